Source: an optimization exercise on an open RTL-to-GDS flow (aim: small area). Production flows keep margins and buffers that such runs may drop.
Where RTL was checked, it was by simulation tests only, not by an equivalence proof against the original.
Runs are listed by start time; runs that overlapped did not see each other's results, and the first one shown may already differ from the original design.
Some runs may be left out. An edit can pass the tests and still lose a function that they never use.
Function not checked in run 1: the RTL went through the layout flow alone.
No activity file was given, so power comes from the tool's default toggle rates.

**flow/run.sh**
```bash
#!/bin/bash
# synth_recipe.tcl (not shown) runs the flow's synth.tcl, then flattens the netlist and writes it again
# the make line also repeats each setting of config.mk as NAME=value (left out here)
make -C /OpenROAD-flow-scripts/flow DESIGN_CONFIG=/design/flow/config.mk WORK_HOME=/design/flow/orfs CLKGATE_MAP_FILE= SYNTH_SCRIPT=/design/flow/synth_recipe.tcl finish
```
**flow/config.mk**
```make
export PLATFORM = sky130hd
export DESIGN_NAME = mem_controller
export DESIGN_NICKNAME = mem_controller
export VERILOG_FILES = /design/flow/design.v
export SDC_FILE = /design/flow/constraint.sdc
export NUM_CORES = 4
export LEC_CHECK = 0
export CAP_MARGIN = 20
export CORE_MARGIN = 2
export CORE_UTILIZATION = 45
export PLACE_DENSITY = 0.6
export SLEW_MARGIN = 20
```
**flow/design.v**
```verilog
module ram  
#(
  parameter DATA_WIDTH    = 10,
  parameter  ADDR_WIDTH    = 12,
  parameter         RAM_TYPE      = "block",
  parameter IF_WIDTH  =   34
)
(
  input  wire                         clk,
  input  wire                         reset,
  input  wire                         s_read_req,
  input  wire [ ADDR_WIDTH  -1 : 0 ]  s_read_addr,
  output reg  [ DATA_WIDTH  -1 : 0 ]  s_read_data,
  input  wire                         s_write_req,
  input  wire [ ADDR_WIDTH  -1 : 0 ]  s_write_addr,
  input  wire [ DATA_WIDTH  -1 : 0 ]  s_write_data
);
  (* RAM_STYLE = RAM_TYPE *)
  reg  [ DATA_WIDTH -1 : 0 ] mem [ 0 : (1<<ADDR_WIDTH) - 1 ];
  reg[ADDR_WIDTH-1:0] rd_addr;
  reg[ADDR_WIDTH-1:0] wr_addr;
  reg[DATA_WIDTH-1:0] wr_data;
  reg[ DATA_WIDTH  -1 : 0 ]  read_data_reg;
  reg rd_addr_v;
  reg wr_addr_v;
  reg [4:0]i;
  always @(posedge clk)
  begin: RAM_WRITE
    if (s_write_req)
      mem[s_write_addr] <= s_write_data;
  end
  always @(posedge clk)
  begin: RAM_READ
    if (reset)
      s_read_data <= 0;
    else if (s_read_req)
      s_read_data <= mem[s_read_addr];
    else 
      s_read_data <= s_read_data;
  end
endmodule
module ram_flag  
#(
  parameter DATA_WIDTH    = 1,
  parameter ADDR_WIDTH    = 4,
  parameter RAM_TYPE      = "block",
  parameter READ_FLAG_LENGTH   = 6
)
(
  input  wire                         clk,
  input                               reset,
  input                               ram_mode,
  input                               s_write_req,
  input  wire [ ADDR_WIDTH  -1 : 0 ]  s_write_addr,
  input  wire [ DATA_WIDTH  -1 : 0 ]  s_write_data,
  input  wire                         s_read_req,
  input  wire [ ADDR_WIDTH  -1 : 0 ]  s_read_addr,
  output reg                          s_read_data_p,
  output reg[READ_FLAG_LENGTH -1 : 0] s_read_data_s
);
  (* RAM_STYLE = RAM_TYPE *)
  reg  [ DATA_WIDTH -1 : 0 ] mem [ 0 : (1<<ADDR_WIDTH) - 1 ];
  wire [ ADDR_WIDTH -1 : 0 ] rd_addr_1 = s_read_addr + 1;
  wire [ ADDR_WIDTH -1 : 0 ] rd_addr_2 = s_read_addr + 2;
  wire [ ADDR_WIDTH -1 : 0 ] rd_addr_3 = s_read_addr + 3;
  wire [ ADDR_WIDTH -1 : 0 ] rd_addr_4 = s_read_addr + 4;
  wire [ ADDR_WIDTH -1 : 0 ] rd_addr_5 = s_read_addr + 5;
  always @(posedge clk)
  begin: RAM_WRITE
    if (s_write_req)
      mem[s_write_addr] <= s_write_data;
  end
  always @(posedge clk) begin: RAM_READ
    if (reset) begin
      s_read_data_s <= 0;
      s_read_data_p <= 0;
    end else if (ram_mode == 1 ) begin
        if ( s_read_req)
          s_read_data_p <= mem[s_read_addr];
        else
          s_read_data_p <= 0;
    end else if (ram_mode == 0) begin
      if ( s_read_req ) begin
        s_read_data_s[0] <= mem[s_read_addr    ];
        s_read_data_s[1] <= mem[rd_addr_1];
        s_read_data_s[2] <= mem[rd_addr_2];
        s_read_data_s[3] <= mem[rd_addr_3];
        s_read_data_s[4] <= mem[rd_addr_4];
        s_read_data_s[5] <= mem[rd_addr_5];
      end else begin
        s_read_data_s[0] <= 0;
        s_read_data_s[1] <= 0;
        s_read_data_s[2] <= 0;
        s_read_data_s[3] <= 0;
        s_read_data_s[4] <= 0;
        s_read_data_s[5] <= 0;
      end
    end       
  end
endmodule
module column_parallel #(	parameter DATA_WIDTH	=	8,
				parameter ADDR_WIDTH  =	6
)(
	input  clk,     
	input  reset,   
  input  mode,
  input  wr_req_p,
  input  [ DATA_WIDTH  - 1 : 0 ] wr_data_p,
  input  rd_en,
	input  rd_req_p,	   
  output	[ DATA_WIDTH	- 1 : 0 ]	rd_data_p
);
  reg   [ ADDR_WIDTH	- 1 : 0 ]	rd_addr;
  reg   [ ADDR_WIDTH  - 1 : 0 ] wr_addr_p;
  wire 	[ DATA_WIDTH	- 1 : 0	]	rd_data;
  reg   [ ADDR_WIDTH  - 1 : 0 ] wr_addr;
  reg								flag_d;
  always @(posedge clk) begin : proc_flag_delay  
  	if(reset) begin
  		flag_d <= 0;
  	end else begin
      flag_d <= rd_req_p; 
  	end
  end
  assign rd_data_p = ( mode == 0 || flag_d ) ? rd_data : 0;  
  always @(posedge clk ) begin : proc_rd_addr
  	if(reset) begin
  		rd_addr <= 0;
  	end 
    else begin
      if(rd_req_p && rd_en )
  			rd_addr <= rd_addr + 1; 
      else
        rd_addr <= rd_addr;
  	end
  end
  always @(posedge clk ) begin : proc_wr_addr_p
    if(reset) begin
      wr_addr_p <= 0;
    end else if(wr_req_p) begin
      wr_addr_p <= wr_addr_p + 1;
    end
  end
  ram #(
    .DATA_WIDTH               ( DATA_WIDTH      ),
    .ADDR_WIDTH               ( ADDR_WIDTH      )
  ) ram_bank (
    .clk                      ( clk             ),   
    .reset                    ( reset           ),   
    .s_write_req              ( wr_req_p       ),   
    .s_write_data             ( wr_data_p      ),   
    .s_write_addr             ( wr_addr_p      ),   
    .s_read_req               ( rd_req_p       	  ),   
    .s_read_data              ( rd_data         ),   
    .s_read_addr              ( rd_addr         )    
  );
endmodule
module mem_controller #(
  parameter DATA_WIDTH  =  8,
  parameter READ_FLAG_LENGTH   = 6,
  parameter READ_REQ_ACT_FLAG = 9'b000_000_111,
  parameter READ_REQ_ACT = 9'b000_000_001,
  parameter ADDR_WIDTH = 4,
  parameter PARALLEL_WIDTH = DATA_WIDTH * 9 , 
  parameter SHIFT_WIDTH = DATA_WIDTH*3,
  parameter NUM_BLOCK = ( 16 / 3 + 1 ) * ( 16 / 3 + 1 ), 
  parameter BLOCK_ADDR_WIDTH = (
(NUM_BLOCK) <= (1<<0) ? 0 : (NUM_BLOCK) <= (1<<1) ? 1 :
(NUM_BLOCK) <= (1<<2) ? 2 : (NUM_BLOCK) <= (1<<3) ? 3 :
(NUM_BLOCK) <= (1<<4) ? 4 : (NUM_BLOCK) <= (1<<5) ? 5 :
(NUM_BLOCK) <= (1<<6) ? 6 : (NUM_BLOCK) <= (1<<7) ? 7 :
(NUM_BLOCK) <= (1<<8) ? 8 : (NUM_BLOCK) <= (1<<9) ? 9 :
(NUM_BLOCK) <= (1<<10) ? 10 : (NUM_BLOCK) <= (1<<11) ? 11 :
(NUM_BLOCK) <= (1<<12) ? 12 : (NUM_BLOCK) <= (1<<13) ? 13 :
(NUM_BLOCK) <= (1<<14) ? 14 : (NUM_BLOCK) <= (1<<15) ? 15 :
(NUM_BLOCK) <= (1<<16) ? 16 : (NUM_BLOCK) <= (1<<17) ? 17 :
(NUM_BLOCK) <= (1<<18) ? 18 : (NUM_BLOCK) <= (1<<19) ? 19 :
(NUM_BLOCK) <= (1<<20) ? 20 : (NUM_BLOCK) <= (1<<21) ? 21 :
(NUM_BLOCK) <= (1<<22) ? 22 : (NUM_BLOCK) <= (1<<23) ? 23 :
(NUM_BLOCK) <= (1<<24) ? 24 : (NUM_BLOCK) <= (1<<25) ? 25 :
(NUM_BLOCK) <= (1<<26) ? 26 : (NUM_BLOCK) <= (1<<27) ? 27 :
(NUM_BLOCK) <= (1<<28) ? 28 : (NUM_BLOCK) <= (1<<29) ? 29 :
(NUM_BLOCK) <= (1<<30) ? 30 : (NUM_BLOCK) <= (1<<31) ? 31 : 32) 
)(
	input	wire	                        clk,     
	input	wire	                        reset,   
  input                               wr_req_pflag,   
  input                               wr_data_pflag0,        
  input                               wr_data_pflag1,
  input                               wr_data_pflag2,
  input                               wr_data_pflag3,
  input                               wr_data_pflag4,
  input                               wr_data_pflag5,
  input                               wr_data_pflag6,
  input                               wr_data_pflag7,
  input                               wr_data_pflag8,
  input                               wr_req_p,
  input [ DATA_WIDTH       - 1 : 0 ]  wr_data_p0,        
  input [ DATA_WIDTH       - 1 : 0 ]  wr_data_p1,
  input [ DATA_WIDTH       - 1 : 0 ]  wr_data_p2,
  input [ DATA_WIDTH       - 1 : 0 ]  wr_data_p3,
  input [ DATA_WIDTH       - 1 : 0 ]  wr_data_p4,
  input [ DATA_WIDTH       - 1 : 0 ]  wr_data_p5,
  input [ DATA_WIDTH       - 1 : 0 ]  wr_data_p6,
  input [ DATA_WIDTH       - 1 : 0 ]  wr_data_p7,
  input [ DATA_WIDTH       - 1 : 0 ]  wr_data_p8,
  input                               wr_req_sflag,
  input [ 16        - 1 : 0 ]  wr_data_sflag,
  input                               wr_req_s,
  input [ DATA_WIDTH       - 1 : 0 ]  wr_data_s,
  input                               mode,   
  input                               start,
  output reg                          en,
  output [ PARALLEL_WIDTH   - 1 : 0 ] parallel_out,
  output [ DATA_WIDTH       - 1 : 0 ] serial_out,
  output [ 4 - 1 : 0 ] act_index,
  output [ 2 - 1 : 0 ] wei_index,  
  output [ 4     : 0 ] row_index,
  output [ 4 - 1 : 0 ] row_val_num,  
  output                              zero_flag,   
  input  [ 4 - 1 : 0 ] cnt,
  input                               row_finish_done_0,  
  input                               row_finish_done_1,   
  input                               row_cal_done
);
  reg [ 1 : 0] state;
  reg  signed [ 4   : 0 ] row_index_signed;
  assign  row_index = row_index_signed[3:0];
  reg                           start_on;
  reg                           start_d;
  reg                           start_dd;
  reg                           start_ddd;
  wire[9      - 1 : 0 ] wr_data_pflag;
  wire[ PARALLEL_WIDTH   - 1 : 0 ] parallel_out_wire;
  wire index_finish;
  assign wr_data_pflag = {wr_data_pflag8 ,   
  wr_data_pflag7,
  wr_data_pflag6,
  wr_data_pflag5,
  wr_data_pflag4,
  wr_data_pflag3,
  wr_data_pflag2,
  wr_data_pflag1,
  wr_data_pflag0} ;
  wire [ DATA_WIDTH       - 1 : 0 ] wr_data_p [ 0 : 9     - 1 ];
  assign wr_data_p[0] = wr_data_p0;
  assign wr_data_p[1] = wr_data_p1;
  assign wr_data_p[2] = wr_data_p2;
  assign wr_data_p[3] = wr_data_p3;
  assign wr_data_p[4] = wr_data_p4;
  assign wr_data_p[5] = wr_data_p5;
  assign wr_data_p[6] = wr_data_p6;
  assign wr_data_p[7] = wr_data_p7;
  assign wr_data_p[8] = wr_data_p8;
  parameter PREP = 2'b00;
  parameter COMP = 2'b01;
  parameter WAIT = 2'b11;
  always @(posedge clk) begin : proc_state
    if(reset) begin
      state <= PREP;
    end else begin
      case (state)
        PREP: if ( en )
                state <= WAIT;
        COMP: if (row_cal_done)
                state <= WAIT;
        WAIT: state <= COMP;
        default: state <= PREP;
      endcase
    end
  end
  parameter PARALLEL_READ = 2'b01;
  parameter PARALLEL_WAIT = 2'b11;
  wire read_wei_finish;
  reg  read_wei_finish_d;
  reg  read_wei_finish_dd;
  reg [1 : 0 ] state_parallel;
  wire parallel_row_read_finish;
  reg parallel_row_read_finish_d;
  always @(posedge clk ) begin : proc_parallel_row_read_finish_d
    if(reset) begin
      parallel_row_read_finish_d <= 0;
    end else begin
      parallel_row_read_finish_d <= parallel_row_read_finish;
    end
  end
  wire row_index_count_3;
  always @(posedge clk ) begin
    if (reset) begin
      state_parallel <= PARALLEL_WAIT;
    end
    else  begin
      case ( state_parallel )
      PARALLEL_WAIT: if( mode == 1 ) begin
                        if( start || en || row_index_count_3 )  
                          state_parallel <= PARALLEL_READ;
                      end else if( read_wei_finish ) 
                          state_parallel <= PARALLEL_READ;
      PARALLEL_READ: if ( parallel_row_read_finish )
                        state_parallel <= PARALLEL_WAIT;
      default: state_parallel <= PARALLEL_WAIT;
      endcase     
    end
  end
  reg flag_state_parallel;
  reg flag_state_parallel_d;
  always @(posedge clk ) begin
    if (reset) begin
      flag_state_parallel <= 0;
      flag_state_parallel_d <= 0;
    end
    else begin
      flag_state_parallel <= state_parallel == PARALLEL_READ;
      flag_state_parallel_d <= flag_state_parallel;      
    end
  end
  parameter SERIAL_READ = 2'b01;
  parameter SERIAL_WAIT = 2'b11;
  reg [1 : 0 ] state_serial;
  reg flag_wei_read;
  always @(posedge clk ) begin
    if (reset) begin
      state_serial <= SERIAL_WAIT;
      flag_wei_read <= 0;
    end
    else  begin
      case ( state_serial )
      SERIAL_WAIT: if( mode == 1 ) begin
                        if( parallel_row_read_finish && !flag_wei_read) begin  
                          state_serial <= SERIAL_READ;
                          flag_wei_read <= 1;
                        end
                    end else if( start )  
                          state_serial <= SERIAL_READ;
      SERIAL_READ: if ( mode == 1 ) 
                        state_serial <= SERIAL_WAIT;
                   else if ( read_wei_finish_d ) 
                        state_serial <= SERIAL_WAIT;
      default: state_serial <= SERIAL_WAIT;
      endcase     
    end
  end
  wire [ 4 - 1 : 0 ] position_1_act;
  wire [ 4 - 1 : 0 ] valid_act_index;
  reg [ 4 - 1 : 0 ] valid_act_index_d;
  reg [ 4 - 1 : 0 ] valid_act_index_dd;
    reg                           s_read_req;
  reg row_cal_done_d;
  wire [ 5 : 0] valid_num_0;
  reg  [ 5 : 0] valid_num_0_d;
  reg  [ 5 : 0] valid_num_0_dd;
  always @(posedge clk ) begin : proc_start_on
       if(reset) begin
         start_on <= 0;
         start_d  <= 0;
         start_dd <= 0;
         start_ddd <= 0;
         read_wei_finish_d <= 0;
         read_wei_finish_dd <= 0;
         valid_act_index_d <= 0;
         valid_act_index_dd <= 0;
         valid_num_0_d <= 0;
         valid_num_0_dd <= 0;
         row_cal_done_d <= 0;
       end else begin
         if(start) begin
           start_on <= 1;
         end
       start_d <= start;  
       start_dd   <= start_d;
       start_ddd <= start_dd;
       read_wei_finish_d <= read_wei_finish;
       read_wei_finish_dd <= read_wei_finish_d;
       valid_act_index_d <= valid_act_index;
       valid_act_index_dd <= valid_act_index_d;
       valid_num_0_d <= valid_num_0;
       valid_num_0_dd <= valid_num_0_d;
       row_cal_done_d <= row_cal_done;
     end
  end
wire [ 16    - 1 : 0 ] flag_serial;
reg signed  [ 16           : 0 ] flag_serial_reg;
  reg   [ ADDR_WIDTH  - 1 : 0 ] rd_addr_s;
wire [ 4 - 1 : 0]rd_addr_serial;
reg  [ 2 * 9    - 1 : 0 ] wei_index_array_full;
reg flag_en;
reg  [ 3:0] m;
  always @(posedge clk ) begin : proc_en
    if(reset) begin
      en <= 0;
      flag_en <= 0;
    end else if ( !flag_en && ( ( (mode == 1 ) && (flag_serial_reg == 0 ) && ( wei_index_array_full != 0) ) || ( mode == 0 && m == 6 ) )  )begin  
      en <= 1;
      flag_en <= 1;
    end else 
      en <= 0;
  end
  reg [ 2       - 1 : 0 ]     wei_index_d;
  wire [ 4  - 1 : 0 ] act_index_0;
  always @(posedge clk ) begin : proc_delay
    if(reset) begin
      wei_index_d <= 0;
    end else begin
      wei_index_d <= wei_index;
    end
  end
  reg [ 4 - 1 : 0 ]   act_index_base;
  assign act_index = ( mode == 1) ? act_index_base + wei_index_d : valid_act_index_d; 
  assign zero_flag = row_val_num == 15;   
  reg [ 2    - 1 : 0 ] row_index_count;
  wire row_index_count_1;
  wire row_index_count_2;
 always @ (posedge clk ) begin
  if(reset) begin
    row_index_count <= 0;  
  end 
  else if ( row_cal_done ) begin
    if(row_index_count < 3)
      row_index_count <= row_index_count + 1;
    else 
      row_index_count <= 1;
  end
 end
  assign row_index_count_1 = state == 3 && row_index_count == 1;
  assign row_index_count_2 = state == 3 && row_index_count == 2;
  assign row_index_count_3 = state == 3 && row_index_count == 3;  
  always @(posedge clk ) begin
  if(reset) begin
    if (mode == 1)
       row_index_signed <= 2;
    else 
      row_index_signed <= -1;
  end else if( ( mode == 1) && row_index_count_3) begin
    row_index_signed <= row_index_signed + 3;
  end else if( (mode == 0) && ( en || row_cal_done == 1 )) 
    row_index_signed <= row_index_signed + 1;
 end
 reg flag_stream_act_1;
always @(posedge clk ) begin
  if (reset) begin
    flag_stream_act_1 <= 0;
  end else if ( mode == 1)  begin
     if ( start || row_index_count_2 ) begin 
        flag_stream_act_1 <= 1;    
     end else if ( row_index_count_2 )
        flag_stream_act_1 <= 0;
  end
end
  reg    [ BLOCK_ADDR_WIDTH  - 1 : 0 ]  wr_addr_pflag;
  wire                                  read_req_pflag;
  wire   [ 9     - 1 : 0 ]   rd_act_flag_p ;
  wire   [ 9     - 1 : 0 ]  rd_req_act_flag;
  wire   [ READ_FLAG_LENGTH  - 1 : 0 ]  rd_act_flag_s   [ 0 : 9     - 1 ];
  reg    [ BLOCK_ADDR_WIDTH  - 1 : 0 ]  rd_addr_pflag;
  reg                                   flag_reused;
  always @(posedge clk) begin
    if (reset) begin
      flag_reused <= 0;
    end else if ( row_cal_done ) begin
      flag_reused <= 1;     
    end else if (row_index_count_3 )
      flag_reused <= 0;  
  end
  always @(posedge clk ) begin : proc_rd_addr_pflag
    if(reset) begin
      rd_addr_pflag <= 0;
    end else if(state_parallel == PARALLEL_READ) begin
      if( mode == 1 ) 
        rd_addr_pflag <= rd_addr_pflag + 1;
      else if( row_index_count_2 ) 
        rd_addr_pflag <= rd_addr_pflag + 6;
    end
  end
  assign parallel_row_read_finish = (mode==1)? ( rd_addr_pflag + 1 ) % 6 == 0 : state_parallel == PARALLEL_READ; 
  always @(posedge clk ) begin : proc_wr_addr_pflag
    if(reset) begin
      wr_addr_pflag <= 0;
    end else if(wr_req_pflag) begin
      wr_addr_pflag <= wr_addr_pflag + 1;
    end
  end
  wire [ 1: 0]block_index;  
  assign block_index = row_index_signed % 3;
  reg  [ 1 : 0 ] shift_pflag;
  always @(posedge clk ) begin : proc_shift_pflag
    if(reset) begin
      shift_pflag <= 0;
    end else if( en || row_cal_done ) begin  
      shift_pflag <= ( row_index_signed + 2 ) % 3;  
    end
  end
  assign rd_req_act_flag = ( mode == 1 ) ? ( state_parallel == PARALLEL_READ ? 9'b111111111 : 9'd0 ) : READ_REQ_ACT_FLAG <<< 3*shift_pflag;
  genvar gv_j;
  generate
    for (gv_j = 0; gv_j < 9; gv_j = gv_j + 1)
    begin : parallel_flag   
      ram_flag #(
        .DATA_WIDTH               ( 1                  ),
        .ADDR_WIDTH               ( BLOCK_ADDR_WIDTH   )
      )
      ram_flag (
        .clk                      ( clk                     ),   
        .reset                    ( reset                   ),   
        .ram_mode                 ( mode                    ),
        .s_write_req              ( wr_req_pflag            ),   
        .s_write_data             ( wr_data_pflag[gv_j]     ),   
        .s_write_addr             ( wr_addr_pflag           ),   
        .s_read_req               ( rd_req_act_flag[gv_j]   ), 
        .s_read_data_p            ( rd_act_flag_p[gv_j]     ),   
        .s_read_data_s            ( rd_act_flag_s[gv_j]     ),
        .s_read_addr              ( rd_addr_pflag           )    
      );
    end
  endgenerate
  wire [ READ_FLAG_LENGTH  - 1 : 0 ] rd_act_flag_s0;
  wire [ READ_FLAG_LENGTH  - 1 : 0 ] rd_act_flag_s1;
  wire [ READ_FLAG_LENGTH  - 1 : 0 ] rd_act_flag_s2;
  wire [ READ_FLAG_LENGTH * 3 - 1 : 0 ] row_act_flag;
  reg  [ READ_FLAG_LENGTH * 3 - 1 : 0 ] row_act_flag_reg;
  reg  [ 1 : 0 ] shift_pflag_d;
  always @(posedge clk ) begin : proc_shift_pflag_d
    if(reset) begin
      shift_pflag_d <= 0;
    end else begin
      shift_pflag_d <= shift_pflag;
    end
  end
  assign rd_act_flag_s0 = ( shift_pflag_d == 3 ) ? 0 : rd_act_flag_s [ 3*shift_pflag_d ];
  assign rd_act_flag_s1 = ( shift_pflag_d == 3 ) ? 0 : rd_act_flag_s [ 3*shift_pflag_d + 1 ];
  assign rd_act_flag_s2 = ( shift_pflag_d == 3 ) ? 0 : rd_act_flag_s [ 3*shift_pflag_d + 2 ];
  assign row_act_flag = { rd_act_flag_s2[5], rd_act_flag_s1[5], rd_act_flag_s0[5],
                          rd_act_flag_s2[4], rd_act_flag_s1[4], rd_act_flag_s0[4],
                          rd_act_flag_s2[3], rd_act_flag_s1[3], rd_act_flag_s0[3],
                          rd_act_flag_s2[2], rd_act_flag_s1[2], rd_act_flag_s0[2],
                          rd_act_flag_s2[1], rd_act_flag_s1[1], rd_act_flag_s0[1],
                          rd_act_flag_s2[0], rd_act_flag_s1[0], rd_act_flag_s0[0]};
  assign valid_num_0 =  rd_act_flag_s0[0]+ rd_act_flag_s1[0]+ rd_act_flag_s2[0]+
                        rd_act_flag_s0[1]+ rd_act_flag_s1[1]+ rd_act_flag_s2[1]+
                        rd_act_flag_s0[2]+ rd_act_flag_s1[2]+ rd_act_flag_s2[2]+
                        rd_act_flag_s0[3]+ rd_act_flag_s1[3]+ rd_act_flag_s2[3]+
                        rd_act_flag_s0[4]+ rd_act_flag_s1[4]+ rd_act_flag_s2[4]+
                        rd_act_flag_s0[5]+ rd_act_flag_s1[5]+ rd_act_flag_s2[5];
  assign position_1_act = (
((~row_act_flag_reg + 1 ) & row_act_flag_reg) <= (1<<0) ? 0 : ((~row_act_flag_reg + 1 ) & row_act_flag_reg) <= (1<<1) ? 1 :
((~row_act_flag_reg + 1 ) & row_act_flag_reg) <= (1<<2) ? 2 : ((~row_act_flag_reg + 1 ) & row_act_flag_reg) <= (1<<3) ? 3 :
((~row_act_flag_reg + 1 ) & row_act_flag_reg) <= (1<<4) ? 4 : ((~row_act_flag_reg + 1 ) & row_act_flag_reg) <= (1<<5) ? 5 :
((~row_act_flag_reg + 1 ) & row_act_flag_reg) <= (1<<6) ? 6 : ((~row_act_flag_reg + 1 ) & row_act_flag_reg) <= (1<<7) ? 7 :
((~row_act_flag_reg + 1 ) & row_act_flag_reg) <= (1<<8) ? 8 : ((~row_act_flag_reg + 1 ) & row_act_flag_reg) <= (1<<9) ? 9 :
((~row_act_flag_reg + 1 ) & row_act_flag_reg) <= (1<<10) ? 10 : ((~row_act_flag_reg + 1 ) & row_act_flag_reg) <= (1<<11) ? 11 :
((~row_act_flag_reg + 1 ) & row_act_flag_reg) <= (1<<12) ? 12 : ((~row_act_flag_reg + 1 ) & row_act_flag_reg) <= (1<<13) ? 13 :
((~row_act_flag_reg + 1 ) & row_act_flag_reg) <= (1<<14) ? 14 : ((~row_act_flag_reg + 1 ) & row_act_flag_reg) <= (1<<15) ? 15 :
((~row_act_flag_reg + 1 ) & row_act_flag_reg) <= (1<<16) ? 16 : ((~row_act_flag_reg + 1 ) & row_act_flag_reg) <= (1<<17) ? 17 :
((~row_act_flag_reg + 1 ) & row_act_flag_reg) <= (1<<18) ? 18 : ((~row_act_flag_reg + 1 ) & row_act_flag_reg) <= (1<<19) ? 19 :
((~row_act_flag_reg + 1 ) & row_act_flag_reg) <= (1<<20) ? 20 : ((~row_act_flag_reg + 1 ) & row_act_flag_reg) <= (1<<21) ? 21 :
((~row_act_flag_reg + 1 ) & row_act_flag_reg) <= (1<<22) ? 22 : ((~row_act_flag_reg + 1 ) & row_act_flag_reg) <= (1<<23) ? 23 :
((~row_act_flag_reg + 1 ) & row_act_flag_reg) <= (1<<24) ? 24 : ((~row_act_flag_reg + 1 ) & row_act_flag_reg) <= (1<<25) ? 25 :
((~row_act_flag_reg + 1 ) & row_act_flag_reg) <= (1<<26) ? 26 : ((~row_act_flag_reg + 1 ) & row_act_flag_reg) <= (1<<27) ? 27 :
((~row_act_flag_reg + 1 ) & row_act_flag_reg) <= (1<<28) ? 28 : ((~row_act_flag_reg + 1 ) & row_act_flag_reg) <= (1<<29) ? 29 :
((~row_act_flag_reg + 1 ) & row_act_flag_reg) <= (1<<30) ? 30 : ((~row_act_flag_reg + 1 ) & row_act_flag_reg) <= (1<<31) ? 31 : 32); 
  reg [ 4  - 1 : 0 ] valid_act_index_reg;
  always @(posedge clk) begin : proc_valid_act_index_reg
    if(reset) begin
      valid_act_index_reg <= 0;
    end else if( row_act_flag_reg != 0 ) begin
      valid_act_index_reg <= valid_act_index + 1;
    end
  end
  assign valid_act_index = position_1_act + valid_act_index_reg;
  always @(posedge clk ) begin : proc_row_act_flag_reg
    if(reset) begin
      row_act_flag_reg <= 0;
    end else if ( en || row_cal_done )  begin  
      row_act_flag_reg <= row_act_flag;
    end else
      row_act_flag_reg <= row_act_flag_reg >> ( position_1_act + 1);
  end
  wire  [ DATA_WIDTH  - 1 : 0 ] rd_data_p [ 0 : 9 -1 ];
  wire [ 9     - 1 : 0 ] rd_req_act;
  assign rd_req_act = ( mode == 1 )? rd_act_flag_p : READ_REQ_ACT <<< ( 3*block_index + valid_act_index % 3 ); 
  genvar gv_i;
  generate
  	for (gv_i = 0; gv_i < 9 ; gv_i  = gv_i + 1)
  	begin : parallel_data
	  column_parallel #(
	  )
	  column_parallel (
      .clk          ( clk                   ), 
      .reset	      ( reset                 ), 
      .mode         ( mode                  ),
      .wr_req_p     ( wr_req_p              ),   
      .wr_data_p    ( wr_data_p[gv_i]       ), 
      .rd_en        ( (mode == 1 || row_act_flag_reg != 0) ),
      .rd_req_p     ( rd_req_act[gv_i]      ), 
      .rd_data_p    ( rd_data_p[gv_i]       )
	  );
	end
  endgenerate
  wire [ DATA_WIDTH -1 : 0 ] serial_in;
  reg   [ 4  - 1 : 0 ] column_parallel_index;
  always @(posedge clk) begin : proc_column_parallel_index
    if(reset) begin
      column_parallel_index <= 0;
    end else begin
      column_parallel_index <= 3*block_index + valid_act_index % 3;
    end
  end
  assign serial_in = ( mode == 1 || column_parallel_index > 8 ) ? 8'b0 : rd_data_p [ column_parallel_index ];
  reg  [ DATA_WIDTH * 3        - 1 : 0 ]     serial_array;
  reg  [ DATA_WIDTH * 9 - 1 : 0 ] serial_array_full;
  wire [ PARALLEL_WIDTH   - 1 : 0 ] parallel_in;
  assign parallel_in = (mode == 1) ? {  rd_data_p [ 2 ], rd_data_p [ 5 ], rd_data_p [ 8 ],
                                        rd_data_p [ 1 ], rd_data_p [ 4 ], rd_data_p [ 7 ],
                                        rd_data_p [ 0 ], rd_data_p [ 3 ], rd_data_p [ 6 ] } : serial_array_full;   
  reg [ PARALLEL_WIDTH * 6  - 1 : 0 ] parallel_array;
  reg [ PARALLEL_WIDTH * 6  - 1 : 0 ] parallel_array_reg;
  always @(posedge clk ) begin
    if(reset) begin
      parallel_array_reg <= 0;
    end else if( ( mode == 1 ) && (flag_state_parallel_d == 1 ) ) begin  
      parallel_array_reg <= {parallel_in, parallel_array_reg [ PARALLEL_WIDTH * 6 - 1 : PARALLEL_WIDTH ]}; 
    end
  end
 always @(posedge clk) begin : proc_act_index_reg 
   if(reset) begin
    act_index_base  <= 0;
   end else if ( mode  == 1 )begin
      if( row_cal_done )
        act_index_base <= 0;
      else if( row_finish_done_0 ) 
          if ( act_index_base >= 12 ) 
            act_index_base <= 0;
          else
            act_index_base <= act_index_base + 3;
   end else begin
        act_index_base <= 0000000000000;
   end
 end
 always @(posedge clk ) begin : proc_parallel_array
   if(reset) begin
     parallel_array <= 0;
   end else if ( (mode == 1 ) && ( en || row_index_count_3) ) begin  
     parallel_array <= parallel_array_reg;  
   end else if ( ( mode == 0 ) && start_dd )
     parallel_array <= parallel_array_reg;  
 end
  assign parallel_out_wire = parallel_array[ ( act_index_base + wei_index_d )*SHIFT_WIDTH+: 3*SHIFT_WIDTH ];
  assign parallel_out = (mode == 1)? { parallel_out_wire [23:16], parallel_out_wire [47:40], parallel_out_wire [71:64],
                                       parallel_out_wire [15:8 ], parallel_out_wire [39:32], parallel_out_wire [63:56],
                                       parallel_out_wire [7 :0 ], parallel_out_wire [31:24], parallel_out_wire [55:48] } 
                                    : serial_array_full;
wire [ 2 * 3    - 1 : 0 ] valid_row;
  reg [ 4       - 1 : 0 ] rd_addr_sflag;
  reg [4 -1 : 0 ]rd_addr_d;
  reg [4 -1 : 0 ]wr_addr;
  wire [16 - 1 : 0 ]flag_array;
  reg                        start_on_d;  
  wire [ 2 - 1 : 0 ] valid_row0;
  wire [ 2 - 1 : 0 ] valid_row1;
  wire [ 2 - 1 : 0 ] valid_row2;
  reg rd_req_wei;
  always @(posedge clk ) begin : proc_rd_req_wei
    if(reset) begin
      rd_req_wei <= 0;
    end else if ( mode == 1 ) begin
      rd_req_wei <= parallel_row_read_finish && !flag_wei_read;  
    end else if ( mode == 0 ) begin
      rd_req_wei <= start;
    end
  end
  always @(posedge clk) begin : proc_rd_addr
     if(reset) begin
       rd_addr_sflag <= 0;
    end else if( rd_req_wei && mode == 1 ) begin 
      rd_addr_sflag <= rd_addr_sflag + 1; 
    end else if( mode == 0 && state_serial == SERIAL_READ )
      rd_addr_sflag <= rd_addr_sflag + 1; 
  end
  assign read_wei_finish = rd_addr_sflag == 9 || row_cal_done;  
  wire [ 4     - 1 : 0 ] valid_index; 
  reg  [ 4     - 1 : 0 ] valid_wei_index_d;
  assign valid_index = (
(( ~flag_serial_reg + 1 ) & flag_serial_reg) <= (1<<0) ? 0 : (( ~flag_serial_reg + 1 ) & flag_serial_reg) <= (1<<1) ? 1 :
(( ~flag_serial_reg + 1 ) & flag_serial_reg) <= (1<<2) ? 2 : (( ~flag_serial_reg + 1 ) & flag_serial_reg) <= (1<<3) ? 3 :
(( ~flag_serial_reg + 1 ) & flag_serial_reg) <= (1<<4) ? 4 : (( ~flag_serial_reg + 1 ) & flag_serial_reg) <= (1<<5) ? 5 :
(( ~flag_serial_reg + 1 ) & flag_serial_reg) <= (1<<6) ? 6 : (( ~flag_serial_reg + 1 ) & flag_serial_reg) <= (1<<7) ? 7 :
(( ~flag_serial_reg + 1 ) & flag_serial_reg) <= (1<<8) ? 8 : (( ~flag_serial_reg + 1 ) & flag_serial_reg) <= (1<<9) ? 9 :
(( ~flag_serial_reg + 1 ) & flag_serial_reg) <= (1<<10) ? 10 : (( ~flag_serial_reg + 1 ) & flag_serial_reg) <= (1<<11) ? 11 :
(( ~flag_serial_reg + 1 ) & flag_serial_reg) <= (1<<12) ? 12 : (( ~flag_serial_reg + 1 ) & flag_serial_reg) <= (1<<13) ? 13 :
(( ~flag_serial_reg + 1 ) & flag_serial_reg) <= (1<<14) ? 14 : (( ~flag_serial_reg + 1 ) & flag_serial_reg) <= (1<<15) ? 15 :
(( ~flag_serial_reg + 1 ) & flag_serial_reg) <= (1<<16) ? 16 : (( ~flag_serial_reg + 1 ) & flag_serial_reg) <= (1<<17) ? 17 :
(( ~flag_serial_reg + 1 ) & flag_serial_reg) <= (1<<18) ? 18 : (( ~flag_serial_reg + 1 ) & flag_serial_reg) <= (1<<19) ? 19 :
(( ~flag_serial_reg + 1 ) & flag_serial_reg) <= (1<<20) ? 20 : (( ~flag_serial_reg + 1 ) & flag_serial_reg) <= (1<<21) ? 21 :
(( ~flag_serial_reg + 1 ) & flag_serial_reg) <= (1<<22) ? 22 : (( ~flag_serial_reg + 1 ) & flag_serial_reg) <= (1<<23) ? 23 :
(( ~flag_serial_reg + 1 ) & flag_serial_reg) <= (1<<24) ? 24 : (( ~flag_serial_reg + 1 ) & flag_serial_reg) <= (1<<25) ? 25 :
(( ~flag_serial_reg + 1 ) & flag_serial_reg) <= (1<<26) ? 26 : (( ~flag_serial_reg + 1 ) & flag_serial_reg) <= (1<<27) ? 27 :
(( ~flag_serial_reg + 1 ) & flag_serial_reg) <= (1<<28) ? 28 : (( ~flag_serial_reg + 1 ) & flag_serial_reg) <= (1<<29) ? 29 :
(( ~flag_serial_reg + 1 ) & flag_serial_reg) <= (1<<30) ? 30 : (( ~flag_serial_reg + 1 ) & flag_serial_reg) <= (1<<31) ? 31 : 32); 
  wire [ 2   - 1 : 0 ] valid_wei_index;
   wire [ 2   - 1 : 0 ] valid_wei_index_back;
  always @(posedge clk ) begin : proc_valid_index_reg_d
    if(reset) begin
      valid_wei_index_d <= 0;
    end else if ( flag_serial_reg != 0) begin
      valid_wei_index_d <= valid_wei_index + 1;
    end
  end
  assign valid_wei_index = ( valid_index + valid_wei_index_d ) % 3; 
  assign valid_wei_index_back = 2 - valid_wei_index;
  reg flag_refresh_flag_serial;
  always @(posedge clk ) begin : proc_flag_refresh_flag_serial
    if(reset) begin
      flag_refresh_flag_serial <= 0;
    end else begin
      flag_refresh_flag_serial <= state_serial == SERIAL_READ;
    end
  end
  reg  [ 3:0] n;
  always @(posedge clk ) begin : proc_flag_serial_reg
    if(reset) begin
      flag_serial_reg <= 0;
    end else if ( flag_refresh_flag_serial )begin  
      flag_serial_reg <= flag_serial; 
    end else 
      flag_serial_reg <= flag_serial_reg >> ( valid_index + 1 ) ; 
  end
  assign index_finish = flag_serial_reg == 0;  
  always @(posedge clk ) begin : proc_wei_index_array_full
    if(reset) begin
      wei_index_array_full <= 0;
      n <= 0;
    end else if( mode == 1 && flag_serial_reg != 0 ) begin  
       wei_index_array_full <= {wei_index_array_full[ 2 * ( 9 - 1)  - 1 : 0 ], valid_wei_index_back }; 
         n <= n + 1;
    end
  end
  assign flag_array = flag_serial;
  assign valid_row0 = ( flag_array[8] + flag_array[7] + flag_array[6] );
  assign valid_row1 = ( flag_array[5] + flag_array[4] + flag_array[3] );
  assign valid_row2 = ( flag_array[2] + flag_array[1] + flag_array[0] );
  assign valid_row  = (mode == 1) ? {valid_row2, valid_row1, valid_row0} : valid_num_0; 
  always @(posedge clk ) begin
    if(reset) begin
      wr_addr <= 0;
    end else if(wr_req_sflag) begin
      wr_addr <= wr_addr + 1;
    end
  end
ram #(
    .DATA_WIDTH               ( 16              ),
    .ADDR_WIDTH               ( 4                    )
  ) ram_sflag (
    .clk                      ( clk                     ),   
    .reset                    ( reset                   ),   
    .s_write_req              ( wr_req_sflag                  ),   
    .s_write_data             ( wr_data_sflag                 ),   
    .s_write_addr             ( wr_addr                 ),   
    .s_read_req               ( rd_req_wei                  ),   
    .s_read_data              ( flag_serial             ),   
    .s_read_addr              ( rd_addr_sflag                 )    
  );
  wire [ DATA_WIDTH - 1 : 0 ] rd_data_wei;
  wire [ DATA_WIDTH - 1 : 0 ] s_read_data;
  wire rd_req_s;
  assign rd_req_s = flag_serial_reg != 0;
  reg   [ ADDR_WIDTH  - 1 : 0 ] wr_addr_s;
  reg  [ ADDR_WIDTH   - 1 : 0 ] k;
  reg                           s_read_req_d;
  reg                           flag_stream_wei;
  reg                           flag_stream_wei_d;
  always @(posedge clk ) begin : proc_s_read_req
    if(reset) begin
      s_read_req <= 0;
      s_read_req_d <= 0;
    end else if(mode == 1 && flag_serial_reg != 0) begin
        s_read_req <= 1;
    end else if( mode == 0 && flag_serial[k] == 1 ) begin
        s_read_req <= 1;
    end else begin
        s_read_req <= 0;
    end
    s_read_req_d <= s_read_req;
  end
  always @(posedge clk) begin : proc_rd_addr_s
    if(reset) begin
      rd_addr_s <= 0;
    end else if( s_read_req ) begin
      rd_addr_s <= rd_addr_s + 1;
    end
  end
  always @(posedge clk ) begin : proc_k
    if(reset) begin
      k <= 0;
    end else if ( mode == 0 && flag_serial != 0 ) begin
      if( k < 9 - 1 )
        k <= k + 1;
    end
  end
  always @(posedge clk ) begin : proc_flag_stream_wei
    if(reset) begin
      flag_stream_wei <= 0;
      flag_stream_wei_d <= 0;
    end else if ( mode == 0 && flag_serial != 0 )begin
      flag_stream_wei <= 1;
    end
    flag_stream_wei_d <= flag_stream_wei;
  end
  always @(posedge clk ) begin : proc_wr_addr_p
    if(reset) begin
      wr_addr_s <= 0;
    end else if(wr_req_s) begin
      wr_addr_s <= wr_addr_s + 1;
    end
  end
  ram #(
    .DATA_WIDTH               ( DATA_WIDTH      ),
    .ADDR_WIDTH               ( ADDR_WIDTH      )
  ) ram_bank (
    .clk                      ( clk             ),   
    .reset                    ( reset           ),   
    .s_write_req              ( wr_req_s       ),   
    .s_write_data             ( wr_data_s      ),   
    .s_write_addr             ( wr_addr_s      ),   
    .s_read_req               ( s_read_req    ),   
    .s_read_data              ( s_read_data    ),   
    .s_read_addr              ( rd_addr_s      )    
  );
   assign rd_data_wei = (mode ==1 )? s_read_data : s_read_req_d ? s_read_data : 0; 
   reg  [ 5       - 1 : 0 ]     row_val_num_a;
   integer     j;
   reg  [ 4       - 1 : 0 ]     count_array;
   reg  [ 4 * 16    - 1 : 0 ]     wei_index_array;
   reg                                        flag_serial_d;
   reg finish_wei_d, finish_wei_dd;
   reg [ DATA_WIDTH            - 1 : 0 ] column_out_serial_d;
   integer i;
  wire [ 35 : 0 ] wei_index_array_full_pad = { 18'b0, wei_index_array_full };
  wire [ 143 : 0 ] serial_array_full_pad = { 72'b0, serial_array_full };
  wire finish_wei;
  always @(posedge clk ) begin : proc_serial_array
    if(reset) begin
      serial_array_full <= 0;
      m <= 0;
    end else if(mode == 1) begin 
        if(s_read_req_d) begin
            if ( m < 9 )
              serial_array_full [ DATA_WIDTH*m +: DATA_WIDTH ] <= rd_data_wei;
            m <= m + 1;
      end       
    end else if ( mode == 0) begin
      if ( flag_stream_wei_d && ( m < 9 ) )  begin
            serial_array_full [ DATA_WIDTH*m +: DATA_WIDTH ] <= rd_data_wei;
            m <= m + 1;
      end
    end
    flag_serial_d <= flag_serial;
    finish_wei_d <= finish_wei;
    finish_wei_dd <= finish_wei_d;
  end
  reg [ DATA_WIDTH - 1: 0 ] serial_out_reg;
  assign serial_out = ( mode == 1)? serial_out_reg : serial_in;
  always @(posedge clk) begin : proc_serial_out
    if(reset) begin
      serial_out_reg   <= 0;
    end else if(mode ==1 ) begin
        begin
          serial_out_reg <= ( i < 3 ) ? serial_array[ DATA_WIDTH* i +:DATA_WIDTH ] : 0;  
        end
    end else if ( mode == 0 ) begin
    end
  end
  always @(posedge clk) begin : proc_wei_index_array  
    if(reset) begin
      j <= 0;
      row_val_num_a<= 0;
      wei_index_array<= 0;
      serial_array <= 0;
    end else if ( mode == 1 && (en || row_cal_done)  ) begin 
      row_val_num_a <= ( j <= 4 ) ? valid_row[ j  +: 2 ] : 2'b00;  
      wei_index_array <= wei_index_array_full_pad[ 2 *count_array +: 2 * 3 ];  
      serial_array <= serial_array_full_pad[ DATA_WIDTH * count_array +: DATA_WIDTH * 3 ]; 
      if( en || (j < 2*row_val_num_a) )
        j <= j + 2;
      else
        j <= 0;
    end else if ( mode == 0 && state == WAIT) begin  
      row_val_num_a <= valid_row;
      wei_index_array <= wei_index_array_full;
    end
  end
  always @(posedge clk ) begin : proc_count_array   
    if(reset) begin
      count_array <= 0;
    end else if( mode ==1 && ( state == WAIT)) begin
        count_array <= ( count_array + row_val_num_a <= ( valid_row[1:0] + valid_row[3:2] )) ? ( count_array + row_val_num_a ) : 0;
    end
  end
  integer base_index;
  always @(posedge clk ) begin : proc_i  
      if(en || reset) begin
        i <= 0;
        base_index <= 0;
      end else if (row_cal_done) begin 
        i <= 0 ;
      end else if( i < row_val_num  ) begin
        i <= i + 1;
      end else
        i <= 0;
    end
  assign row_val_num = row_val_num_a - 1;
  reg [ 4     - 1 : 0 ] valid_index_d;
  reg [ 4     - 1 : 0 ] valid_index_dd;  
  always @(posedge clk ) begin : proc_valid_index_d
    if(reset) begin
      valid_index_d <= 0;
    end else begin
      valid_index_d <= valid_index;
      valid_index_dd <= valid_index_d;  
    end
  end
  assign wei_index = (mode == 1)? wei_index_array[2*i +: 2] : valid_index_dd;  
endmodule
```
**flow/constraint.sdc**
```tcl
create_clock -name core_clock -period 10.0 [get_ports {clk}]
set_input_delay 2.0000 -clock core_clock [delete_from_list [all_inputs] [get_ports {clk}]]
set_output_delay 2.0000 -clock core_clock [all_outputs]
set_load 0.01 [all_outputs]
```
==> impl_metrics.tcl, run 1 <==
set metrics [dict create \
    clock-sinks 7051 \
    numPortBuffers 210 \
    ys_types 90 \
    finalSetupViolations 0 \
    postCtsSetupBuffers 0 \
    grt_max_degree 202 \
    clk_pin_slew_ps 60 \
    yosysMostFrequentCell "edfxtp_1" \
    syn-cell-area_um2 311000 \
    wl_per_cell_um 28.7 \
    clk_latency_ps 1160 \
    die_w_um 835 \
    die_y_um 835 \
    fillCellCount 57200 \
    drt_first_pass_iters 10 \
    fin_total_pwr_uw 73300 \
    tightestPinTransition_ps 1280 \
    fin_skew_ps 81.5 \
    num_vias 180000 \
    leakage_uw 0.105 \
    numCtsBuffers 721 \
    power_density_nw_per_um2 212 \
    drv_cap 0 \
    cts-root-buf "clkbuf_16" \
    crit_buf_inv 3 \
    worstPathMaxFanout 13 \
    core.rowCount 305 \
    synth_area_leader_cell "edfxtp_1" \
    wl_mm 846 \
    fin_nets 19900 \
    core_um2 689000 \
    synthTopCellsByArea "edfxtp_1 54%, mux4_2 20%, dfxtp_1 9.5%, nand2_1 3.1%, mux2i_1 2.1%" \
    run_status "complete, no violations" \
    cts_resized 0 \
    worst_path_most_repeated_cell "buf_4" \
    ir_worst_vdd_mv 1.38 \
    synth_area_per_cell_um2 15.7 \
    ys_warn_count 6 \
    crit_type "reg -> out" \
    synth_ff_type "edfxtp_1" \
    maxSlewHeadroom_pct 13.8 \
    netlist.area_leader.share_pct 53.8 \
    startpoint_type "flop" \
    async_reset_ff_share_pct 0 \
    finalCriticalPeriod_ps 9750 \
    hold-worst-slack_ps 362 \
    clk_path_buf_depth 4 \
    ctsHoldBuffers 0 \
    largest_reg_flops 4608 \
    path_delay_family "compound AO/OA/AOI/OAI gates" \
    fin_crit_sh_pct 97.5 \
    area_growth_syn_to_layout_pct 11.3 \
    hold_violations 0 \
    dieArea_um2 698000 \
    cts_tree "built" \
    max_stage_delay_ps 880 \
    synth_edf_count 5575 \
    crit_chain "ha_4, fa_1, xor2_1, ha_1, a21o_1, a21oi_1, xor2_4, nor4_2, nand2_1, buf_4, nor2_1, buf_4, a221oi_1, o22ai_1, clkdlybuf4s50_1" \
    syn_inst 19800 \
    ctsHtreeMaxLevel 6 \
    slew_violations 0 \
    first_iter_violations 20800 \
    rsz0062_at_grt "no" \
    antenna_found_initial 71 \
    hpwl_mm 541 \
    cp_slowest_cell "nor2_1" \
    grt.total_usage_pct 23.6 \
    crit_required_ps 8000 \
    drc 0 \
    cp_data_arrival_time_ps 7750 \
    gp_congestion 0.894 \
    worstHoldPathType "reg -> reg" \
    vias_per_cell 6.10 \
    max_freq_mhz 103 \
    setup_tns_ps 0 \
    drive_above_1_share_pct 22.6 \
    initial_core_util_pct 45.1 \
    end_kind "primary output" \
    ys_seq_elements 7051 \
    boundaryPins 217 \
    grt_pass1_vias 173000 \
    ys_top_cells_by_count "5575 x edfxtp_1, 2726 x mux4_2, 2531 x nand2_1, 1476 x dfxtp_1, 1402 x nor2_1" \
    fin_util_pct 50.2 \
    ant_nets 0 \
    overflow 0 \
    grt_pass1_wl_mm 1230 \
    seq_area_frac_synth_pct 63.3 \
]
## cell usage in the layout, fill, tap and decap left out, types with 115 or more instances in the layout
| cell | netlist | layout |
|---|---|---|
| clkinv_2 | 0 | 132 |
| mux4_2 | 2726 | 2726 |
| mux2i_1 | 648 | 648 |
| edfxtp_1 | 5575 | 5575 |
| nand2_1 | 2531 | 2530 |
| clkbuf_16 | 0 | 729 |
| clkbuf_1 | 1139 | 153 |
| nor2_1 | 1402 | 1353 |
| ha_1 | 120 | 115 |
| clkinv_1 | 2 | 116 |
| nor2b_1 | 154 | 152 |
| mux2_2 | 148 | 148 |
| nand3_1 | 224 | 224 |
| buf_4 | 5 | 317 |
| inv_1 | 183 | 182 |
| dfxtp_1 | 1476 | 1435 |
| clkdlybuf4s50_1 | 0 | 126 |
| a21oi_1 | 1288 | 1285 |
| a211oi_1 | 146 | 145 |
| o21ai_0 | 321 | 320 |
## stage by stage
stage               cells  setup slack, ps  cell area, um2
finish              29500              249          346000
global route        29400             7.82          346000
CTS                 29400              286          346000
detailed placement  28100              582          322000
global placement    28100              740          322000
floorplan           19800             1530          311000
## worst reg2reg max path: cells and delay by family (launching register included)
kind / cells / cell delay (ps)
AOI/OAI and AO/OA: 10 / 2730
xor gates and xnor gates: 2 / 650
adders and majority gates: 7 / 2230
buffers and inverters: 4 / 360
DFF: 1 / 340
muxes: 2 / 640
and+or+nand+nor: 9 / 2390
## power breakdown
| group | internal, uW | switching [uW] |
|---|---|---|
| clock | 15300 | 11600 |
| combinational | 4880 | 8880 |
| sequential | 32000 | 586 |
| total | 52200 | 21100 |
## worst paths after layout
kind	startpoint	endpoint	slack, ps	cells after the start
worst max-delay path	act_index_base[0]$_SDFFE_PP0P_	parallel_out[57]	250	15
worst min-delay path	flag_stream_wei$_SDFFE_PP0P_	flag_stream_wei_d$_DFF_P_	360	0
worst max register to register	row_act_flag_reg[7]$_SDFF_PP0_	parallel_data[5].column_parallel.rd_addr[5]$_SDFFE_PP0P_	600	34
worst min register to register	flag_stream_wei$_SDFFE_PP0P_	flag_stream_wei_d$_DFF_P_	360	0
## layout make-up
cell class	count	area [um2]	share of cell area, %
antenna	46	115	0.0333
clock inverter	399	4150	1.20
multi-input combinational	11100	108000	31.3
sequential	7051	197000	56.9
clock buffer	933	19500	5.63
timing repair buffer	533	4640	1.34
inverter	187	714	0.206
tap	9210	11500	3.33
## logic make-up after synthesis
family	count (synthesis)	share of synthesized area, %
flops	7051	63.3
simple gates	4810	6.46
mux	3523	22.4
compound gates	2432	4.71
buf+inv	1679	2.04
xor+xnor	158	0.455
fa+ha+maj	144	0.637
other cells	1	0.00121
## metal layers
layer | up-vias | share of wire, % | track usage, %
li1 | 77400 | - | -
met1 | 93300 | 42 | 33.9
met2 | 7399 | 46 | 36.5
met3 | 1583 | 7.6 | 3.93
met4 | 32 | 4.4 | 8.79
met5 | - | 0.023 | 0
==> run 2, diff against run 1 <==
--- a/flow/design.v
+++ b/flow/design.v
@@ -490,28 +490,78 @@
     end
   end
   assign rd_req_act_flag = ( mode == 1 ) ? ( state_parallel == PARALLEL_READ ? 9'b111111111 : 9'd0 ) : READ_REQ_ACT_FLAG <<< 3*shift_pflag;
-  genvar gv_j;
+  reg  [ 575 : 0 ] pfmem;
+  integer pfw_e;
+  always @(posedge clk) begin : proc_pfmem
+    for (pfw_e = 0; pfw_e < 64; pfw_e = pfw_e + 1)
+      if (wr_req_pflag && wr_addr_pflag == pfw_e)
+        pfmem[ 9*pfw_e +: 9 ] <= wr_data_pflag;
+  end
+  wire [ 2 : 0 ] pf_h1 = rd_addr_pflag[5:3] + 3'd1;
+  wire [ 7 : 0 ] pf_s0 = 8'd1 << rd_addr_pflag[5:3];
+  wire [ 7 : 0 ] pf_s1 = 8'd1 << pf_h1;
+  wire [ 71 : 0 ] pf_r0, pf_r1;
+  genvar gv_pb, gv_pe;
   generate
-    for (gv_j = 0; gv_j < 9; gv_j = gv_j + 1)
-    begin : parallel_flag   
-      ram_flag #(
-        .DATA_WIDTH               ( 1                  ),
-        .ADDR_WIDTH               ( BLOCK_ADDR_WIDTH   )
-      )
-      ram_flag (
-        .clk                      ( clk                     ),   
-        .reset                    ( reset                   ),   
-        .ram_mode                 ( mode                    ),
-        .s_write_req              ( wr_req_pflag            ),   
-        .s_write_data             ( wr_data_pflag[gv_j]     ),   
-        .s_write_addr             ( wr_addr_pflag           ),   
-        .s_read_req               ( rd_req_act_flag[gv_j]   ), 
-        .s_read_data_p            ( rd_act_flag_p[gv_j]     ),   
-        .s_read_data_s            ( rd_act_flag_s[gv_j]     ),
-        .s_read_addr              ( rd_addr_pflag           )    
-      );
+    for (gv_pb = 0; gv_pb < 72; gv_pb = gv_pb + 1) begin : pf_blk
+      wire [ 7 : 0 ] d;
+      for (gv_pe = 0; gv_pe < 8; gv_pe = gv_pe + 1) begin : pf_d
+        assign d[gv_pe] = pfmem[ 72*gv_pe + gv_pb ];
+      end
+      sel_or #( .N(8) ) u0 ( .d(d), .s(pf_s0), .y(pf_r0[gv_pb]) );
+      sel_or #( .N(8) ) u1 ( .d(d), .s(pf_s1), .y(pf_r1[gv_pb]) );
+    end
+  endgenerate
+  wire [ 7 : 0 ] pf_sl = 8'd1 << rd_addr_pflag[2:0];
+  wire [ 8 : 0 ] pf_entry;
+  genvar gv_pc;
+  generate
+    for (gv_pc = 0; gv_pc < 9; gv_pc = gv_pc + 1) begin : pf_ent
+      wire [ 7 : 0 ] d;
+      for (gv_pe = 0; gv_pe < 8; gv_pe = gv_pe + 1) begin : pf_d
+        assign d[gv_pe] = pf_r0[ 9*gv_pe + gv_pc ];
+      end
+      sel_or #( .N(8) ) u ( .d(d), .s(pf_sl), .y(pf_entry[gv_pc]) );
+    end
+  endgenerate
+  reg  [ 8 : 0 ] rd_act_flag_p_r;
+  always @(posedge clk) begin : proc_rd_act_flag_p
+    if (reset)
+      rd_act_flag_p_r <= 0;
+    else if (mode == 1 && state_parallel == PARALLEL_READ)
+      rd_act_flag_p_r <= pf_entry;
+    else
+      rd_act_flag_p_r <= 0;
+  end
+  assign rd_act_flag_p = rd_act_flag_p_r;
+  wire [ 2 : 0 ] pf_gs = { shift_pflag == 2, shift_pflag == 1, shift_pflag == 0 };
+  wire [ 47 : 0 ] pf_gn;  
+  genvar gv_pk;
+  generate
+    for (gv_pk = 0; gv_pk < 3; gv_pk = gv_pk + 1) begin : pf_grp
+      for (gv_pe = 0; gv_pe < 8; gv_pe = gv_pe + 1) begin : pf_e
+        sel_aoi3 u0 ( .d({ pf_r0[9*gv_pe + 6 + gv_pk], pf_r0[9*gv_pe + 3 + gv_pk], pf_r0[9*gv_pe + gv_pk] }), .s(pf_gs), .y(pf_gn[16*gv_pk + gv_pe]) );
+        sel_aoi3 u1 ( .d({ pf_r1[9*gv_pe + 6 + gv_pk], pf_r1[9*gv_pe + 3 + gv_pk], pf_r1[9*gv_pe + gv_pk] }), .s(pf_gs), .y(pf_gn[16*gv_pk + 8 + gv_pe]) );
+      end
     end
   endgenerate
+  wire [ 3 : 0 ] pf_ws = 4'd1 << rd_addr_pflag[2:1];
+  wire [ 17 : 0 ] pf_wn;  
+  genvar gv_pi;
+  generate
+    for (gv_pk = 0; gv_pk < 3; gv_pk = gv_pk + 1) begin : pf_wk
+      for (gv_pi = 0; gv_pi < 6; gv_pi = gv_pi + 1) begin : pf_wi
+        sel_or #( .N(4) ) u ( .d({ pf_gn[16*gv_pk + gv_pi + 6], pf_gn[16*gv_pk + gv_pi + 4], pf_gn[16*gv_pk + gv_pi + 2], pf_gn[16*gv_pk + gv_pi] }), .s(pf_ws), .y(pf_wn[6*gv_pk + gv_pi]) );
+      end
+    end
+  endgenerate
+  reg  [ 17 : 0 ] pf_win;
+  always @(posedge clk) begin : proc_pf_win
+    if (reset || mode == 1 || shift_pflag == 3)
+      pf_win <= 0;
+    else
+      pf_win <= ~pf_wn;
+  end
   wire [ READ_FLAG_LENGTH  - 1 : 0 ] rd_act_flag_s0;
   wire [ READ_FLAG_LENGTH  - 1 : 0 ] rd_act_flag_s1;
   wire [ READ_FLAG_LENGTH  - 1 : 0 ] rd_act_flag_s2;
@@ -525,9 +575,9 @@
       shift_pflag_d <= shift_pflag;
     end
   end
-  assign rd_act_flag_s0 = ( shift_pflag_d == 3 ) ? 0 : rd_act_flag_s [ 3*shift_pflag_d ];
-  assign rd_act_flag_s1 = ( shift_pflag_d == 3 ) ? 0 : rd_act_flag_s [ 3*shift_pflag_d + 1 ];
-  assign rd_act_flag_s2 = ( shift_pflag_d == 3 ) ? 0 : rd_act_flag_s [ 3*shift_pflag_d + 2 ];
+  assign rd_act_flag_s0 = pf_win[5:0];
+  assign rd_act_flag_s1 = pf_win[11:6];
+  assign rd_act_flag_s2 = pf_win[17:12];
   assign row_act_flag = { rd_act_flag_s2[5], rd_act_flag_s1[5], rd_act_flag_s0[5],
                           rd_act_flag_s2[4], rd_act_flag_s1[4], rd_act_flag_s0[4],
                           rd_act_flag_s2[3], rd_act_flag_s1[3], rd_act_flag_s0[3],
@@ -577,23 +627,55 @@
   wire  [ DATA_WIDTH  - 1 : 0 ] rd_data_p [ 0 : 9 -1 ];
   wire [ 9     - 1 : 0 ] rd_req_act;
   assign rd_req_act = ( mode == 1 )? rd_act_flag_p : READ_REQ_ACT <<< ( 3*block_index + valid_act_index % 3 ); 
-  genvar gv_i;
+  reg  [ 5 : 0 ] wr_addr_p;
+  always @(posedge clk) begin : proc_wr_addr_p_col
+    if (reset)
+      wr_addr_p <= 0;
+    else if (wr_req_p)
+      wr_addr_p <= wr_addr_p + 1;
+  end
+  wire [ 63 : 0 ] col_wsel = {64{wr_req_p}} & ( 64'd1 << wr_addr_p );
+  wire col_rd_en = ( mode == 1 || row_act_flag_reg != 0 );
+  genvar gv_i, gv_e, gv_b;
   generate
-  	for (gv_i = 0; gv_i < 9 ; gv_i  = gv_i + 1)
-  	begin : parallel_data
-	  column_parallel #(
-	  )
-	  column_parallel (
-      .clk          ( clk                   ), 
-      .reset	      ( reset                 ), 
-      .mode         ( mode                  ),
-      .wr_req_p     ( wr_req_p              ),   
-      .wr_data_p    ( wr_data_p[gv_i]       ), 
-      .rd_en        ( (mode == 1 || row_act_flag_reg != 0) ),
-      .rd_req_p     ( rd_req_act[gv_i]      ), 
-      .rd_data_p    ( rd_data_p[gv_i]       )
-	  );
-	end
+    for (gv_i = 0; gv_i < 9 ; gv_i = gv_i + 1)
+    begin : parallel_data
+      reg  [ 511 : 0 ] m;
+      reg  [ 5 : 0 ] ra;
+      reg  [ 7 : 0 ] q;
+      integer we;
+      always @(posedge clk) begin : proc_m
+        for (we = 0; we < 64; we = we + 1)
+          if (col_wsel[we])
+            m[ 8*we +: 8 ] <= wr_data_p[gv_i];
+      end
+      wire rq = rd_req_act[gv_i];
+      wire [ 7 : 0 ] hi = {8{rq}} & ( 8'd1 << ra[5:3] );
+      wire [ 7 : 0 ] lo = 8'd1 << ra[2:0];
+      wire [ 63 : 0 ] sel;
+      for (gv_e = 0; gv_e < 64; gv_e = gv_e + 1) begin : g_sel
+        assign sel[gv_e] = hi[gv_e/8] & lo[gv_e%8];
+      end
+      wire [ 7 : 0 ] r;
+      for (gv_b = 0; gv_b < 8; gv_b = gv_b + 1) begin : g_bit
+        wire [ 63 : 0 ] d;
+        for (gv_e = 0; gv_e < 64; gv_e = gv_e + 1) begin : g_d
+          assign d[gv_e] = m[ 8*gv_e + gv_b ];
+        end
+        sel_or #( .N(64) ) u ( .d(d), .s(sel), .y(r[gv_b]) );
+      end
+      always @(posedge clk) begin : proc_rd
+        if (reset)
+          ra <= 0;
+        else if (rq && col_rd_en)
+          ra <= ra + 1;
+        if (reset)
+          q <= 0;
+        else if (rq || mode == 1)
+          q <= r;
+      end
+      assign rd_data_p[gv_i] = q;
+    end
   endgenerate
   wire [ DATA_WIDTH -1 : 0 ] serial_in;
   reg   [ 4  - 1 : 0 ] column_parallel_index;
@@ -611,14 +693,10 @@
   assign parallel_in = (mode == 1) ? {  rd_data_p [ 2 ], rd_data_p [ 5 ], rd_data_p [ 8 ],
                                         rd_data_p [ 1 ], rd_data_p [ 4 ], rd_data_p [ 7 ],
                                         rd_data_p [ 0 ], rd_data_p [ 3 ], rd_data_p [ 6 ] } : serial_array_full;   
-  reg [ PARALLEL_WIDTH * 6  - 1 : 0 ] parallel_array;
   reg [ PARALLEL_WIDTH * 6  - 1 : 0 ] parallel_array_reg;
   always @(posedge clk ) begin
-    if(reset) begin
-      parallel_array_reg <= 0;
-    end else if( ( mode == 1 ) && (flag_state_parallel_d == 1 ) ) begin  
-      parallel_array_reg <= {parallel_in, parallel_array_reg [ PARALLEL_WIDTH * 6 - 1 : PARALLEL_WIDTH ]}; 
-    end
+    if( ( mode == 1 ) && (flag_state_parallel_d == 1 ) )
+      parallel_array_reg <= {parallel_in, parallel_array_reg [ PARALLEL_WIDTH * 6 - 1 : PARALLEL_WIDTH ]};
   end
  always @(posedge clk) begin : proc_act_index_reg 
    if(reset) begin
@@ -635,15 +713,30 @@
         act_index_base <= 0000000000000;
    end
  end
+ reg [ 407 : 0 ] parallel_array;
+ reg             parallel_loaded;
  always @(posedge clk ) begin : proc_parallel_array
-   if(reset) begin
-     parallel_array <= 0;
-   end else if ( (mode == 1 ) && ( en || row_index_count_3) ) begin  
-     parallel_array <= parallel_array_reg;  
-   end else if ( ( mode == 0 ) && start_dd )
-     parallel_array <= parallel_array_reg;  
+   if ( (mode == 1 ) && ( en || row_index_count_3) )
+     parallel_array <= parallel_array_reg[ 407 : 0 ];
  end
-  assign parallel_out_wire = parallel_array[ ( act_index_base + wei_index_d )*SHIFT_WIDTH+: 3*SHIFT_WIDTH ];
+ always @(posedge clk ) begin : proc_parallel_loaded
+   if(reset)
+     parallel_loaded <= 0;
+   else if ( (mode == 1 ) && ( en || row_index_count_3) )
+     parallel_loaded <= 1;
+ end
+  wire [ 4 : 0 ] par_off = act_index_base + wei_index_d;
+  wire [ 14 : 0 ] par_sel = {15{parallel_loaded}} & ( 15'd1 << par_off );
+  genvar gv_w, gv_x;
+  generate
+    for (gv_w = 0; gv_w < 72; gv_w = gv_w + 1) begin : par_w
+      wire [ 14 : 0 ] d;
+      for (gv_x = 0; gv_x < 15; gv_x = gv_x + 1) begin : par_d
+        assign d[gv_x] = parallel_array[ 24*gv_x + gv_w ];
+      end
+      sel_or #( .N(15) ) u ( .d(d), .s(par_sel), .y(parallel_out_wire[gv_w]) );
+    end
+  endgenerate
   assign parallel_out = (mode == 1)? { parallel_out_wire [23:16], parallel_out_wire [47:40], parallel_out_wire [71:64],
                                        parallel_out_wire [15:8 ], parallel_out_wire [39:32], parallel_out_wire [63:56],
                                        parallel_out_wire [7 :0 ], parallel_out_wire [31:24], parallel_out_wire [55:48] } 
@@ -745,19 +838,33 @@
       wr_addr <= wr_addr + 1;
     end
   end
-ram #(
-    .DATA_WIDTH               ( 16              ),
-    .ADDR_WIDTH               ( 4                    )
-  ) ram_sflag (
-    .clk                      ( clk                     ),   
-    .reset                    ( reset                   ),   
-    .s_write_req              ( wr_req_sflag                  ),   
-    .s_write_data             ( wr_data_sflag                 ),   
-    .s_write_addr             ( wr_addr                 ),   
-    .s_read_req               ( rd_req_wei                  ),   
-    .s_read_data              ( flag_serial             ),   
-    .s_read_addr              ( rd_addr_sflag                 )    
-  );
+  reg  [ 255 : 0 ] sfmem;
+  reg  [ 15 : 0 ] flag_serial_r;
+  integer sfw_e;
+  always @(posedge clk) begin : proc_sfmem
+    for (sfw_e = 0; sfw_e < 16; sfw_e = sfw_e + 1)
+      if (wr_req_sflag && wr_addr == sfw_e)
+        sfmem[ 16*sfw_e +: 16 ] <= wr_data_sflag;
+  end
+  wire [ 15 : 0 ] sf_sel = 16'd1 << rd_addr_sflag;
+  wire [ 15 : 0 ] sf_rd;
+  genvar gv_sb, gv_se;
+  generate
+    for (gv_sb = 0; gv_sb < 16; gv_sb = gv_sb + 1) begin : sf_b
+      wire [ 15 : 0 ] d;
+      for (gv_se = 0; gv_se < 16; gv_se = gv_se + 1) begin : sf_d
+        assign d[gv_se] = sfmem[ 16*gv_se + gv_sb ];
+      end
+      sel_or #( .N(16) ) u ( .d(d), .s(sf_sel), .y(sf_rd[gv_sb]) );
+    end
+  endgenerate
+  always @(posedge clk) begin : proc_flag_serial
+    if (reset)
+      flag_serial_r <= 0;
+    else if (rd_req_wei)
+      flag_serial_r <= sf_rd;
+  end
+  assign flag_serial = flag_serial_r;
   wire [ DATA_WIDTH - 1 : 0 ] rd_data_wei;
   wire [ DATA_WIDTH - 1 : 0 ] s_read_data;
   wire rd_req_s;
@@ -811,28 +918,42 @@
       wr_addr_s <= wr_addr_s + 1;
     end
   end
-  ram #(
-    .DATA_WIDTH               ( DATA_WIDTH      ),
-    .ADDR_WIDTH               ( ADDR_WIDTH      )
-  ) ram_bank (
-    .clk                      ( clk             ),   
-    .reset                    ( reset           ),   
-    .s_write_req              ( wr_req_s       ),   
-    .s_write_data             ( wr_data_s      ),   
-    .s_write_addr             ( wr_addr_s      ),   
-    .s_read_req               ( s_read_req    ),   
-    .s_read_data              ( s_read_data    ),   
-    .s_read_addr              ( rd_addr_s      )    
-  );
+  reg  [ 127 : 0 ] wmem;
+  reg  [ 7 : 0 ] s_read_data_r;
+  integer ww_e;
+  always @(posedge clk) begin : proc_wmem
+    for (ww_e = 0; ww_e < 16; ww_e = ww_e + 1)
+      if (wr_req_s && wr_addr_s == ww_e)
+        wmem[ 8*ww_e +: 8 ] <= wr_data_s;
+  end
+  wire [ 15 : 0 ] w_sel = 16'd1 << rd_addr_s;
+  wire [ 7 : 0 ] w_rd;
+  genvar gv_wb, gv_we;
+  generate
+    for (gv_wb = 0; gv_wb < 8; gv_wb = gv_wb + 1) begin : w_b
+      wire [ 15 : 0 ] d;
+      for (gv_we = 0; gv_we < 16; gv_we = gv_we + 1) begin : w_d
+        assign d[gv_we] = wmem[ 8*gv_we + gv_wb ];
+      end
+      sel_or #( .N(16) ) u ( .d(d), .s(w_sel), .y(w_rd[gv_wb]) );
+    end
+  endgenerate
+  always @(posedge clk) begin : proc_s_read_data
+    if (reset)
+      s_read_data_r <= 0;
+    else if (s_read_req)
+      s_read_data_r <= w_rd;
+  end
+  assign s_read_data = s_read_data_r;
    assign rd_data_wei = (mode ==1 )? s_read_data : s_read_req_d ? s_read_data : 0; 
    reg  [ 5       - 1 : 0 ]     row_val_num_a;
-   integer     j;
+   reg  [ 3 : 0 ] j;  
    reg  [ 4       - 1 : 0 ]     count_array;
-   reg  [ 4 * 16    - 1 : 0 ]     wei_index_array;
+   reg  [ 5 : 0 ]     wei_index_array;  
    reg                                        flag_serial_d;
    reg finish_wei_d, finish_wei_dd;
    reg [ DATA_WIDTH            - 1 : 0 ] column_out_serial_d;
-   integer i;
+   reg  [ 3 : 0 ] i;  
   wire [ 35 : 0 ] wei_index_array_full_pad = { 18'b0, wei_index_array_full };
   wire [ 143 : 0 ] serial_array_full_pad = { 72'b0, serial_array_full };
   wire finish_wei;
@@ -878,13 +999,12 @@
       row_val_num_a <= ( j <= 4 ) ? valid_row[ j  +: 2 ] : 2'b00;  
       wei_index_array <= wei_index_array_full_pad[ 2 *count_array +: 2 * 3 ];  
       serial_array <= serial_array_full_pad[ DATA_WIDTH * count_array +: DATA_WIDTH * 3 ]; 
-      if( en || (j < 2*row_val_num_a) )
+      if( en || ( {2'b00, j} < {row_val_num_a, 1'b0} ) )
         j <= j + 2;
       else
         j <= 0;
     end else if ( mode == 0 && state == WAIT) begin  
       row_val_num_a <= valid_row;
-      wei_index_array <= wei_index_array_full;
     end
   end
   always @(posedge clk ) begin : proc_count_array   
@@ -894,11 +1014,9 @@
         count_array <= ( count_array + row_val_num_a <= ( valid_row[1:0] + valid_row[3:2] )) ? ( count_array + row_val_num_a ) : 0;
     end
   end
-  integer base_index;
   always @(posedge clk ) begin : proc_i  
       if(en || reset) begin
         i <= 0;
-        base_index <= 0;
       end else if (row_cal_done) begin 
         i <= 0 ;
       end else if( i < row_val_num  ) begin
@@ -917,5 +1035,30 @@
       valid_index_dd <= valid_index_d;  
     end
   end
-  assign wei_index = (mode == 1)? wei_index_array[2*i +: 2] : valid_index_dd;  
+  assign wei_index = (mode == 1)? ( i < 3 ? wei_index_array[2*i +: 2] : 2'b00 ) : valid_index_dd;  
+endmodule
+module sel_aoi3 ( input [ 2 : 0 ] d, input [ 2 : 0 ] s, output y );
+  assign y = ~|( d & s );
+endmodule
+module sel_aoi2 ( input [ 1 : 0 ] d, input [ 1 : 0 ] s, output y );
+  assign y = ~|( d & s );
+endmodule
+module sel_or #( parameter N = 3 ) ( input [ N - 1 : 0 ] d, input [ N - 1 : 0 ] s, output y );
+  localparam N3 = ( N % 3 == 1 && N > 1 ) ? ( N - 4 ) / 3 : N / 3;
+  localparam N2 = ( N - 3*N3 == 4 ) ? 2 : ( N - 3*N3 == 2 ) ? 1 : 0;
+  localparam N1 = N - 3*N3 - 2*N2;
+  wire [ N3 + N2 + N1 - 1 : 0 ] t;
+  genvar g;
+  generate
+    for (g = 0; g < N3; g = g + 1) begin : g3
+      sel_aoi3 u ( .d(d[3*g +: 3]), .s(s[3*g +: 3]), .y(t[g]) );
+    end
+    for (g = 0; g < N2; g = g + 1) begin : g2
+      sel_aoi2 u ( .d(d[3*N3 + 2*g +: 2]), .s(s[3*N3 + 2*g +: 2]), .y(t[N3 + g]) );
+    end
+    if (N1 == 1) begin : g1
+      assign t[N3 + N2] = ~( d[N-1] & s[N-1] );
+    end
+  endgenerate
+  assign y = ~&t;
 endmodule
--- a/flow/config.mk
+++ b/flow/config.mk
@@ -7,6 +7,10 @@
 export LEC_CHECK = 0
 export CAP_MARGIN = 20
 export CORE_MARGIN = 2
-export CORE_UTILIZATION = 45
-export PLACE_DENSITY = 0.6
+export CORE_UTILIZATION = 65
+export CTS_BUF_LIST = sky130_fd_sc_hd__clkbuf_16
+export CTS_CLUSTER_DIAMETER = 60
+export CTS_CLUSTER_SIZE = 24
+export PLACE_DENSITY = 0.75
 export SLEW_MARGIN = 20
+export SYNTH_HIERARCHICAL = 1
==> impl_metrics.tcl, run 2 <==
set metrics [dict create \
    overflow 0 \
    num_vias 156000 \
    slew_violations 0 \
    syn-cell-area_um2 256000 \
    ir_worst_vdd_mv 0.730 \
    ys_types 100 \
    die_w_um 631 \
    met3_length_mm 94.6 \
    maxSlewHeadroom_pct 18.5 \
    sequentialPowerShare_pct 50.1 \
    switching_power_uw 19300 \
    wl_met2_mm 330 \
    fin_skew_ps 53.1 \
    synth_edf_count 6415 \
    r2r_slack_ps 300 \
    cp_slowest_cell "or4_1" \
    vias_per_cell 7.53 \
    power_density_nw_per_um2 227 \
    largest_reg_flops 4608 \
    first_iter_violations 35500 \
    worstPathMaxFanout 8 \
    hpwl_mm 450 \
    numCtsBuffers 432 \
    run_status "complete, no violations" \
    setup_tns_ps 0 \
    cp_data_arrival_time_ps 10590 \
    rr_worst_depth 38 \
    synth_area_leader_cell "edfxtp_1" \
    finalCriticalPeriod_ps 9700 \
    ys_warn_count 7 \
    gp_congestion 0.956 \
    hold_violations 0 \
    end_kind "flop" \
    ys_seq_elements 6857 \
    worstHoldPathType "reg -> reg" \
    netlist.area_leader.share_pct 75.4 \
    grt.total_usage_pct 34.6 \
    numPortBuffers 210 \
    core.rowCount 230 \
    cts_tree "built" \
    syn_inst 14100 \
    fin_nets 15400 \
    crit_type "reg -> reg" \
    boundaryPins 217 \
    grt_max_degree 167 \
    clock-sinks 6857 \
    yosysMostFrequentCell "edfxtp_1" \
    startpoint_type "flop" \
    tightestPinTransition_ps 1220 \
    min_to "flag_stream_wei_d$_DFF_P_" \
    finalSetupViolations 0 \
    hold-worst-slack_ps 361 \
    drive_above_1_share_pct 13.1 \
    drv_cap 0 \
    ys_top_cells_by_count "6415 x edfxtp_1, 2176 x a222oi_1, 1103 x nor2_1, 719 x nand2_1, 442 x dfxtp_1" \
    grt_pass1_wl_mm 1010 \
    synthTopCellsByArea "edfxtp_1 75%, a222oi_1 8.5%, dfxtp_1 3.5%, a22oi_2 1.7%, nor2_1 1.6%" \
    r2r-end "parallel_data[6].q[5]$_SDFFE_PP0P_" \
    worstReg2RegStart "row_act_flag_reg[14]$_SDFF_PP0_" \
    power_frac_comb_pct 19.6 \
    drc 0 \
    clk_path_buf_depth 4 \
    crit_required_ps 10890 \
    max_stage_delay_ps 570 \
    hold_path_depth 0 \
    ctsHtreeMaxLevel 5 \
    clk_latency_ps 1030 \
    wl_mm 706 \
    seq_area_frac_synth_pct 78.8 \
    drt-met1-wl_mm 242 \
    clk_pin_slew_ps 90 \
    final_common_cell "edfxtp_1" \
    initial_core_util_pct 65.2 \
    dieArea_um2 398000 \
    area_growth_syn_to_layout_pct 11.0 \
    antenna_found_initial 37 \
    swShare_pct 29.9 \
    fin_util_pct 72.4 \
    layout_common_cells "6415 x edfxtp_1, 2176 x a222oi_1, 1005 x nor2_1" \
    synth_ff_type "edfxtp_1" \
    wl_per_cell_um 34.1 \
    grt_pass1_vias 149000 \
    min-delay-start "flag_stream_wei$_SDFFE_PP0P_" \
    async_reset_ff_share_pct 0 \
    fin_crit_sh_pct 97.0 \
    cts-root-buf "clkbuf_16" \
    internal_power_uw 45300 \
    leakage_uw 0.0890 \
    drt_first_pass_iters 17 \
    die_y_um 631 \
    core_um2 392000 \
    pre_cts_ws_ps -300 \
    final_cell_count_no_fill 20700 \
    layout_setup_ws_ps 298 \
    dp_cells 19900 \
    ant_nets 0 \
    top_layer_used "met5" \
    clockPowerShare_pct 30.2 \
    max_freq_mhz 103 \
    synth_area_per_cell_um2 18.1 \
]
==> run 2: changes by cell type in the layout (fill, tap and decap cells not counted), moves of 285 or more <==
cell	before	now
nand2_1	2530	713
mux2i_1	648	326
edfxtp_1	5575	6415
a21oi_1	1285	130
nor2_1	1353	1005
a222oi_1	28	2176
nand4_1	58	377
a22oi_2	0	345
clkbuf_16	729	438
buf_4	317	602
dfxtp_1	1435	439
mux4_2	2726	34
==> run 2: power groups by stage <==
| stage | clock [uW] | sequential, uW | combinational, uW |
|---|---|---|---|
| after floorplan | 0 | 32600 | 7040 |
| final | 19500 | 32300 | 12700 |
| after global routing | 20600 | 32400 | 13300 |
| after CTS | 19600 | 32300 | 12000 |
| after detailed placement | 0 | 33000 | 11900 |
| after global placement | 0 | 32900 | 11600 |
==> run 2: worst max path at each step <==
stage,startpoint,endpoint,slack [ps],depth (start not counted)
5_1_grt,row_act_flag_reg[14]$_SDFF_PP0_,parallel_data[2].q[4]$_SDFFE_PP0P_,-80,37
3_3_place_gp,row_act_flag_reg[14]$_SDFF_PP0_,parallel_data[1].q[0]$_SDFFE_PP0P_,-360,37
4_1_cts,row_act_flag_reg[14]$_SDFF_PP0_,parallel_data[2].q[4]$_SDFFE_PP0P_,-2,37
3_5_place_dp,row_act_flag_reg[14]$_SDFF_PP0_,parallel_data[1].q[0]$_SDFFE_PP0P_,-300,38
2_1_floorplan,mode,parallel_array_reg[0]$_DFFE_PP_,910,5
6_report,row_act_flag_reg[14]$_SDFF_PP0_,parallel_data[6].q[5]$_SDFFE_PP0P_,300,38
==> run 2: per-stage QoR <==
stage          total power (uW)  area [um2]
2_1_floorplan             39600      256000
3_3_place_gp              44600      268000
3_5_place_dp              44900      268000
4_1_cts                   64000      283000
5_1_grt                   66300      284000
6_report                  64500      284000
==> run 2: critical path: cells and delay by family, from the launching register on <==
family	cells	cell delay (ps)
adders and majority gates	6	1850
and+or+nand+nor	16	4010
AOI/OAI and AO/OA	7	1770
muxes	2	240
buffers and inverters	5	650
xor gates and xnor gates	2	680
DFF	1	360
==> run 2: metal layers <==
metal / track usage, % / vias up
met3: 7.74 / 1713
met2: 54.6 / 12600
met4: 17.0 / 2
li1: - / 63800
met1: 46.2 / 77800
met5: 0 / -
==> run 2: cells by family (layout without fill, tap and decap cells) <==
logic type               after synthesis  count (layout)  share of synthesized area (%)
other                                  1              34                        0.00147
XOR/XNOR                              85              85                          0.302
buffers and inverters                386            1687                          0.595
AND/OR/NAND/NOR                     3228            3228                           6.08
flip-flops                          6857            6857                           78.8
multiplexers                         384             384                           1.69
AO/OA/AOI/OAI                       3017            3017                           11.5
adder cells (fa/ha/maj)              187             187                          0.982
==> run 2: repair_timing <==
item,4_1_cts,5_1_grt
gates cloned,0,0
endpoints found under the setup margin,7,72
pin swaps,0,14
hold buffers,0,0
setup buffers,0,7
gates resized for setup,9,50
==> run 2: area by class of cell <==
cell class | instances | area (um2)
Tap cell | 5220 | 6530
Sequential cell | 6857 | 201000
Clock buffer | 438 | 11000
Antenna cell | 33 | 82.6
Inverter | 135 | 509
Clock inverter | 356 | 4250
Multi-Input combinational cell | 6902 | 53700
Timing Repair Buffer | 758 | 6200
Fill cell | 23100 | 108000
==> run 2: modules after synthesis (local to each module, per instance), a selection <==
module	cells	cell area, um2	flops+latches	times used
sel_aoi2	1	12.5	0	345
mem_controller	10800	224000	6857	1
sel_aoi3	1	10.0	0	2166
==> run 3, diff against run 2 <==
--- a/flow/config.mk
+++ b/flow/config.mk
@@ -8,9 +8,9 @@
 export CAP_MARGIN = 20
 export CORE_MARGIN = 2
 export CORE_UTILIZATION = 65
-export CTS_BUF_LIST = sky130_fd_sc_hd__clkbuf_16
-export CTS_CLUSTER_DIAMETER = 60
-export CTS_CLUSTER_SIZE = 24
+export CTS_BUF_LIST = sky130_fd_sc_hd__clkbuf_8
+export CTS_CLUSTER_DIAMETER = 40
+export CTS_CLUSTER_SIZE = 18
 export PLACE_DENSITY = 0.75
 export SLEW_MARGIN = 20
 export SYNTH_HIERARCHICAL = 1
==> impl_metrics.tcl, run 3 <==
set metrics [dict create \
    run_status "complete, no violations" \
    num_vias 157000 \
    rsz0062_at_grt "yes" \
    synth_area_per_cell_um2 18.1 \
    finalCriticalPeriod_ps 9630 \
    cts_tree "built" \
    leakage_uw 0.0891 \
    die_w_um 631 \
    synthTopCellsByArea "edfxtp_1 75%, a222oi_1 8.5%, dfxtp_1 3.5%, a22oi_2 1.7%, nor2_1 1.6%" \
    wl_per_cell_um 33.4 \
    area_growth_syn_to_layout_pct 10.9 \
    ys_types 100 \
    fin_area_um2 283000 \
    ys_top_cells_by_count "6415 x edfxtp_1, 2176 x a222oi_1, 1103 x nor2_1, 719 x nand2_1, 442 x dfxtp_1" \
    syn-cell-area_um2 256000 \
    grt_pass1_wl_mm 1010 \
    fin_crit_sh_pct 96.3 \
    fin_total_pwr_uw 63600 \
    gp_congestion 0.956 \
    startpoint_type "flop" \
    worstPathMaxFanout 8 \
    vias_per_cell 7.42 \
    synthSimpleGateAreaFrac_pct 6.08 \
    max_stage_delay_ps 570 \
    end_kind "flop" \
    worstReg2RegStart "row_act_flag_reg[14]$_SDFF_PP0_" \
    crit_buf_inv 5 \
    yosysMostFrequentCell "edfxtp_1" \
    largest_reg_flops 4608 \
    ys_seq_elements 6857 \
    netlist.area_leader.share_pct 75.4 \
    clk_latency_ps 1320 \
    slew_violations 0 \
    final_common_cell "edfxtp_1" \
    path_delay_family "simple AND/OR/NAND/NOR gates" \
    boundaryPins 217 \
    hold_violations 0 \
    synth_top_family_by_area "compound AO/OA/AOI/OAI gates" \
    first_iter_violations 35300 \
    wl_mm 705 \
    numPortBuffers 210 \
    crit_cells 38 \
    clock-sinks 6857 \
    drive_above_1_share_pct 15.2 \
    synthXorXnorAreaFrac_pct 0.302 \
    synthMuxAreaShare_pct 1.69 \
    cp_slowest_cell "or4_1" \
    hpwl_mm 450 \
    ctsHtreeMaxLevel 6 \
    grt_pass1_vias 150000 \
    cp_data_arrival_time_ps 10800 \
    layout_common_cells "6415 x edfxtp_1, 2176 x a222oi_1, 981 x nor2_1" \
    antenna_found_initial 40 \
    r2r-end "parallel_data[1].q[0]$_SDFFE_PP0P_" \
    clk_path_buf_depth 4 \
    grt_max_degree 167 \
    synth_area_leader_cell "edfxtp_1" \
    ys_warn_count 7 \
    cts-root-buf "clkbuf_8" \
    crit_required_ps 11170 \
    yosys.area_share.adder_pct 0.982 \
    async_reset_ff_share_pct 0 \
    synth_edf_count 6415 \
    fin_skew_ps 125 \
    grt.total_usage_pct 34.5 \
    core_um2 392000 \
    synth_ff_type "edfxtp_1" \
    syn_inst 14100 \
    r2r_slack_ps 370 \
    drv_cap 0 \
    pre_cts_ws_ps -300 \
    drt_first_pass_iters 22 \
    max_freq_mhz 104 \
    place_area_um2 268000 \
    drc 0 \
    core.rowCount 230 \
    startpoint "row_act_flag_reg[14]$_SDFF_PP0_" \
    fin_nets 15600 \
    final_cell_count_no_fill 21100 \
    hold-worst-slack_ps 356 \
    seq_area_frac_synth_pct 78.8 \
    layout_setup_ws_ps 373 \
    ant_nets 0 \
    finalSetupViolations 0 \
    power_density_nw_per_um2 224 \
    maxSlewHeadroom_pct 11.6 \
    dp_cells 19900 \
    fillCellCount 23200 \
    die_y_um 631 \
    numCtsBuffers 649 \
    overflow 0 \
    clk_pin_slew_ps 100 \
    dieArea_um2 398000 \
    endpoint "parallel_data[1].q[0]$_SDFFE_PP0P_" \
    crit_type "reg -> reg" \
    ir_worst_vdd_mv 0.734 \
    worstHoldPathType "reg -> reg" \
    ctsHoldBuffers 0 \
    rr_worst_depth 38 \
    tightestPinTransition_ps 1320 \
    initial_core_util_pct 65.2 \
    synth-compound-area-share_pct 11.5 \
]
[run 3: cell counts after synthesis]
No cell type changed its count.
[run 3: cell type report]
| cell class | instances | area [um2] | area share [%] |
|---|---|---|---|
| timing repair buffer | 763 | 6270 | 2.21 |
| antenna | 34 | 85.1 | 0.0300 |
| sequential | 6857 | 201000 | 71.1 |
| multi-input combinational | 6902 | 53800 | 19.0 |
| tap | 5220 | 6530 | 2.30 |
| inverter | 135 | 509 | 0.180 |
| clock buffer | 677 | 9320 | 3.29 |
| clock inverter | 508 | 5350 | 1.89 |
[run 3: power by group]
group | switching [uW] | leakage, uW | internal, uW
Clock | 10300 | 0.00743 | 8300
Sequential | 647 | 0.0615 | 31700
Combinational | 8290 | 0.0202 | 4350
[run 3: timing repair]
item                       in CTS  in global routing
setup endpoints to repair      12                 72
gates cloned                    0                  0
gates resized for setup        14                 85
buffers inserted                0                  8
pin swaps                       1                 23
[run 3: metrics by stage]
| stage | utilization, % | TNS (ps) |
|---|---|---|
| finish | 72.3 | 0 |
| floorplan | - | 0 |
| CTS | 72.1 | 0 |
| global route | 72.3 | -126 |
| global placement | 68.3 | -808 |
| detailed placement | 68.3 | -719 |
[run 3: kinds of logic after synthesis]
group / count (synthesis)
and+or+nand+nor: 3228
adders and majority gates: 187
xor gates and xnor gates: 85
muxes: 384
AOI/OAI and AO/OA: 3017
buffers and inverters: 386
other: 1
DFF: 6857
[run 3: worst min-delay path by stage]
stage | startpoint | end | slack (ps) | depth (start not counted)
after global placement | flag_stream_wei$_SDFFE_PP0P_ | flag_stream_wei_d$_DFF_P_ | 350 | 0
after global routing | flag_stream_wei$_SDFFE_PP0P_ | flag_stream_wei_d$_DFF_P_ | 370 | 0
final | flag_stream_wei$_SDFFE_PP0P_ | flag_stream_wei_d$_DFF_P_ | 360 | 0
after CTS | flag_stream_wei$_SDFFE_PP0P_ | flag_stream_wei_d$_DFF_P_ | 360 | 0
after floorplan | s_read_req$_SDFF_PP0_ | s_read_req_d$_DFF_P_ | 330 | 0
after detailed placement | flag_stream_wei$_SDFFE_PP0P_ | flag_stream_wei_d$_DFF_P_ | 350 | 0
[run 3: layer usage]
metal,track usage (%),vias to the layer above,part of all wire [%]
li1,-,64300,-
met1,45.8,77800,34
met2,54.5,12600,47
met3,7.87,1858,13
met4,17.4,12,5.7
met5,0,-,0.013
[run 3: per-module statistics from Yosys (local to each module, per instance), excerpt]
module | times used | cell area [um2]
mem_controller | 1 | 224000
sel_aoi2 | 345 | 12.5
sel_aoi3 | 2166 | 10.0
==> run 4, diff against run 3 <==
--- a/flow/design.v
+++ b/flow/design.v
@@ -726,21 +726,25 @@
      parallel_loaded <= 1;
  end
   wire [ 4 : 0 ] par_off = act_index_base + wei_index_d;
-  wire [ 14 : 0 ] par_sel = {15{parallel_loaded}} & ( 15'd1 << par_off );
+  wire [ 14 : 0 ] par_sel = {15{parallel_loaded & mode}} & ( 15'd1 << par_off );
+  function integer par_map ( input integer k );
+    case (k)
+      0: par_map = 6; 1: par_map = 3; 2: par_map = 0;
+      3: par_map = 7; 4: par_map = 4; 5: par_map = 1;
+      6: par_map = 8; 7: par_map = 5; default: par_map = 2;
+    endcase
+  endfunction
   genvar gv_w, gv_x;
   generate
     for (gv_w = 0; gv_w < 72; gv_w = gv_w + 1) begin : par_w
-      wire [ 14 : 0 ] d;
+      wire [ 15 : 0 ] d;
       for (gv_x = 0; gv_x < 15; gv_x = gv_x + 1) begin : par_d
-        assign d[gv_x] = parallel_array[ 24*gv_x + gv_w ];
+        assign d[gv_x] = parallel_array[ 24*gv_x + 8*par_map(gv_w/8) + gv_w%8 ];
       end
-      sel_or #( .N(15) ) u ( .d(d), .s(par_sel), .y(parallel_out_wire[gv_w]) );
+      assign d[15] = serial_array_full[gv_w];
+      sel_or #( .N(16) ) u ( .d(d), .s({ ~mode, par_sel }), .y(parallel_out[gv_w]) );
     end
   endgenerate
-  assign parallel_out = (mode == 1)? { parallel_out_wire [23:16], parallel_out_wire [47:40], parallel_out_wire [71:64],
-                                       parallel_out_wire [15:8 ], parallel_out_wire [39:32], parallel_out_wire [63:56],
-                                       parallel_out_wire [7 :0 ], parallel_out_wire [31:24], parallel_out_wire [55:48] } 
-                                    : serial_array_full;
 wire [ 2 * 3    - 1 : 0 ] valid_row;
   reg [ 4       - 1 : 0 ] rd_addr_sflag;
   reg [4 -1 : 0 ]rd_addr_d;
@@ -978,7 +982,18 @@
     finish_wei_dd <= finish_wei_d;
   end
   reg [ DATA_WIDTH - 1: 0 ] serial_out_reg;
-  assign serial_out = ( mode == 1)? serial_out_reg : serial_in;
+  wire [ 15 : 0 ] cpi_sel = {16{~mode}} & ( 16'd1 << column_parallel_index );
+  genvar gv_so, gv_sc;
+  generate
+    for (gv_so = 0; gv_so < 8; gv_so = gv_so + 1) begin : so_b
+      wire [ 9 : 0 ] d;
+      for (gv_sc = 0; gv_sc < 9; gv_sc = gv_sc + 1) begin : so_d
+        assign d[gv_sc] = rd_data_p[gv_sc][gv_so];
+      end
+      assign d[9] = serial_out_reg[gv_so];
+      sel_or #( .N(10) ) u ( .d(d), .s({ mode, cpi_sel[8:0] }), .y(serial_out[gv_so]) );
+    end
+  endgenerate
   always @(posedge clk) begin : proc_serial_out
     if(reset) begin
       serial_out_reg   <= 0;
@@ -989,6 +1004,26 @@
     end else if ( mode == 0 ) begin
     end
   end
+  wire [ 15 : 0 ] ca_sel = 16'd1 << count_array;
+  wire [ 23 : 0 ] serial_array_sl;
+  wire [ 5 : 0 ] wei_index_array_sl;
+  genvar gv_sa, gv_sk;
+  generate
+    for (gv_sa = 0; gv_sa < 24; gv_sa = gv_sa + 1) begin : sa_b
+      wire [ (71 - gv_sa)/8 : 0 ] d;
+      for (gv_sk = 0; gv_sk <= (71 - gv_sa)/8; gv_sk = gv_sk + 1) begin : sa_d
+        assign d[gv_sk] = serial_array_full[ 8*gv_sk + gv_sa ];
+      end
+      sel_or #( .N((71 - gv_sa)/8 + 1) ) u ( .d(d), .s(ca_sel[ (71 - gv_sa)/8 : 0 ]), .y(serial_array_sl[gv_sa]) );
+    end
+    for (gv_sa = 0; gv_sa < 6; gv_sa = gv_sa + 1) begin : wa_b
+      wire [ (17 - gv_sa)/2 : 0 ] d;
+      for (gv_sk = 0; gv_sk <= (17 - gv_sa)/2; gv_sk = gv_sk + 1) begin : wa_d
+        assign d[gv_sk] = wei_index_array_full[ 2*gv_sk + gv_sa ];
+      end
+      sel_or #( .N((17 - gv_sa)/2 + 1) ) u ( .d(d), .s(ca_sel[ (17 - gv_sa)/2 : 0 ]), .y(wei_index_array_sl[gv_sa]) );
+    end
+  endgenerate
   always @(posedge clk) begin : proc_wei_index_array  
     if(reset) begin
       j <= 0;
@@ -997,8 +1032,8 @@
       serial_array <= 0;
     end else if ( mode == 1 && (en || row_cal_done)  ) begin 
       row_val_num_a <= ( j <= 4 ) ? valid_row[ j  +: 2 ] : 2'b00;  
-      wei_index_array <= wei_index_array_full_pad[ 2 *count_array +: 2 * 3 ];  
-      serial_array <= serial_array_full_pad[ DATA_WIDTH * count_array +: DATA_WIDTH * 3 ]; 
+      wei_index_array <= wei_index_array_sl;
+      serial_array <= serial_array_sl;
       if( en || ( {2'b00, j} < {row_val_num_a, 1'b0} ) )
         j <= j + 2;
       else
@@ -1040,24 +1075,17 @@
 module sel_aoi3 ( input [ 2 : 0 ] d, input [ 2 : 0 ] s, output y );
   assign y = ~|( d & s );
 endmodule
-module sel_aoi2 ( input [ 1 : 0 ] d, input [ 1 : 0 ] s, output y );
-  assign y = ~|( d & s );
-endmodule
 module sel_or #( parameter N = 3 ) ( input [ N - 1 : 0 ] d, input [ N - 1 : 0 ] s, output y );
-  localparam N3 = ( N % 3 == 1 && N > 1 ) ? ( N - 4 ) / 3 : N / 3;
-  localparam N2 = ( N - 3*N3 == 4 ) ? 2 : ( N - 3*N3 == 2 ) ? 1 : 0;
-  localparam N1 = N - 3*N3 - 2*N2;
-  wire [ N3 + N2 + N1 - 1 : 0 ] t;
+  localparam N3 = N / 3;
+  localparam NR = N - 3*N3;
+  wire [ N3 + NR - 1 : 0 ] t;
   genvar g;
   generate
     for (g = 0; g < N3; g = g + 1) begin : g3
       sel_aoi3 u ( .d(d[3*g +: 3]), .s(s[3*g +: 3]), .y(t[g]) );
     end
-    for (g = 0; g < N2; g = g + 1) begin : g2
-      sel_aoi2 u ( .d(d[3*N3 + 2*g +: 2]), .s(s[3*N3 + 2*g +: 2]), .y(t[N3 + g]) );
-    end
-    if (N1 == 1) begin : g1
-      assign t[N3 + N2] = ~( d[N-1] & s[N-1] );
+    for (g = 0; g < NR; g = g + 1) begin : g1
+      assign t[N3 + g] = ~( d[3*N3 + g] & s[3*N3 + g] );
     end
   endgenerate
   assign y = ~&t;
==> flow/flow/run.sh (new file) <==
#!/bin/bash
# The standard layout (standard.sh, unchanged synthesis, floorplan,
# placement and routing), except that clock tree synthesis inserts no dummy
# loads. CTS_ARGS replaces the CTS options built from CTS_BUF_LIST,
# CTS_CLUSTER_SIZE and CTS_CLUSTER_DIAMETER, so it repeats them.
set -euo pipefail
CTS="-sink_clustering_enable -repair_clock_nets"
CTS="$CTS -sink_clustering_size ${CLUSTER_SIZE:-18} -sink_clustering_max_diameter ${CLUSTER_DIAMETER:-40}"
CTS="$CTS -buf_list sky130_fd_sc_hd__clkbuf_8 -dont_use_dummy_load"
bash standard.sh "CTS_ARGS=$CTS" finish > standard.log 2>&1
==> flow/standard.sh (new file) <==
#!/bin/bash
# synth_recipe.tcl (not shown) runs the flow's synth.tcl, then flattens the netlist and writes it again
# the make line also repeats each setting of config.mk as NAME=value (left out here)
make -C /OpenROAD-flow-scripts/flow DESIGN_CONFIG=/design/flow/config.mk WORK_HOME=/design/flow/orfs CLKGATE_MAP_FILE= SYNTH_SCRIPT=/design/flow/synth_recipe.tcl "${@:-finish}"
==> flow/config.mk (replaced) <==
export PLATFORM = sky130hd
export DESIGN_NAME = mem_controller
export DESIGN_NICKNAME = mem_controller
export VERILOG_FILES = /design/flow/design.v
export SDC_FILE = /design/flow/constraint.sdc
export NUM_CORES = 4
export LEC_CHECK = 0
export CAP_MARGIN = 10
export CORE_MARGIN = 2
export CORE_UTILIZATION = 55
export CTS_BUF_LIST = sky130_fd_sc_hd__clkbuf_8
export CTS_CLUSTER_DIAMETER = 40
export CTS_CLUSTER_SIZE = 18
export PLACE_DENSITY = 0.65
export SLEW_MARGIN = 10
export SYNTH_HIERARCHICAL = 1
removed: flow/run.sh
==> impl_metrics.tcl, run 4 <==
set metrics [dict create \
    run_status "complete, no violations" \
    clk_path_buf_depth 4 \
    ys_types 100 \
    cts-root-buf "clkbuf_8" \
    min-delay-start "parallel_array_reg[71]$_DFFE_PP_" \
    drv_cap 0 \
    startpoint_type "flop" \
    ys_seq_elements 6857 \
    rsz0062_at_grt "yes" \
    ir_worst_vdd_mv 1.66 \
    ys_top_cells_by_count "6415 x edfxtp_1, 2374 x a222oi_1, 1088 x nor2_1, 563 x nand2_1, 442 x dfxtp_1" \
    min_to "parallel_array[71]$_DFFE_PP_" \
    drt_first_pass_iters 17 \
    ctsHtreeMaxLevel 6 \
    end_kind "flop" \
    fin_crit_sh_pct 96.6 \
    initial_core_util_pct 55.1 \
    grt_pass1_wl_mm 1010 \
    cp_slowest_cell "a2111oi_1" \
    dieArea_um2 465000 \
    finalCriticalPeriod_ps 9660 \
    gp_congestion 0.932 \
    vias_per_cell 7.19 \
    clock-sinks 6857 \
    grt_pass1_vias 147000 \
    core.rowCount 249 \
    place_area_um2 266000 \
    numPortBuffers 210 \
    yosysMostFrequentCell "edfxtp_1" \
    ctsHoldBuffers 0 \
    crit_required_ps 11210 \
    path_delay_family "simple AND/OR/NAND/NOR gates" \
    wl_per_cell_um 33.9 \
    fin_area_um2 276000 \
    crit_type "reg -> reg" \
    rr_worst_depth 38 \
    ys_warn_count 7 \
    area_growth_syn_to_layout_pct 9.27 \
    worstPathMaxFanout 10 \
    r2r_slack_ps 340 \
    synth_edf_count 6415 \
    finalSetupViolations 0 \
    syn_inst 13900 \
    hold-worst-slack_ps 386 \
    seq_area_frac_synth_pct 79.6 \
    cp_data_arrival_time_ps 10870 \
    clk_latency_ps 1290 \
    synth_area_per_cell_um2 18.2 \
    power_density_nw_per_um2 225 \
    drive_above_1_share_pct 11.3 \
    num_vias 153000 \
    hpwl_mm 461 \
    crit_buf_inv 8 \
    hold_violations 0 \
    first_iter_violations 33600 \
    max_stage_delay_ps 590 \
    fin_nets 15400 \
    die_w_um 682 \
    syn-cell-area_um2 253000 \
    drc 0 \
    synthTopCellsByArea "edfxtp_1 76%, a222oi_1 9.4%, dfxtp_1 3.5%, nor2_1 1.6%, nand4_1 1.1%" \
    fin_skew_ps 119 \
    core_um2 459000 \
    r2r-end "parallel_data[7].q[3]$_SDFFE_PP0P_" \
    tightestPinTransition_ps 1330 \
    layout_setup_ws_ps 342 \
    numCtsBuffers 698 \
    netlist.area_leader.share_pct 76.1 \
    worstReg2RegStart "row_act_flag_reg[4]$_SDFF_PP0_" \
    grt_max_degree 187 \
    wl_mm 720 \
    synth_ff_type "edfxtp_1" \
    slew_violations 0 \
    boundaryPins 217 \
    worstHoldPathType "reg -> reg" \
    clk_pin_slew_ps 100 \
    layout_common_cells "6415 x edfxtp_1, 2374 x a222oi_1, 867 x nor2_1" \
    maxSlewHeadroom_pct 10.4 \
    grt.total_usage_pct 29.9 \
    die_y_um 682 \
    synth_area_leader_cell "edfxtp_1" \
    pre_cts_ws_ps -218 \
    cts_tree "built" \
    async_reset_ff_share_pct 0 \
    final_common_cell "edfxtp_1" \
    leakage_uw 0.0861 \
    ant_nets 0 \
    hold_path_depth 0 \
    antenna_found_initial 42 \
    max_freq_mhz 104 \
    overflow 0 \
    largest_reg_flops 4608 \
]
[run 4: cell count changes after synthesis, sizes merged, moves of 69 or more]
cell,before,now
mux2,22,95
a222oi,2176,2374
a211oi,26,99
nand2,720,563
a22oi,364,136
mux2i,328,259
and4,97,2
[run 4: power by group]
group / internal, uW / leakage, uW / switching (uW) / total [uW]
Clock: 6170 / 0.00502 / 8620 / 14800
Sequential: 31800 / 0.0613 / 801 / 32600
Combinational: 4720 / 0.0198 / 9970 / 14700
Total: 42700 / 0.0861 / 19400 / 62100
[run 4: stage by stage]
step	total power, uW	util (%)	cells	TNS [ps]
floorplan	41000	-	13900	0
global placement	46700	57.9	20500	-5920
detailed placement	47000	57.9	20500	-1030
CTS	61500	60.0	21200	-8.67
global route	64100	60.2	21200	-4550
finish	62100	60.2	21200	0
[run 4: modules after synthesis (local to each module, per instance), excerpt]
module / flip-flops and latches / cells inside
mem_controller: 6857 / 10300
sel_aoi3: 0 / 1
[run 4: what timing repair did]
action                                  CTS  global route
pin swaps                                 1             8
resized for setup                         0           218
buffers inserted                          3             8
gates cloned                              0             0
endpoints found under the setup margin    9            72
[run 4: layout make-up]
| type | count | area [um2] |
|---|---|---|
| diodes | 27 | 67.6 |
| fillers | 32800 | 182000 |
| flip-flops and latches | 6857 | 201000 |
| clock buffers | 698 | 9610 |
| inverters | 144 | 543 |
| repair buffers | 664 | 5360 |
| well taps | 6149 | 7690 |
| multi-input cells | 6681 | 51700 |
[run 4: worst max path at each step]
stage	slack, ps	end	startpoint	cells after the start
3_5_place_dp	-220	parallel_data[4].q[7]$_SDFFE_PP0P_	row_act_flag_reg[9]$_SDFF_PP0_	37
3_3_place_gp	-440	parallel_data[4].q[7]$_SDFFE_PP0P_	row_act_flag_reg[4]$_SDFF_PP0_	37
6_report	340	parallel_data[7].q[3]$_SDFFE_PP0P_	row_act_flag_reg[4]$_SDFF_PP0_	38
4_1_cts	-9	parallel_data[7].q[3]$_SDFFE_PP0P_	row_act_flag_reg[9]$_SDFF_PP0_	38
5_1_grt	-140	parallel_data[6].q[3]$_SDFFE_PP0P_	row_act_flag_reg[4]$_SDFF_PP0_	42
2_1_floorplan	250	parallel_array[0]$_DFFE_PP_	mode	6
[run 4: layer usage]
layer	global-route usage [%]	wire length, um	part of all wire [%]	vias to the layer above
met1	41.6	270000	38	76800
met2	46.7	330000	46	11000
li1	-	-	-	63200
met5	0.260	337	0.047	-
met3	6.23	87900	12	1543
met4	12.0	31700	4.4	30
[run 4: logic make-up after synthesis]
group,Yosys count,synth area share [%]
AOI/OAI and AO/OA,3018,11.3
muxes,362,1.52
DFF,6857,79.6
other,1,0.00148
buffers and inverters,359,0.564
xor gates and xnor gates,71,0.246
and+or+nand+nor,3042,5.76
adders and majority gates,187,0.992
==> run 5, diff against run 4 <==
--- a/flow/design.v
+++ b/flow/design.v
@@ -650,7 +650,7 @@
             m[ 8*we +: 8 ] <= wr_data_p[gv_i];
       end
       wire rq = rd_req_act[gv_i];
-      wire [ 7 : 0 ] hi = {8{rq}} & ( 8'd1 << ra[5:3] );
+      wire [ 7 : 0 ] hi = 8'd1 << ra[5:3];
       wire [ 7 : 0 ] lo = 8'd1 << ra[2:0];
       wire [ 63 : 0 ] sel;
       for (gv_e = 0; gv_e < 64; gv_e = gv_e + 1) begin : g_sel
@@ -671,8 +671,10 @@
           ra <= ra + 1;
         if (reset)
           q <= 0;
-        else if (rq || mode == 1)
+        else if (rq)
           q <= r;
+        else if (mode == 1)
+          q <= 0;
       end
       assign rd_data_p[gv_i] = q;
     end
==> flow/run.sh (new file) <==
#!/bin/bash
# synth_recipe.tcl (not shown) runs the flow's synth.tcl, then flattens the netlist and writes it again
# the make line also repeats each setting of config.mk as NAME=value (left out here)
make -C /OpenROAD-flow-scripts/flow DESIGN_CONFIG=/design/flow/config.mk WORK_HOME=/design/flow/orfs CLKGATE_MAP_FILE= SYNTH_SCRIPT=/design/flow/synth_recipe.tcl finish
==> flow/config.mk (replaced) <==
export PLATFORM = sky130hd
export DESIGN_NAME = mem_controller
export DESIGN_NICKNAME = mem_controller
export VERILOG_FILES = /design/flow/design.v
export SDC_FILE = /design/flow/constraint.sdc
export NUM_CORES = 4
export LEC_CHECK = 0
export CAP_MARGIN = 20
export CORE_MARGIN = 2
export CORE_UTILIZATION = 50
export CTS_BUF_LIST = sky130_fd_sc_hd__clkbuf_8
export CTS_CLUSTER_DIAMETER = 40
export CTS_CLUSTER_SIZE = 18
export PLACE_DENSITY = 0.65
export SLEW_MARGIN = 20
export SYNTH_HIERARCHICAL = 1
removed: flow/flow/run.sh
removed: flow/standard.sh
==> impl_metrics.tcl, run 5 <==
set metrics [dict create \
    overflow 0 \
    cts-root-buf "clkbuf_8" \
    wl_mm 708 \
    fin_total_pwr_uw 61300 \
    sequentialPowerShare_pct 53.0 \
    leakage_uw 0.0883 \
    dieArea_um2 511000 \
    end_kind "flop" \
    synth_area_leader_cell "edfxtp_1" \
    cp_data_arrival_time_ps 10430 \
    worstReg2RegStart "row_act_flag_reg[14]$_SDFF_PP0_" \
    syn_inst 13900 \
    fin_crit_sh_pct 92.1 \
    grt_pass1_vias 143000 \
    min-delay-start "flag_stream_wei$_SDFFE_PP0P_" \
    core_um2 502000 \
    clk_latency_ps 1360 \
    maxSlewHeadroom_pct 14.5 \
    numCtsBuffers 740 \
    ys_warn_count 7 \
    yosysMostFrequentCell "edfxtp_1" \
    largest_reg_flops 4608 \
    swShare_pct 28.5 \
    r2r_slack_ps 790 \
    netlist.area_leader.share_pct 76.3 \
    min_to "flag_stream_wei_d$_DFF_P_" \
    final_common_cell "edfxtp_1" \
    syn-cell-area_um2 252000 \
    max_freq_mhz 109 \
    max_stage_delay_ps 750 \
    numPortBuffers 210 \
    grt_pass1_wl_mm 998 \
    finalCriticalPeriod_ps 9210 \
    synth_ff_type "edfxtp_1" \
    gp_congestion 0.899 \
    drv_cap 0 \
    fin_nets 15200 \
    run_status "complete, no violations" \
    synth_area_per_cell_um2 18.1 \
    ys_types 88 \
    die_y_um 715 \
    synthTopCellsByArea "edfxtp_1 76%, a222oi_1 9.4%, dfxtp_1 3.5%, nor2_1 1.7%, nand4_1 1.1%" \
    ys_seq_elements 6857 \
    clock-sinks 6857 \
    cts_tree "built" \
    synth_edf_count 6415 \
    clockPowerShare_pct 34.0 \
    initial_core_util_pct 50.3 \
    hold_violations 0 \
    switching_power_uw 17500 \
    hold_path_depth 0 \
    worstPathMaxFanout 18 \
    ir_worst_vdd_mv 0.723 \
    boundaryPins 217 \
    internal_power_uw 43800 \
    cp_slowest_cell "nor4_1" \
    layout_common_cells "6415 x edfxtp_1, 2375 x a222oi_1, 1019 x nor2_1" \
    crit_type "reg -> reg" \
    clk_path_buf_depth 4 \
    ctsHoldBuffers 0 \
    die_w_um 715 \
    startpoint_type "flop" \
    rsz0062_at_grt "no" \
    async_reset_ff_share_pct 0 \
    grt.total_usage_pct 26.7 \
    setup_tns_ps 0 \
    vias_per_cell 6.80 \
    num_vias 152000 \
    final_cell_count_no_fill 22300 \
    first_iter_violations 31500 \
    worstHoldPathType "reg -> reg" \
    core.rowCount 260 \
    grt_max_degree 171 \
    drc 0 \
    power_density_nw_per_um2 217 \
    hpwl_mm 444 \
    slew_violations 0 \
    drive_above_1_share_pct 12.6 \
    dp_cells 20900 \
    rr_worst_depth 30 \
    ctsHtreeMaxLevel 6 \
    power_frac_comb_pct 13.1 \
    ant_nets 0 \
    seq_area_frac_synth_pct 79.8 \
    r2r-end "parallel_data[8].ra[5]$_SDFFE_PP0P_" \
    finalSetupViolations 0 \
    tightestPinTransition_ps 1280 \
    clk_pin_slew_ps 100 \
    ys_top_cells_by_count "6415 x edfxtp_1, 2375 x a222oi_1, 1115 x nor2_1, 678 x nand2_1, 442 x dfxtp_1" \
    antenna_found_initial 43 \
    crit_required_ps 11220 \
    drt_first_pass_iters 17 \
    area_growth_syn_to_layout_pct 11.7 \
    wl_per_cell_um 31.8 \
    fin_skew_ps 128 \
    fillCellCount 38300 \
]
==> run 5: stage by stage <==
| step | worst slack (ps) | cell area, um2 | hold WS [ps] | util (%) |
|---|---|---|---|---|
| global placement | 1010 | 264000 | 342 | 52.6 |
| global route | 51.2 | 282000 | 380 | 56.1 |
| detailed placement | 968 | 264000 | 354 | 52.7 |
| floorplan | 174 | 252000 | 329 | - |
| finish | 786 | 282000 | 366 | 56.1 |
| CTS | 872 | 282000 | 367 | 56.1 |
==> run 5: cell type report <==
class	count	area, um2	share of cell area [%]
clock buffer	753	10400	3.67
antenna	21	52.6	0.0186
inverter	153	582	0.206
timing repair buffer	474	3850	1.37
clock inverter	645	7000	2.48
tap	6681	8360	2.96
multi-input combinational	6696	50300	17.8
sequential	6857	201000	71.4
==> run 5: how the worst max path moves through the flow <==
stage	from	end	cells past startpoint
final	row_act_flag_reg[14]$_SDFF_PP0_	parallel_data[8].ra[5]$_SDFFE_PP0P_	30
after CTS	row_act_flag_reg[13]$_SDFF_PP0_	parallel_data[8].ra[5]$_SDFFE_PP0P_	30
after global routing	row_act_flag_reg[14]$_SDFF_PP0_	parallel_data[8].ra[5]$_SDFFE_PP0P_	30
after floorplan	mode	parallel_array[0]$_DFFE_PP_	4
after detailed placement	row_act_flag_reg[10]$_SDFF_PP0_	parallel_data[8].ra[5]$_SDFFE_PP0P_	30
after global placement	row_act_flag_reg[10]$_SDFF_PP0_	parallel_data[8].ra[5]$_SDFFE_PP0P_	30
==> run 5: repair_timing <==
action,CTS,global route
buffers inserted,0,0
endpoints found under the setup margin,0,1
gates resized for setup,0,1
==> run 5: layer usage <==
metal	vias to the layer above	GRT usage, %	wire length, um
met4	42	10.1	29500
met3	1342	5.67	83800
met5	-	0.141	330
li1	63700	-	-
met2	9806	40.8	320000
met1	76700	38.0	275000
==> run 5: per-module statistics from Yosys (local to each module, per instance), excerpt <==
module	cells inside	area (um2)
mem_controller	10300	221000
sel_aoi3	1	10.0
==> run 5: cell families after synthesis <==
group	synth area share, %
flip-flops	79.8
multiplexers	1.35
AO/OA/AOI/OAI	11.3
XOR/XNOR	0.258
buffers and inverters	0.575
AND/OR/NAND/NOR	5.71
other	0.00149
adder cells (fa/ha/maj)	0.994
==> run 5: power groups by stage <==
stage / combinational, uW / clock, uW / sequential (uW)
final: 8010 / 20800 / 32500
after global routing: 8600 / 22200 / 32500
after CTS: 7800 / 21100 / 32400
after detailed placement: 7760 / 0 / 33000
after global placement: 7710 / 0 / 33000
after floorplan: 5240 / 0 / 32700
==> run 5: critical path: cells and delay by family (launching register included) <==
kind / cells / cell delay [ps]
fa+ha+maj: 7 / 2560
simple gates: 7 / 2370
compound gates: 7 / 1900
buf+inv: 6 / 850
xor+xnor: 2 / 750
flops: 1 / 370
mux: 1 / 220
==> run 6, diff against run 5 <==
==> flow/flow/run.sh (new file) <==
#!/bin/bash
# The standard layout (standard.sh, unchanged synthesis, floorplan,
# placement and routing), except that clock tree synthesis inserts no dummy
# loads. CTS_ARGS replaces the CTS options built from CTS_BUF_LIST,
# CTS_CLUSTER_SIZE and CTS_CLUSTER_DIAMETER, so it repeats them.
set -euo pipefail
CTS="-sink_clustering_enable -repair_clock_nets"
CTS="$CTS -sink_clustering_size ${CLUSTER_SIZE:-18} -sink_clustering_max_diameter ${CLUSTER_DIAMETER:-40}"
CTS="$CTS -buf_list sky130_fd_sc_hd__clkbuf_8 -dont_use_dummy_load"
bash standard.sh "CTS_ARGS=$CTS" finish > standard.log 2>&1
==> flow/standard.sh (new file) <==
#!/bin/bash
# synth_recipe.tcl (not shown) runs the flow's synth.tcl, then flattens the netlist and writes it again
# the make line also repeats each setting of config.mk as NAME=value (left out here)
make -C /OpenROAD-flow-scripts/flow DESIGN_CONFIG=/design/flow/config.mk WORK_HOME=/design/flow/orfs CLKGATE_MAP_FILE= SYNTH_SCRIPT=/design/flow/synth_recipe.tcl "${@:-finish}"
--- a/flow/config.mk
+++ b/flow/config.mk
@@ -5,12 +5,12 @@
 export SDC_FILE = /design/flow/constraint.sdc
 export NUM_CORES = 4
 export LEC_CHECK = 0
-export CAP_MARGIN = 20
+export CAP_MARGIN = 10
 export CORE_MARGIN = 2
 export CORE_UTILIZATION = 50
 export CTS_BUF_LIST = sky130_fd_sc_hd__clkbuf_8
 export CTS_CLUSTER_DIAMETER = 40
 export CTS_CLUSTER_SIZE = 18
 export PLACE_DENSITY = 0.65
-export SLEW_MARGIN = 20
+export SLEW_MARGIN = 10
 export SYNTH_HIERARCHICAL = 1
removed: flow/run.sh
==> impl_metrics.tcl, run 6 <==
set metrics [dict create \
    run_status "complete, but fails checks" \
    so_faults "max-capacitance violations, max-slew violations" \
    clockPowerShare_pct 27.5 \
    cts_tree "built" \
    ctsHtreeMaxLevel 6 \
    fin_skew_ps 188 \
    ys_top_cells_by_count "6415 x edfxtp_1, 2375 x a222oi_1, 1115 x nor2_1, 678 x nand2_1, 442 x dfxtp_1" \
    async_reset_ff_share_pct 0 \
    worstHoldPathType "reg -> reg" \
    drive_above_1_share_pct 9.21 \
    antenna_found_initial 50 \
    clock-sinks 6857 \
    crit_buf_inv 6 \
    fillCellCount 38900 \
    internal_power_uw 40900 \
    hpwl_mm 444 \
    dieArea_um2 511000 \
    gp_congestion 0.899 \
    die_w_um 715 \
    sequentialPowerShare_pct 58.2 \
    end_kind "flop" \
    area_growth_syn_to_layout_pct 8.82 \
    largest_reg_flops 4608 \
    ys_warn_count 7 \
    cp_slowest_cell "fa_1" \
    synth_area_per_cell_um2 18.1 \
    postCtsSetupBuffers 0 \
    drv_cap 1 \
    core.rowCount 260 \
    initial_core_util_pct 50.3 \
    netlist.area_leader.share_pct 76.3 \
    clk_latency_ps 1390 \
    seq_area_frac_synth_pct 79.8 \
    synth_area_leader_cell "edfxtp_1" \
    layout_common_cells "6415 x edfxtp_1, 2375 x a222oi_1, 1020 x nor2_1" \
    synth_ff_type "edfxtp_1" \
    wl_per_cell_um 32.6 \
    power_frac_comb_pct 14.3 \
    crit_required_ps 11190 \
    leakage_uw 0.0849 \
    layout_setup_ws_ps 972 \
    ys_types 88 \
    first_iter_violations 30500 \
    overflow 0 \
    path_delay_family "adder cells" \
    syn_inst 13900 \
    cts_resized 0 \
    numCtsBuffers 737 \
    die_y_um 715 \
    rsz0062_at_grt "no" \
    switching_power_uw 14800 \
    setup_tns_ps 0 \
    clk_pin_slew_ps 90 \
    max_freq_mhz 111 \
    wl_mm 705 \
    drc 0 \
    tightestPinTransition_ps 1490 \
    grt_max_degree 171 \
    worstPathMaxFanout 18 \
    boundaryPins 217 \
    grt.total_usage_pct 26.6 \
    power_density_nw_per_um2 203 \
    swShare_pct 26.6 \
    fin_crit_sh_pct 90.3 \
    syn-cell-area_um2 252000 \
    ir_worst_vdd_mv 0.724 \
    finalCriticalPeriod_ps 9030 \
    ctsHoldBuffers 0 \
    hold-worst-slack_ps 361 \
    yosysMostFrequentCell "edfxtp_1" \
    clk_path_buf_depth 4 \
    maxSlewHeadroom_pct -0.0472 \
    synthTopCellsByArea "edfxtp_1 76%, a222oi_1 9.4%, dfxtp_1 3.5%, nor2_1 1.7%, nand4_1 1.1%" \
    numPortBuffers 210 \
    max_stage_delay_ps 740 \
    vias_per_cell 6.92 \
    final_common_cell "edfxtp_1" \
    crit_type "reg -> reg" \
    synth_edf_count 6415 \
    num_vias 150000 \
    finalSetupViolations 0 \
    drt_first_pass_iters 17 \
    grt_pass1_vias 142000 \
    grt_pass1_wl_mm 993 \
    slew_violations 1 \
    ant_nets 0 \
    fin_nets 15200 \
    pre_cts_ws_ps 963 \
    startpoint_type "flop" \
    cts-root-buf "clkbuf_8" \
    cp_data_arrival_time_ps 10210 \
    hold_violations 0 \
    ys_seq_elements 6857 \
    core_um2 502000 \
]
[run 6: worst register-to-register path: cells and delay by family (launching register included)]
family	cells	cell delay (ps)
XOR/XNOR	2	750
buffers and inverters	6	880
AO/OA/AOI/OAI	7	1860
AND/OR/NAND/NOR	7	2340
multiplexers	1	240
adder cells (fa/ha/maj)	7	2590
flip-flops	1	340
[run 6: modules after synthesis, one instance, submodules excluded, a selection]
| module | flops+latches | cell area, um2 |
|---|---|---|
| mem_controller | 6857 | 221000 |
| sel_aoi3 | 0 | 10.0 |
[run 6: cell families (layout without fill, tap and decap cells)]
family	Yosys count	count (layout)	synth area share [%]
AOI/OAI and AO/OA	3058	3058	11.3
xor gates and xnor gates	71	71	0.258
adders and majority gates	187	187	0.994
buffers and inverters	379	1363	0.575
DFF	6857	6857	79.8
muxes	320	320	1.35
other	1	20	0.00149
and+or+nand+nor	3059	3059	5.71
[run 6: path summary, 6_finish.rpt]
path	cells past startpoint	slack, ps	endpoint	start
setup / recovery	30	970	parallel_data[8].ra[5]$_SDFFE_PP0P_	row_act_flag_reg[1]$_SDFF_PP0_
hold / removal	0	360	parallel_array_reg[354]$_DFFE_PP_	parallel_array_reg[426]$_DFFE_PP_
setup reg to reg	30	970	parallel_data[8].ra[5]$_SDFFE_PP0P_	row_act_flag_reg[1]$_SDFF_PP0_
hold reg to reg	0	360	parallel_array_reg[354]$_DFFE_PP_	parallel_array_reg[426]$_DFFE_PP_
[run 6: area by class of cell]
| class | instances | area [um2] | area share (%) |
|---|---|---|---|
| antenna | 19 | 47.5 | 0.0173 |
| inverter | 153 | 582 | 0.212 |
| tap | 6681 | 8360 | 3.04 |
| clock buffer | 737 | 10100 | 3.69 |
| timing repair buffer | 473 | 3780 | 1.38 |
| multi-input combinational | 6696 | 50300 | 18.3 |
| sequential | 6857 | 201000 | 73.3 |
[run 6: metal layers]
metal	track usage, %	routed length (um)	part of all wire [%]	up-vias
met5	0	302	0.043	-
met4	9.76	28700	4.1	48
met3	5.83	82800	12	1347
met2	40.6	318000	45	9590
met1	37.7	275000	39	75700
li1	-	-	-	62800
[run 6: stage by stage]
step           instance area (um2)  utilization (%)  total power [uW]  std cells
2_1_floorplan               252000                -             37900      13900
3_3_place_gp                264000             52.6             40700      20900
3_5_place_dp                264000             52.6             40800      20900
4_1_cts                     275000             54.7             55700      21600
5_1_grt                     275000             54.7             57700      21600
6_report                    275000             54.7             55700      21600
[run 6: power by group through the flow]
stage	combinational (uW)	clock, uW	sequential, uW
6_report	7980	15300	32400
5_1_grt	8600	16600	32500
2_1_floorplan	5240	0	32700
3_3_place_gp	7710	0	33000
4_1_cts	7820	15500	32400
3_5_place_dp	7780	0	33000
==> run 7, diff against run 6 <==
--- a/flow/config.mk
+++ b/flow/config.mk
@@ -5,12 +5,12 @@
 export SDC_FILE = /design/flow/constraint.sdc
 export NUM_CORES = 4
 export LEC_CHECK = 0
-export CAP_MARGIN = 10
+export CAP_MARGIN = 20
 export CORE_MARGIN = 2
 export CORE_UTILIZATION = 50
 export CTS_BUF_LIST = sky130_fd_sc_hd__clkbuf_8
 export CTS_CLUSTER_DIAMETER = 40
 export CTS_CLUSTER_SIZE = 18
 export PLACE_DENSITY = 0.65
-export SLEW_MARGIN = 10
+export SLEW_MARGIN = 20
 export SYNTH_HIERARCHICAL = 1
==> impl_metrics.tcl, run 7 <==
set metrics [dict create \
    run_status "complete, no violations" \
    core_um2 502000 \
    numCtsBuffers 740 \
    drt_first_pass_iters 17 \
    fin_util_pct 54.7 \
    layout_setup_ws_ps 823 \
    finalCriticalPeriod_ps 9180 \
    drv_cap 0 \
    tightestPinTransition_ps 1240 \
    clk_pin_slew_ps 80 \
    boundaryPins 217 \
    synth_area_leader_cell "edfxtp_1" \
    swShare_pct 26.7 \
    initial_core_util_pct 50.3 \
    startpoint_type "flop" \
    synth_edf_count 6415 \
    worstPathMaxFanout 18 \
    syn-cell-area_um2 252000 \
    hpwl_mm 444 \
    crit_type "reg -> reg" \
    power_frac_comb_pct 14.3 \
    ant_nets 0 \
    fin_nets 15200 \
    drc 0 \
    rsz0062_at_grt "no" \
    clockPowerShare_pct 27.5 \
    max_stage_delay_ps 740 \
    overflow 0 \
    postCtsSetupBuffers 0 \
    sequentialPowerShare_pct 58.2 \
    fin_crit_sh_pct 91.8 \
    fillCellCount 38900 \
    wl_mm 705 \
    wl_per_cell_um 32.6 \
    end_kind "flop" \
    grt_max_degree 171 \
    vias_per_cell 6.94 \
    synth_area_per_cell_um2 18.1 \
    ys_types 88 \
    die_w_um 715 \
    max_freq_mhz 109 \
    clock-sinks 6857 \
    crit_buf_inv 6 \
    maxSlewHeadroom_pct 16.8 \
    crit_required_ps 11150 \
    core.rowCount 260 \
    cp_data_arrival_time_ps 10330 \
    switching_power_uw 14900 \
    cts-root-buf "clkbuf_8" \
    ir_worst_vdd_mv 0.720 \
    largest_reg_flops 4608 \
    die_y_um 715 \
    ys_warn_count 7 \
    synthTopCellsByArea "edfxtp_1 76%, a222oi_1 9.4%, dfxtp_1 3.5%, nor2_1 1.7%, nand4_1 1.1%" \
    gp_congestion 0.899 \
    syn_inst 13900 \
    clk_latency_ps 1360 \
    antenna_found_initial 43 \
    ctsHtreeMaxLevel 6 \
    leakage_uw 0.0849 \
    numPortBuffers 210 \
    num_vias 150000 \
    ys_top_cells_by_count "6415 x edfxtp_1, 2375 x a222oi_1, 1115 x nor2_1, 678 x nand2_1, 442 x dfxtp_1" \
    pre_cts_ws_ps 968 \
    drive_above_1_share_pct 9.24 \
    cts_tree "built" \
    seq_area_frac_synth_pct 79.8 \
    async_reset_ff_share_pct 0 \
    layout_common_cells "6415 x edfxtp_1, 2375 x a222oi_1, 1019 x nor2_1" \
    synth_ff_type "edfxtp_1" \
    setup_tns_ps 0 \
    clk_path_buf_depth 4 \
    power_density_nw_per_um2 203 \
    grt_pass1_vias 142000 \
    finalSetupViolations 0 \
    dieArea_um2 511000 \
    grt_pass1_wl_mm 992 \
    final_common_cell "edfxtp_1" \
    grt.total_usage_pct 26.5 \
    hold_violations 0 \
    internal_power_uw 40900 \
    area_growth_syn_to_layout_pct 8.88 \
    first_iter_violations 31300 \
    worstHoldPathType "reg -> reg" \
    slew_violations 0 \
    path_delay_family "adder cells" \
    ys_seq_elements 6857 \
    yosysMostFrequentCell "edfxtp_1" \
    cp_slowest_cell "fa_1" \
    fin_skew_ps 179 \
    netlist.area_leader.share_pct 76.3 \
]
-- run 7: cell count changes in the layout (fill, tap and decap cells not counted), moves of 3 or more --
cell / before / now
buf_2: 78 / 43
diode_2: 19 / 27
buf_4: 259 / 294
clkbuf_8: 737 / 740
-- run 7: layout make-up --
type | instances | area (um2) | area share, %
Sequential cell | 6857 | 201000 | 73.3
Multi-Input combinational cell | 6696 | 50300 | 18.3
Clock buffer | 740 | 10200 | 3.71
Tap cell | 6681 | 8360 | 3.04
Timing Repair Buffer | 473 | 3850 | 1.40
Inverter | 153 | 582 | 0.212
Antenna cell | 27 | 67.6 | 0.0246
-- run 7: repair_timing --
| item | in CTS | in global routing |
|---|---|---|
| endpoints found under the setup margin | 0 | 1 |
| hold buffers | 0 | 0 |
| resized for setup | 0 | 1 |
-- run 7: logic make-up (layout without fill, tap and decap cells) --
| family | after synthesis | count (layout) | synth area share, % |
|---|---|---|---|
| AND/OR/NAND/NOR | 3059 | 3059 | 5.71 |
| XOR/XNOR | 71 | 71 | 0.258 |
| buffers and inverters | 379 | 1366 | 0.575 |
| adder cells (fa/ha/maj) | 187 | 187 | 0.994 |
| flip-flops | 6857 | 6857 | 79.8 |
| other | 1 | 28 | 0.00149 |
| multiplexers | 320 | 320 | 1.35 |
| AO/OA/AOI/OAI | 3058 | 3058 | 11.3 |
-- run 7: routing by layer --
| metal | global-route usage, % | share of wire, % | vias up |
|---|---|---|---|
| met4 | 9.68 | 4.1 | 30 |
| met2 | 40.7 | 45 | 9613 |
| met5 | 0.141 | 0.037 | - |
| met3 | 5.36 | 12 | 1326 |
| met1 | 38.0 | 39 | 76200 |
| li1 | - | - | 62800 |
-- run 7: worst paths after layout --
check / startpoint / to / slack (ps) / depth (start not counted)
setup / recovery: row_act_flag_reg[14]$_SDFF_PP0_ / parallel_data[8].ra[5]$_SDFFE_PP0P_ / 820 / 30
hold / removal: parallel_array_reg[426]$_DFFE_PP_ / parallel_array_reg[354]$_DFFE_PP_ / 330 / 0
setup reg to reg: row_act_flag_reg[14]$_SDFF_PP0_ / parallel_data[8].ra[5]$_SDFFE_PP0P_ / 820 / 30
hold reg to reg: parallel_array_reg[426]$_DFFE_PP_ / parallel_array_reg[354]$_DFFE_PP_ / 330 / 0
-- run 7: per-module statistics from Yosys (local to each module, per instance), a selection --
module	flops+latches	times used	area [um2]
sel_aoi3	0	2374	10.0
mem_controller	6857	1	221000
-- run 7: per-stage QoR --
step           total power [uW]  cell area, um2  hold slack [ps]  cells
5_1_grt                   57700          275000              359  21600
4_1_cts                   55800          275000              344  21600
3_3_place_gp              40700          264000              342  20900
2_1_floorplan             37900          252000              329  13900
6_report                  55800          275000              330  21600
3_5_place_dp              40800          264000              354  20900
-- run 7: power by group through the flow --
| stage | clock network, uW | logic (uW) | registers [uW] |
|---|---|---|---|
| finish | 15300 | 7980 | 32500 |
| global route | 16600 | 8600 | 32500 |
| CTS | 15600 | 7800 | 32400 |
| detailed placement | 0 | 7760 | 33000 |
| global placement | 0 | 7710 | 33000 |
| floorplan | 0 | 5240 | 32700 |

-- port drivers added, routing unchanged --
The flow's constraints put no driver on any port. The routed layouts listed below were extracted and timed again, unchanged, in two steps. Step 1 assumes that a clkbuf_16 drives the clock port and a buf_2 every other input. Step 2 times the ports against the registers' clock, not the clock port: input delays grow and output delays shrink by t, the midpoint of the rising clock arrivals with the driver on. Three values: ideal, step 1, step 2; two values: the first two.
| run | t (ns) | slack for setup (ns) | worst setup path at the end | latest minus earliest clock arrival (ns) | worst slew at a driven data input, ns |
|---|---|---|---|---|---|
| run 1 | 1.248 | 0.249 / 0.117 / 0.596 | register to register | 0.100 / 0.100 | 0.45 |
| run 2 | 1.139 | 0.298 / 0.298 / 0.298 | register to register | 0.065 / 0.065 | 0.26 |
| run 3 | 1.385 | 0.373 / 0.373 / 0.373 | register to register | 0.135 / 0.135 | 0.25 |
| run 4 | 1.381 | 0.342 / 0.342 / 0.342 | register to register | 0.176 / 0.177 | 0.34 |
| run 5 | 1.424 | 0.786 / 0.786 / 0.786 | register to register | 0.149 / 0.148 | 0.24 |
| run 6 | 1.400 | 0.972 / 0.972 / 0.972 | register to register | 0.227 / 0.226 | 0.25 |
| run 7 | 1.363 | 0.823 / 0.823 / 0.823 | register to register | 0.242 / 0.242 | 0.25 |
